This is an optimization exercise on Yosys and OpenROAD, whose aim is small area and a short achievable clock period, not a production implementation.
RTL that was checked went through simulation tests only; none was proved equivalent to the original.
Runs are listed by start time; runs that overlapped did not see each other's results, and the first one shown may already differ from the original design.
Some runs may be left out. An edit can pass the tests and still lose a function that they never use.
Function not checked in run 1: the RTL went through the layout flow alone.

--- flow/design.v ---
module mux # (parameter WIDTH = 32)
(input [WIDTH-1:0] d0, d1,
input s,
output [WIDTH-1:0] OUT);
assign OUT = s ? d1 : d0;
endmodule
module Adder #(parameter ADDER_WIDTH = 32)
(
input  [ADDER_WIDTH - 1 : 0] IN_1 , IN_2 ,
output [ADDER_WIDTH - 1 : 0] OUT  
);
assign OUT = IN_1 + IN_2 ;
endmodule
module Shifter
(
input   [31 : 0]  in ,
output  [31 : 0]  shifted_in
);
assign shifted_in = in << 2 ;
endmodule
module Sign_Extend #(parameter DATA_IN = 16 , DATA_OUT = 32 )
(
 input   [DATA_IN  - 1 : 0]  IN ,
 output  [DATA_OUT - 1 : 0]  OUT 
);
assign OUT = { {DATA_IN{IN[DATA_IN-1]} } , IN } ;  
endmodule
module PC #(parameter PC_WIDTH = 32)
(
input                          CLK ,RST,
input      [PC_WIDTH - 1 : 0]   PC_reg ,
output reg [PC_WIDTH - 1 : 0]   PC 
);
always @( posedge CLK or negedge RST )
begin
if (!RST)
  PC <= 32'b0 ;
else 
  PC <= PC_reg ;
end
endmodule
module Register_File #(parameter RegAdd_WIDTH = 5 , RegFile_WIDTH = 32 , RegFile_DEPTH = 32)
(
 input                                  CLK ,RST ,
 input                                  WE3 ,
 input      [RegAdd_WIDTH - 1 : 0]      A1 , A2 , A3 ,
 input      [RegFile_WIDTH - 1 : 0]     WD3 ,
 output reg [RegFile_WIDTH - 1 : 0]     RD1 ,RD2
);
reg [RegFile_WIDTH - 1 : 0] RegFile [RegFile_DEPTH - 1 : 0] ;
integer I ;
always @(posedge CLK or negedge RST)
begin
if(!RST)   
    begin
      for (I = 0 ; I < RegFile_DEPTH ; I = I +1)
        begin
          RegFile[I] <= {RegFile_WIDTH{1'b0}}; 
        end
     end
else if (WE3) 
   RegFile[A3] <= WD3 ;
end 
always @*
begin
   RD1 = RegFile[A1] ;
   RD2 = RegFile[A2] ;
end
endmodule
module ALU #(parameter ALUResult_WIDTH = 32 ,
                       ALUIN_WIDTH   = 32 ,
					             ALUControl_WIDTH = 3  
	        )
(
input          [ALUIN_WIDTH - 1 : 0]         SrcA , SrcB , 
input          [ALUControl_WIDTH - 1 : 0]    ALUControl ,
output reg     [ALUResult_WIDTH - 1 : 0]     ALUResult ,
output reg                                   Zero_flag 
) ;
always @*
begin
 ALUResult = 32'b0 ;
 case (ALUControl)
 3'b000 : ALUResult = SrcA & SrcB ;
 3'b001 : ALUResult = SrcA | SrcB ;
 3'b010 : ALUResult = SrcA + SrcB ;
 3'b100 : ALUResult = SrcA - SrcB ;
 3'b101 : ALUResult = SrcA * SrcB ;
 3'b110 : begin 
           if(SrcA < SrcB)
             ALUResult = 32'b1 ; 
		   else
		     ALUResult = 32'b0 ; 
		  end
default : ALUResult = 32'b0 ;
 endcase
end
always @* begin
 Zero_flag = (ALUResult == 32'b0);
end 
endmodule
module Data_Path 
   #(parameter MIPS_SIZE = 32 , 
			   ALUControl_WIDTH = 3 ,
			   RegAdd_WIDTH = 5  
    )
(
 input                                 CLK , RST ,
 input   [MIPS_SIZE - 1 : 0 ]          ReadData ,
 output  [MIPS_SIZE - 1 : 0 ]          WriteData ,
 output  [MIPS_SIZE - 1 : 0]           PC ,
 input   [MIPS_SIZE - 1 : 0]           instr ,
 output  [MIPS_SIZE - 1 : 0]           ALUResult ,
 output                                Zero_flag ,
 input                                 MemtoReg ,
 input                                 PCSrc ,
 input   [ALUControl_WIDTH - 1 : 0]    ALUControl ,
 input                                 ALUSrc ,
 input                                 RegDst ,
 input                                 RegWrite  ,
 input                                 Jump
);
wire  [RegAdd_WIDTH - 1 : 0]   A3_mux ;
wire  [MIPS_SIZE - 1 : 0]      WD3_Result ;
wire  [MIPS_SIZE - 1 : 0]      RD1_SrcA ;
wire  [MIPS_SIZE - 1 : 0]      SrcB_mux ;
wire  [MIPS_SIZE - 1 : 0]      Signlmm ; 
wire  [MIPS_SIZE - 1 : 0]      Signlmm_Shift ; 
wire  [MIPS_SIZE - 1 : 0]      PCPlus4 ;
wire  [MIPS_SIZE - 1 : 0]      PCBranch ;
wire  [MIPS_SIZE - 1 : 0]      Branch_mux ;
wire  [MIPS_SIZE - 1 : 0]      Shift_mux ;
wire  [MIPS_SIZE - 1 : 0]      PC_mux ;
Register_File RegFile (
.CLK(CLK) ,
.RST(RST) ,
.A1(instr[25:21]) ,
.A2(instr[20:16]) ,
.A3(A3_mux) ,
.WE3(RegWrite) ,
.WD3(WD3_Result) ,
.RD1(RD1_SrcA) ,
.RD2(WriteData)
);
mux #(.WIDTH(5)) MUX_A3 (
.d0(instr[20:16]) ,
.d1(instr[15:11]) ,
.s(RegDst) ,
.OUT(A3_mux)
);
mux  MUX_Result (
.d0(ALUResult) ,
.d1(ReadData) ,
.s(MemtoReg) ,
.OUT(WD3_Result)
);
Sign_Extend Sign_Extend (
.IN(instr[15:0]) ,
.OUT(Signlmm) 
);
mux  MUX_SrcB (
.d0(WriteData) ,
.d1(Signlmm) ,
.s(ALUSrc) ,
.OUT(SrcB_mux)
);
ALU ALU1 (
.SrcA(RD1_SrcA) ,
.SrcB(SrcB_mux) ,
.ALUControl(ALUControl) ,
.ALUResult(ALUResult) ,
.Zero_flag(Zero_flag)
);
Shifter SLT_Signlmm (
.in(Signlmm) ,
.shifted_in(Signlmm_Shift)
);
Shifter SLT_PCJump (
.in({6'd0 ,instr[25:0] }) ,
.shifted_in(Shift_mux)
);
Adder Adder_PCBranch(
.IN_1(Signlmm_Shift) ,
.IN_2(PCPlus4) ,
.OUT(PCBranch)
);
Adder Adder_PCPlus4(
.IN_1(PC) ,
.IN_2(32'd4) ,
.OUT(PCPlus4)
);
mux MUX_Branch (
.d0(PCPlus4) ,
.d1(PCBranch) ,
.s(PCSrc) ,
.OUT(Branch_mux)
);
mux MUX_PCJump (
.d0(Branch_mux) ,
.d1({PCPlus4[31:28],Shift_mux[27:0]}) ,
.s(Jump) ,
.OUT(PC_mux)
);
PC PC1 (
.CLK(CLK) ,
.RST(RST) ,
.PC_reg(PC_mux) ,
.PC(PC)
);
endmodule
module MainDecoder 
						(
						input[5:0] OpCode,
						output reg [1:0] ALUOp,
						output reg Jump,
						output reg MemWrite,RegWrite,MemtoReg,RegDest,ALUSrc,Branch
						);
						always @(*)
						begin
						    Jump     = 1'b0 ;
                ALUOp    = 2'b00 ;
                MemWrite = 1'b0 ;
                RegWrite = 1'b0 ;
                RegDest   = 1'b0 ;
                ALUSrc   = 1'b0 ;
                MemtoReg = 1'b0 ;
                Branch   = 1'b0 ;
							case(OpCode)
								6'b100011:                     
								begin
									RegWrite = 1'b1;
									ALUSrc = 1'b1;
									MemtoReg = 1'b1;
								end
								6'b10_1011:                    
								begin
									MemWrite = 1'b1;
									ALUSrc = 1'b1;
									MemtoReg = 1'b1;
								end
								 6'b00_0000 : begin    
                    ALUOp    = 2'b10 ;
                    RegWrite = 1'b1 ;
                     RegDest   = 1'b1 ;
                end
								6'b00_1000:                  
								begin									
								  RegWrite = 1'b1;
									ALUSrc = 1'b1;
								end
								6'b00_0100:                     
								begin
									ALUOp = 2'b01;
									Branch = 1'b1;
								end
								6'b00_0010:                      
								begin
									Jump = 1'b1;
								end
								default:
								begin
									Jump = 1'b0;
									ALUOp = 2'b00;
									MemWrite = 1'b0;
									RegWrite = 1'b0;
									RegDest = 1'b0;
									ALUSrc = 1'b0;
									MemtoReg = 1'b0;
									Branch = 1'b0; 
								end
							endcase
						end
endmodule 
module ALUDecoder
					  (
					  input[1:0] ALUOp,
					  input [5:0] Funct,
					  output reg [2:0] ALUControl
					  );
					  always @(*)
					  begin
						case(ALUOp)
						2'b00: ALUControl = 3'b010;
						2'b01:ALUControl = 3'b100;
						2'b10: 
						begin
							case(Funct)
								6'b100000: ALUControl = 3'b010;    
								6'b100010: ALUControl = 3'b100;    
								6'b101010: ALUControl = 3'b110;    
								6'b011100: ALUControl = 3'b101;    
								default: ALUControl = 3'b010;    
							endcase
						end
						default:ALUControl = 3'b010;
						endcase
					  end
endmodule 
module ControlUnit
						(
						input [5:0] OpCode,
						input [5:0] Funct,
						input zero,
						output Jump,
						output MemtoReg,MemWrite,ALUSrc,RegDest,RegWrite,PCSrc,
					   output [2:0] ALUControl
						);
						wire Branch;
						wire [1:0] ALUOp;
						MainDecoder maindec
						(
						.OpCode(OpCode),
						.Jump(Jump),
						.ALUOp(ALUOp),
						.MemtoReg(MemtoReg),
						.MemWrite(MemWrite),
						.Branch(Branch),
						.ALUSrc(ALUSrc),
						.RegDest(RegDest),
						.RegWrite(RegWrite)
						);
						ALUDecoder aludec
						(
						.ALUOp(ALUOp),
					   .Funct(Funct),
					   .ALUControl(ALUControl)
						);
						and (PCSrc,zero,Branch);
endmodule 
module MIPS
#( parameter    MIPS_SIZE = 32 ,
			    ALUControl_WIDTH = 3
)
(
input  wire                           CLK ,
input  wire                           RST ,
output wire [MIPS_SIZE - 1 : 0]       imem_addr ,
input  wire [MIPS_SIZE - 1 : 0]       imem_rdata ,
output wire [MIPS_SIZE - 1 : 0]       dmem_addr ,
output wire [MIPS_SIZE - 1 : 0]       dmem_wdata ,
output wire                           dmem_we ,
input  wire [MIPS_SIZE - 1 : 0]       dmem_rdata
);
 wire                                 Zero_flag ;
 wire                                 MemtoReg ;
 wire                                 PCSrc ;
 wire   [ALUControl_WIDTH - 1 : 0]    ALUControl ;
 wire                                 ALUSrc ;
 wire                                 RegDst ;
 wire                                 RegWrite  ;
 wire                                 Jump ;
 wire                                 MemWrite ;
 wire   [MIPS_SIZE - 1 : 0 ]          ReadData ;
 wire   [MIPS_SIZE - 1 : 0 ]          WriteData ;
 wire   [MIPS_SIZE - 1 : 0]           PC ;
 wire   [MIPS_SIZE - 1 : 0]           instr ;
 wire   [MIPS_SIZE - 1 : 0]           ALUOut ;
Data_Path DP (
.CLK(CLK) ,
.RST(RST) ,
.ReadData(ReadData) ,
.WriteData(WriteData) ,
.PC(PC) ,
.instr(instr) ,
.ALUResult(ALUOut) ,
.Zero_flag(Zero_flag) ,
.MemtoReg(MemtoReg) ,
.PCSrc(PCSrc) ,
.ALUControl(ALUControl) ,
.ALUSrc(ALUSrc) ,
.RegDst(RegDst) ,
.RegWrite(RegWrite) ,
.Jump(Jump)
);
ControlUnit CU (
.OpCode(instr[31:26]) ,
.Funct(instr[5:0]) ,
.zero(Zero_flag) ,
.MemtoReg(MemtoReg) ,
.MemWrite(MemWrite) ,
.PCSrc(PCSrc) ,
.ALUControl(ALUControl) ,
.ALUSrc(ALUSrc) ,
.RegDest(RegDst) ,
.RegWrite(RegWrite)  ,
.Jump(Jump)
);
assign imem_addr  = PC ;
assign instr      = imem_rdata ;
assign dmem_addr  = ALUOut ;
assign dmem_wdata = WriteData ;
assign dmem_we    = MemWrite ;
assign ReadData   = dmem_rdata ;
endmodule
--- flow/run.sh ---
#!/bin/bash
# synth_recipe.tcl (not shown) runs the flow's synth.tcl, then flattens the netlist and writes it again
# the make line also repeats each setting of config.mk as NAME=value (left out here)
make -C /OpenROAD-flow-scripts/flow DESIGN_CONFIG=/design/flow/config.mk WORK_HOME=/design/flow/orfs CLKGATE_MAP_FILE= SYNTH_SCRIPT=/design/flow/synth_recipe.tcl finish
--- flow/config.mk ---
export PLATFORM = sky130hd
export DESIGN_NAME = MIPS
export DESIGN_NICKNAME = MIPS
export VERILOG_FILES = /design/flow/design.v
export SDC_FILE = /design/flow/constraint.sdc
export NUM_CORES = 4
export LEC_CHECK = 0
export CAP_MARGIN = 20
export CORE_MARGIN = 2
export CORE_UTILIZATION = 30
export SETUP_SLACK_MARGIN = 0.5
export SLEW_MARGIN = 20
--- flow/constraint.sdc ---
create_clock -name core_clock -period 18.5 [get_ports {CLK}]
set_input_delay 3.7000 -clock core_clock [delete_from_list [all_inputs] [get_ports {CLK}]]
set_output_delay 3.7000 -clock core_clock [all_outputs]
set_load 0.01 [all_outputs]
==> flow_results.xml, run 1 <==
<?xml version="1.0" encoding="UTF-8"?>
<metrics>
  <group name="place">
    <metric name="place_congestion" unit="">1.07</metric>
    <metric name="placement.io_buffers" unit="">160</metric>
    <metric name="hpwlAfterDp" unit="um">303000</metric>
  </group>
  <group name="detailed_routing">
    <metric name="drt.antenna.violating_nets" unit="">0</metric>
    <metric name="drt_first_iter_violations" unit="">12603</metric>
    <metric name="drt-pass1-iter-count" unit="">14</metric>
    <metric name="route.detailed.vias_per_inst" unit="">6.17</metric>
    <metric name="postRouteWirelength" unit="um">434000</metric>
    <metric name="drc" unit="">0</metric>
    <metric name="wl_per_cell" unit="um">34.3</metric>
    <metric name="routed-via-count" unit="">78086</metric>
  </group>
  <group name="synthesis">
    <metric name="post_synth_inst_count" unit="">8925</metric>
    <metric name="synth_top_cells_by_count" unit="">nand2_1 (1475), dfrtp_1 (1054), o21ai_0 (1041), inv_1 (638), nor2_1 (555)</metric>
    <metric name="synth.cell_area" unit="sq um">75400</metric>
    <metric name="post_synth_num_cell_types" unit="">103</metric>
    <metric name="dominantRegCellSynth" unit="">dfrtp_1</metric>
    <metric name="synth_area_leaders" unit="">dfrtp_1 (35%), fa_1 (11%), nand2_1 (7.3%)</metric>
    <metric name="synth.top_cell.area_share" unit="%">35.0</metric>
    <metric name="ys_async_sr_fraction" unit="%">100</metric>
    <metric name="syn-mean-instance-area" unit="sq um">8.44</metric>
    <metric name="synth_enable_flop_cells" unit="">0</metric>
    <metric name="sequential_to_total_area_share_from_yosys_stat" unit="%">35.0</metric>
    <metric name="biggest_area_consumer_among_synthesized_cells" unit="">dfrtp_1</metric>
    <metric name="synth.ff_latch_count" unit="">1054</metric>
    <metric name="synth.most_common_cell" unit="">nand2_1</metric>
    <metric name="synth-warning-count" unit="">6</metric>
  </group>
  <group name="floorplanning">
    <metric name="total_core_area" unit="sq um">250000</metric>
    <metric name="ioPinCount" unit="">163</metric>
    <metric name="rows" unit="">184</metric>
    <metric name="die_area" unit="sq um">255000</metric>
    <metric name="die_y" unit="um">505</metric>
    <metric name="fp.dieW" unit="um">505</metric>
    <metric name="initial_utilization" unit="%">30.1</metric>
  </group>
  <group name="global_route">
    <metric name="grt_start_max_net_pins" unit="">176</metric>
    <metric name="first_pass_grt_wire_length" unit="um">599000</metric>
    <metric name="grt_pass1_vias" unit="">74553</metric>
    <metric name="globalRouteOverflowTotal" unit="">0</metric>
    <metric name="all_layer_gr_usage" unit="%">33.0</metric>
    <metric name="antenna_found_initial" unit="">39</metric>
  </group>
  <group name="worst_setup_path">
    <metric name="crit-reg2reg-capture" unit="">DP.PC1.PC[19]$_DFF_PN0_</metric>
    <metric name="cp-startpoint" unit="">imem_rdata[17]</metric>
    <metric name="path_delay_family" unit="">adder cells</metric>
    <metric name="crit_arrival" unit="ns">14.10</metric>
    <metric name="stage_delay_of_the_slowest_cell_on_the_critical_path" unit="ns">0.62</metric>
    <metric name="path_class" unit="">in2out</metric>
    <metric name="startpoint_type" unit="">input pin</metric>
    <metric name="worstSetupEndpoint" unit="">dmem_addr[31]</metric>
    <metric name="worstSetupPathDepth" unit="">36</metric>
    <metric name="worstPathBufferInverterCount" unit="">11</metric>
    <metric name="reg2reg_setup_slack" unit="ns">6.73</metric>
    <metric name="critPathMaxFanout" unit="">31</metric>
    <metric name="worstReg2RegStart" unit="">DP.RegFile.RegFile[18][11]$_DFFE_PN0P_</metric>
    <metric name="worstPathRequired" unit="ns">14.80</metric>
    <metric name="cp_common_cell" unit="">fa_1</metric>
    <metric name="worstRegToRegCells" unit="">41</metric>
    <metric name="cp-end-kind" unit="">primary output</metric>
    <metric name="crit_path_top_delay_cell" unit="">buf_4</metric>
  </group>
  <group name="status">
    <metric name="status" unit="">finished clean</metric>
  </group>
  <group name="timing">
    <metric name="tightest_slew" unit="ns">1.26</metric>
    <metric name="final_max_slew_viol_count" unit="">0</metric>
    <metric name="finalWorstPathRequiredPeriod" unit="ns">17.80</metric>
    <metric name="count_of_endpoints_failing_hold_in_the_final_timing_report" unit="">0</metric>
    <metric name="maxSlewHeadroom" unit="%">16.0</metric>
    <metric name="fmax" unit="GHz">0.0562</metric>
    <metric name="rsz0062_at_grt" unit="">no</metric>
    <metric name="finalSetupViolations" unit="">0</metric>
    <metric name="finalClockSkew" unit="ns">0.0960</metric>
    <metric name="final.period_utilization" unit="%">96.2</metric>
  </group>
  <group name="clocking">
    <metric name="cts_hold_repair.buffers" unit="">0</metric>
    <metric name="clk_pin_slew" unit="ns">0.06</metric>
    <metric name="tritoncts" unit="">built</metric>
    <metric name="cts_max_path_buffers" unit="">3</metric>
    <metric name="tritoncts.num_buffers" unit="">118</metric>
    <metric name="cts.root.buffer_cell" unit="">clkbuf_16</metric>
    <metric name="worst_skew_pair.late_latency" unit="ns">0.84</metric>
    <metric name="h-tree-depth" unit="">3</metric>
    <metric name="cts.sinks" unit="">1054</metric>
  </group>
  <group name="finish">
    <metric name="finish.utilization" unit="%">35.7</metric>
    <metric name="max_reg_flops" unit="">1024</metric>
    <metric name="areaGrowthSynthToFinish" unit="%">18.7</metric>
    <metric name="layout-drive-gt1-share" unit="%">13.2</metric>
    <metric name="nets" unit="">9918</metric>
  </group>
  <group name="min_path">
    <metric name="type_of_the_worst_min_delay_path" unit="">reg2reg</metric>
  </group>
  <group name="flow_run">
    <metric name="maxCapViolations" unit="">0</metric>
  </group>
</metrics>
routing by layer:
layer / track usage, % / share of wire [%]
met3: 12.5 / 14
met4: 22.1 / 8.4
met5: 0.0938 / 0.091
met1: 42.3 / 38
met2: 45.7 / 40
logic make-up (layout without fill, tap and decap cells):
logic type,after synthesis,after routing,share of synthesized area [%]
buf+inv,1368,1728,7.37
mux,144,144,2.05
xor+xnor,140,140,1.76
compound gates,2220,2220,18.5
other cells,1,23,0.00498
simple gates,3336,3336,20.2
flops,1054,1054,35.0
fa+ha+maj,662,662,15.1
per-stage QoR:
step                      setup WS [ns]  hold WS (ns)  cells  setup TNS (ns)  instance area [sq um]
final                             0.704         0.503  12655               0                  89500
after global routing              0.440         0.529  12641               0                  89400
after CTS                         0.575         0.504  12611               0                  88700
after detailed placement          0.126         0.490  12385               0                  84500
after global placement          -0.0187         0.466  12384         -0.0187                  84400
after floorplan                    2.01         0.450   8926               0                  75400
cells in the final DEF, fill, tap and decap left out, drive strengths merged, types with 212 or more instances in the layout:
master	n
nand3	536
buf	703
ha	251
a21oi	213
nor2	560
nand2	1475
dfrtp	1054
inv	637
a22oi	493
fa	411
and3	212
o21ai	1057
how the worst min path moves through the flow:
stage	start	end	slack, ns	depth (start not counted)
2_1_floorplan	DP.RegFile.RegFile[4][19]$_DFFE_PN0P_	DP.RegFile.RegFile[4][19]$_DFFE_PN0P_	0.45	2
3_3_place_gp	DP.RegFile.RegFile[4][19]$_DFFE_PN0P_	DP.RegFile.RegFile[4][19]$_DFFE_PN0P_	0.47	2
3_5_place_dp	DP.RegFile.RegFile[3][12]$_DFFE_PN0P_	DP.RegFile.RegFile[3][12]$_DFFE_PN0P_	0.49	2
4_1_cts	DP.RegFile.RegFile[3][12]$_DFFE_PN0P_	DP.RegFile.RegFile[3][12]$_DFFE_PN0P_	0.50	2
5_1_grt	DP.RegFile.RegFile[4][19]$_DFFE_PN0P_	DP.RegFile.RegFile[4][19]$_DFFE_PN0P_	0.53	2
6_report	DP.RegFile.RegFile[0][19]$_DFFE_PN0P_	DP.RegFile.RegFile[0][19]$_DFFE_PN0P_	0.50	2
repair_timing:
action	4_1_cts	5_1_grt
pin swaps	2	5
resized for setup	29	99
setup endpoints to repair	2	8
setup buffers	10	20
gates cloned	0	1
worst register-to-register path, delay by kind of cell, from the launching register on:
family,cells,cell delay [ns]
buffers and inverters,12,1.99
muxes,2,0.62
AOI/OAI and AO/OA,7,1.97
adders and majority gates,9,3.60
and+or+nand+nor,10,2.73
xor gates and xnor gates,1,0.15
DFF,1,0.51
layout make-up:
cell class,count,area [sq um]
diodes,21,52.6
flip-flops and latches,1054,26400
clock buffers,166,3380
multi-input cells,6504,44700
fillers,25823,161000
well taps,3348,4190
repair buffers,857,7640
clock inverters,50,646
inverters,655,2500
Power of run 1 is not shown: the default activity estimate is doubtful for this run.
--- run 2: outline of the changes from run 1 ---
flow/design.v: 394 -> 2159 lines; modules unchanged: 0
  Register_File: edited, 28 -> 41 lines
  RegWord: new, 10 lines
  HoldBit: new, 3 lines
  RdBit: new, 10 lines
  AOI3: new, 3 lines
  ALU: edited, 32 -> 13 lines
  MulTree: new, 1991 lines, shown in part
  MulResolve: new, 3 lines
  PPBit: new, 1 line
  FA: new, 1 line
  HA: new, 1 line
  MIPS: edited, 65 -> 82 lines
  removed: mux, Adder, Shifter, Sign_Extend, PC, Data_Path, MainDecoder, ALUDecoder, ControlUnit
==> module Register_File as of run 2 <==
module Register_File
(
 input         CLK, RST,
 input         WE3,
 input  [4:0]  A1, A2, A3,
 input  [31:0] WD3,
 input         pv,
 input  [4:0]  pd,
 input  [31:0] Pval,
 output [31:0] RD1, RD2
);
reg  [31:0] valid;
wire [31:0] sel1 = 32'b1 << A1;
wire [31:0] sel2 = 32'b1 << A2;
wire [31:0] selw = 32'b1 << A3;
wire [31:0] selp = pv ? (32'b1 << pd) : 32'b0;
wire [31:0] en   = valid & ~selp;
wire [32:0] s1   = {pv & (A1 == pd), sel1 & en};
wire [32:0] s2   = {pv & (A2 == pd), sel2 & en};
wire [31:0] nwe  = ~(selw & {32{WE3}});
wire [31:0] nwd  = ~WD3;
wire [1023:0] q;
genvar i, j;
generate
  for (i = 0; i < 32; i = i + 1) begin : r
    RegWord w (.CLK(CLK), .nwe(nwe[i]), .nwd(nwd), .q(q[i*32 +: 32]));
    always @(posedge CLK or negedge RST)
      if (!RST)       valid[i] <= 1'b0;
      else if (~nwe[i]) valid[i] <= 1'b1;
  end
  for (j = 0; j < 32; j = j + 1) begin : b
    wire [32:0] d;
    for (i = 0; i < 32; i = i + 1) begin : c
      assign d[i] = q[i*32 + j];
    end
    assign d[32] = Pval[j];
    RdBit r1 (.d(d), .s(s1), .y(RD1[j]));
    RdBit r2 (.d(d), .s(s2), .y(RD2[j]));
  end
endgenerate
endmodule
==> module RegWord as of run 2 <==
module RegWord (input CLK, input nwe, input [31:0] nwd, output reg [31:0] q);
wire [31:0] d;
genvar j;
generate
  for (j = 0; j < 32; j = j + 1) begin : b
    HoldBit h (.nwe(nwe), .nwd(nwd[j]), .q(q[j]), .d(d[j]));
  end
endgenerate
always @(posedge CLK) q <= d;
endmodule
==> module HoldBit as of run 2 <==
module HoldBit (input nwe, input nwd, input q, output d);
assign d = ~((nwd | nwe) & ~(q & nwe));
endmodule
==> module RdBit as of run 2 <==
module RdBit (input [32:0] d, input [32:0] s, output y);
wire [10:0] g;
genvar k;
generate
  for (k = 0; k < 11; k = k + 1) begin : a
    AOI3 u (.d(d[3*k +: 3]), .s(s[3*k +: 3]), .y(g[k]));
  end
endgenerate
assign y = ~&g;
endmodule
==> module AOI3 as of run 2 <==
module AOI3 (input [2:0] d, input [2:0] s, output y);
assign y = ~((d[0] & s[0]) | (d[1] & s[1]) | (d[2] & s[2]));
endmodule
==> module ALU as of run 2 <==
module ALU
(
 input  [31:0] A, B, M,
 input         sub,
 output [31:0] sum,
 output        ltu,
 output [63:0] rows
);
wire cout;
assign {cout, sum} = {1'b0, A} + {1'b0, B ^ {32{sub}}} + {32'b0, sub};
assign ltu = ~cout;
MulTree mul (.a(A), .b(M), .rows(rows));
endmodule
==> module MulTree as of run 2, first 56 of 1991 lines <==
module MulTree (input [31:0] a, b, output [63:0] rows);
wire [31:0] an = ~a;
wire [31:0] bn = ~b;
wire pp0_0;
PPBit upp0_0 (.an(an[0]), .bn(bn[0]), .y(pp0_0));
wire pp0_1;
PPBit upp0_1 (.an(an[1]), .bn(bn[0]), .y(pp0_1));
wire pp0_2;
PPBit upp0_2 (.an(an[2]), .bn(bn[0]), .y(pp0_2));
wire pp0_3;
PPBit upp0_3 (.an(an[3]), .bn(bn[0]), .y(pp0_3));
wire pp0_4;
PPBit upp0_4 (.an(an[4]), .bn(bn[0]), .y(pp0_4));
wire pp0_5;
PPBit upp0_5 (.an(an[5]), .bn(bn[0]), .y(pp0_5));
wire pp0_6;
PPBit upp0_6 (.an(an[6]), .bn(bn[0]), .y(pp0_6));
wire pp0_7;
PPBit upp0_7 (.an(an[7]), .bn(bn[0]), .y(pp0_7));
wire pp0_8;
PPBit upp0_8 (.an(an[8]), .bn(bn[0]), .y(pp0_8));
wire pp0_9;
PPBit upp0_9 (.an(an[9]), .bn(bn[0]), .y(pp0_9));
wire pp0_10;
PPBit upp0_10 (.an(an[10]), .bn(bn[0]), .y(pp0_10));
wire pp0_11;
PPBit upp0_11 (.an(an[11]), .bn(bn[0]), .y(pp0_11));
wire pp0_12;
PPBit upp0_12 (.an(an[12]), .bn(bn[0]), .y(pp0_12));
wire pp0_13;
PPBit upp0_13 (.an(an[13]), .bn(bn[0]), .y(pp0_13));
wire pp0_14;
PPBit upp0_14 (.an(an[14]), .bn(bn[0]), .y(pp0_14));
wire pp0_15;
PPBit upp0_15 (.an(an[15]), .bn(bn[0]), .y(pp0_15));
wire pp0_16;
PPBit upp0_16 (.an(an[16]), .bn(bn[0]), .y(pp0_16));
wire pp0_17;
PPBit upp0_17 (.an(an[17]), .bn(bn[0]), .y(pp0_17));
wire pp0_18;
PPBit upp0_18 (.an(an[18]), .bn(bn[0]), .y(pp0_18));
wire pp0_19;
PPBit upp0_19 (.an(an[19]), .bn(bn[0]), .y(pp0_19));
wire pp0_20;
PPBit upp0_20 (.an(an[20]), .bn(bn[0]), .y(pp0_20));
wire pp0_21;
PPBit upp0_21 (.an(an[21]), .bn(bn[0]), .y(pp0_21));
wire pp0_22;
PPBit upp0_22 (.an(an[22]), .bn(bn[0]), .y(pp0_22));
wire pp0_23;
PPBit upp0_23 (.an(an[23]), .bn(bn[0]), .y(pp0_23));
wire pp0_24;
PPBit upp0_24 (.an(an[24]), .bn(bn[0]), .y(pp0_24));
wire pp0_25;
PPBit upp0_25 (.an(an[25]), .bn(bn[0]), .y(pp0_25));
wire pp0_26;
==> module MulResolve as of run 2 <==
module MulResolve (input [63:0] rows, output [31:0] p);
assign p = rows[31:0] + rows[63:32];
endmodule
==> module PPBit as of run 2 <==
module PPBit (input an, bn, output y); assign y = ~(an | bn); endmodule
==> module FA as of run 2 <==
module FA (input a, b, c, output s, co); assign s = a ^ b ^ c; assign co = (a & b) | (a & c) | (b & c); endmodule
==> module HA as of run 2 <==
module HA (input a, b, output s, co); assign s = a ^ b; assign co = a & b; endmodule
==> module MIPS as of run 2 <==
module MIPS
(
input  wire        CLK ,
input  wire        RST ,
output wire [31:0] imem_addr ,
input  wire [31:0] imem_rdata ,
output wire [31:0] dmem_addr ,
output wire [31:0] dmem_wdata ,
output wire        dmem_we ,
input  wire [31:0] dmem_rdata
);
wire [5:0]  op    = imem_rdata[31:26];
wire [4:0]  rs    = imem_rdata[25:21];
wire [4:0]  rt    = imem_rdata[20:16];
wire [4:0]  rd    = imem_rdata[15:11];
wire [5:0]  funct = imem_rdata[5:0];
wire [15:0] imm16 = imem_rdata[15:0];
wire [31:0] imm   = {{16{imm16[15]}}, imm16};
wire isR    = (op == 6'b000000);
wire isLW   = (op == 6'b100011);
wire isSW   = (op == 6'b101011);
wire isADDI = (op == 6'b001000);
wire isBEQ  = (op == 6'b000100);
wire isJ    = (op == 6'b000010);
wire fSub   = (funct == 6'b100010);
wire fSlt   = (funct == 6'b101010);
wire fMul   = (funct == 6'b011100);
wire        useImm = isLW | isSW | isADDI;
wire        sub    = isR & (fSub | fSlt);
wire        isMul  = isR & fMul;
wire        selSlt = isR & fSlt;
reg  [63:0] P;
reg  [4:0]  pd;
reg         pv;
wire [31:0] Pval;
MulResolve mres (.rows(P), .p(Pval));
wire        normWE = (isR & ~fMul) | isLW | isADDI;
wire [4:0]  normWA = isR ? rd : rt;
wire        regWE  = isMul ? pv : normWE;
wire [4:0]  wAddr  = isMul ? pd : normWA;
wire [31:0] RD1, RD2;
wire [31:0] WD;
Register_File RF (
  .CLK(CLK), .RST(RST), .WE3(regWE),
  .A1(rs), .A2(rt), .A3(wAddr), .WD3(WD),
  .pv(pv), .pd(pd), .Pval(Pval),
  .RD1(RD1), .RD2(RD2)
);
wire [31:0] sum;
wire        ltu;
wire [63:0] rows;
ALU ALU1 (
  .A(RD1), .B(useImm ? imm : RD2), .M(RD2), .sub(sub),
  .sum(sum), .ltu(ltu), .rows(rows)
);
assign WD = isMul  ? Pval :
            isLW   ? dmem_rdata :
            selSlt ? {31'b0, ltu} :
                     sum;
always @(posedge CLK)
  if (isMul) begin
    P  <= rows;
    pd <= rd;
  end
always @(posedge CLK or negedge RST)
  if (!RST)                          pv <= 1'b0;
  else if (isMul)                    pv <= 1'b1;
  else if (normWE && normWA == pd)   pv <= 1'b0;
wire        eq   = (RD1 == RD2);
reg  [29:0] pc;
wire [29:0] pc4  = pc + 30'd1;
wire [29:0] pcbr = pc4 + {{14{imm16[15]}}, imm16};
wire [29:0] pcj  = {pc4[29:26], imem_rdata[25:0]};
wire [29:0] npc  = isJ ? pcj : ((isBEQ & eq) ? pcbr : pc4);
always @(posedge CLK or negedge RST)
  if (!RST) pc <= 30'b0;
  else      pc <= npc;
assign imem_addr  = {pc, 2'b00};
assign dmem_addr  = sum;
assign dmem_wdata = RD2;
assign dmem_we    = isSW;
endmodule
--- a/flow/config.mk
+++ b/flow/config.mk
@@ -7,6 +7,8 @@
 export LEC_CHECK = 0
 export CAP_MARGIN = 20
 export CORE_MARGIN = 2
-export CORE_UTILIZATION = 30
-export SETUP_SLACK_MARGIN = 0.5
+export CORE_UTILIZATION = 35
+export SETUP_SLACK_MARGIN = 5
 export SLEW_MARGIN = 20
+export SYNTH_HIERARCHICAL = 1
+export SYNTH_MINIMUM_KEEP_SIZE = 0
==> run 2 against run 1 <==
Effect of this change: cell count decreased by 24%; synthesized cell count down 23%; critical path depth fell by 18; routed wire length down 32%; register-to-register slack better by 2.5 ns; largest cell class unchanged; hold slack lost 0.042 ns; maximum frequency rose by 33%; core utilization increased by 5.1 points; critical endpoint is now dmem_addr[25]; first-iteration DRC count fell by 9.5%; non-clock buffer count down 512; critical path type unchanged; highest routed layer unchanged.
==> flow_results.xml, run 2 <==
<?xml version="1.0" encoding="UTF-8"?>
<metrics>
  <group name="clocking">
    <metric name="cts_max_path_buffers" unit="">3</metric>
    <metric name="worst_skew_pair.late_latency" unit="ns">0.80</metric>
    <metric name="h-tree-depth" unit="">4</metric>
    <metric name="clk_pin_slew" unit="ns">0.06</metric>
    <metric name="tritoncts" unit="">built</metric>
    <metric name="cts_hold_repair.buffers" unit="">0</metric>
    <metric name="tritoncts.num_buffers" unit="">131</metric>
    <metric name="cts.root.buffer_cell" unit="">clkbuf_16</metric>
    <metric name="cts.sinks" unit="">1156</metric>
  </group>
  <group name="detailed_routing">
    <metric name="met2WireLength" unit="um">121000</metric>
    <metric name="postRouteWirelength" unit="um">295000</metric>
    <metric name="drt.antenna.violating_nets" unit="">0</metric>
    <metric name="drc" unit="">0</metric>
    <metric name="routedLengthMet1" unit="um">112000</metric>
    <metric name="routed-via-count" unit="">62158</metric>
    <metric name="route.detailed.vias_per_inst" unit="">6.43</metric>
    <metric name="top_layer" unit="">met5</metric>
    <metric name="wl_per_cell" unit="um">30.5</metric>
    <metric name="met3RoutedLength" unit="um">37000</metric>
    <metric name="drt_first_iter_violations" unit="">11409</metric>
    <metric name="drt-pass1-iter-count" unit="">14</metric>
  </group>
  <group name="worst_setup_path">
    <metric name="worstPathRequired" unit="ns">14.80</metric>
    <metric name="reg2reg_setup_slack" unit="ns">9.19</metric>
    <metric name="crit-reg2reg-capture" unit="">P[31]$_DFFE_PP_</metric>
    <metric name="cp-end-kind" unit="">primary output</metric>
    <metric name="crit_arrival" unit="ns">9.63</metric>
    <metric name="path_class" unit="">in2out</metric>
    <metric name="startpoint_type" unit="">input pin</metric>
    <metric name="worstRegToRegCells" unit="">21</metric>
    <metric name="worstReg2RegStart" unit="">P[4]$_DFFE_PP_</metric>
    <metric name="cp-startpoint" unit="">imem_rdata[18]</metric>
    <metric name="worstSetupEndpoint" unit="">dmem_addr[25]</metric>
    <metric name="critPathMaxFanout" unit="">32</metric>
  </group>
  <group name="synthesis">
    <metric name="synthXorXnorAreaFrac" unit="%">2.51</metric>
    <metric name="synth.top_cell.area_share" unit="%">32.2</metric>
    <metric name="yosys.area_share.adder" unit="%">16.3</metric>
    <metric name="ys_async_sr_fraction" unit="%">5.45</metric>
    <metric name="synth.ff_latch_count" unit="">1156</metric>
    <metric name="sequential_to_total_area_share_from_yosys_stat" unit="%">37.9</metric>
    <metric name="biggest_area_consumer_among_synthesized_cells" unit="">dfxtp_1</metric>
    <metric name="synth.cell_area" unit="sq um">63800</metric>
    <metric name="post_synth_num_cell_types" unit="">103</metric>
    <metric name="synth_top_family_by_area" unit="">compound AO/OA/AOI/OAI gates</metric>
    <metric name="synth_area_leaders" unit="">dfxtp_1 (32%), fa_1 (14%), a222oi_1 (11%)</metric>
    <metric name="synth-warning-count" unit="">9</metric>
    <metric name="synth_enable_flop_cells" unit="">69</metric>
    <metric name="syn-mean-instance-area" unit="sq um">9.29</metric>
    <metric name="synth_top_cells_by_count" unit="">nand2_1 (1214), o21ai_1 (1028), dfxtp_1 (1024), a222oi_1 (705), nor2_1 (655)</metric>
    <metric name="post_synth_inst_count" unit="">6866</metric>
    <metric name="dominantRegCellSynth" unit="">dfxtp_1</metric>
    <metric name="post_synthesis_share_of_cell_area_spent_on_and_or_nand_and_nor_gates" unit="%">17.2</metric>
    <metric name="synth.mux.area_fraction" unit="%">0.538</metric>
    <metric name="synth-compound-area-share" unit="%">23.5</metric>
    <metric name="synth.most_common_cell" unit="">nand2_1</metric>
  </group>
  <group name="finish">
    <metric name="multi_input_comb_area" unit="sq um">39000</metric>
    <metric name="layout.cells.non_filler" unit="">9669</metric>
    <metric name="nets" unit="">7831</metric>
    <metric name="ff_latch_area" unit="sq um">24100</metric>
    <metric name="layout-drive-gt1-share" unit="%">8.14</metric>
    <metric name="finish.utilization" unit="%">40.8</metric>
    <metric name="top_regs" unit="">RF.r.w.q (1024), P (64), RF.valid (32)</metric>
    <metric name="final_common_cell" unit="">nand2_1</metric>
    <metric name="final.fill_count" unit="">17705</metric>
    <metric name="largest_register_by_flop_count" unit="">RF.r.w.q</metric>
    <metric name="max_reg_flops" unit="">1024</metric>
    <metric name="areaGrowthSynthToFinish" unit="%">15.9</metric>
    <metric name="mostFrequentLayoutCells" unit="">nand2_1 (1189), o21ai_1 (1033), dfxtp_1 (1024)</metric>
  </group>
  <group name="timing">
    <metric name="maxSlewHeadroom" unit="%">13.0</metric>
    <metric name="finalHoldWorstSlack" unit="ns">0.461</metric>
    <metric name="fmax" unit="GHz">0.0750</metric>
    <metric name="rsz0062_at_grt" unit="">no</metric>
    <metric name="finalSetupViolations" unit="">0</metric>
    <metric name="count_of_endpoints_failing_hold_in_the_final_timing_report" unit="">0</metric>
    <metric name="final.period_utilization" unit="%">72.1</metric>
    <metric name="setup_total_negative_slack" unit="ns">0</metric>
    <metric name="final_max_slew_viol_count" unit="">0</metric>
    <metric name="finalWorstPathRequiredPeriod" unit="ns">13.33</metric>
    <metric name="tightest_slew" unit="ns">1.30</metric>
    <metric name="finalClockSkew" unit="ns">0.0495</metric>
  </group>
  <group name="floorplanning">
    <metric name="total_core_area" unit="sq um">181000</metric>
    <metric name="initial_utilization" unit="%">35.2</metric>
    <metric name="ioPinCount" unit="">163</metric>
    <metric name="die_area" unit="sq um">186000</metric>
    <metric name="fp.dieW" unit="um">431</metric>
    <metric name="rows" unit="">156</metric>
    <metric name="die_y" unit="um">431</metric>
  </group>
  <group name="global_route">
    <metric name="antenna_found_initial" unit="">35</metric>
    <metric name="globalRouteOverflowTotal" unit="">0</metric>
    <metric name="grt_pass1_vias" unit="">59678</metric>
    <metric name="grt_start_max_net_pins" unit="">66</metric>
    <metric name="all_layer_gr_usage" unit="%">31.0</metric>
    <metric name="first_pass_grt_wire_length" unit="um">421000</metric>
  </group>
  <group name="min_path">
    <metric name="type_of_the_worst_min_delay_path" unit="">reg2reg</metric>
  </group>
  <group name="place">
    <metric name="place_congestion" unit="">1.01</metric>
    <metric name="placedCellCount" unit="">9425</metric>
    <metric name="hpwlAfterDp" unit="um">192000</metric>
    <metric name="placement.io_buffers" unit="">160</metric>
  </group>
  <group name="flow_run">
    <metric name="maxCapViolations" unit="">0</metric>
  </group>
  <group name="status">
    <metric name="status" unit="">finished clean</metric>
  </group>
</metrics>
run 2: changes by cell type in the layout (fill, tap and decap cells not counted), moves of 195 or more:
cell,previous run,this run
a222oi_1,17,705
a22oi_1,491,2
and3_1,210,15
buf_4,624,183
dfrtp_1,1054,63
dfxtp_1,0,1024
inv_1,629,109
nand2_1,1445,1189
nand3_1,527,132
o21ai_0,1035,74
o21ai_1,14,1033
run 2: cells by family (layout without fill, tap and decap cells):
group           Yosys count  after routing
compound gates         2147           2147
flops                  1156           1156
xor+xnor                183            183
fa+ha+maj               568            568
other cells               2             13
buf+inv                 269            691
simple gates           2509           2509
mux                      32             32
run 2: critical path: stages:
cell	delay, ns
clkbuf_2	0.26
nor2_1	0.08
nand2_1	0.27
nor3_2	0.10
buf_4	0.32
a222oi_1	0.42
nand4_1	0.41
or3_1	0.62
mux2_2	0.32
xor2_1	0.38
ha_1	0.38
a211oi_1	0.28
nor2_1	0.09
a211o_1	0.31
a21o_1	0.23
or2_4	0.28
a311oi_2	0.50
clkdlybuf4s50_1	0.64
run 2: modules after synthesis (local to each module, per instance):
module / cell area (sq um) / flip-flops and latches
HoldBit: 8.76 / 0
RdBit: 23.8 / 0
ALU: 2350 / 0
MulResolve: 1720 / 0
PPBit: 3.75 / 0
FA: 20.0 / 0
HA: 12.5 / 0
MulTree: 733 / 0
AOI3: 10.0 / 0
Register_File: 2410 / 32
RegWord: 641 / 32
MIPS: 7460 / 100
run 2: repair_timing:
item | in CTS | in global routing
resized for setup | 22 | 25
endpoints found under the setup margin | 22 | 18
pin swaps | 6 | 8
gates cloned | 0 | 0
buffers inserted | 3 | 5
run 2: layer usage:
metal / GRT usage [%] / up-vias
met3: 9.16 / 1046
met5: 0.598 / -
met1: 39.3 / 29913
li1: - / 26955
met4: 21.4 / 26
met2: 45.1 / 4218
run 2: worst min path at each step:
stage                     cells after the start                        to  slack (ns)                startpoint
after floorplan                               1  RF.valid[10]$_DFFE_PN0P_        0.43  RF.valid[10]$_DFFE_PN0P_
after global placement                        1  RF.valid[26]$_DFFE_PN0P_        0.44  RF.valid[26]$_DFFE_PN0P_
after detailed placement                      1  RF.valid[26]$_DFFE_PN0P_        0.45  RF.valid[26]$_DFFE_PN0P_
after CTS                                     1  RF.valid[30]$_DFFE_PN0P_        0.46  RF.valid[30]$_DFFE_PN0P_
after global routing                          2  RF.r[16].w.q[26]$_DFF_P_        0.48  RF.r[16].w.q[26]$_DFF_P_
final                                         1  RF.valid[30]$_DFFE_PN0P_        0.46  RF.valid[30]$_DFFE_PN0P_
run 2: final cells by class:
class	instances	area share [%]
diodes	10	0.0339
clock buffers	179	5.18
clock inverters	46	0.701
inverters	121	0.616
multi-input cells	5442	52.7
flip-flops and latches	1156	32.7
well taps	2370	4.01
repair buffers	345	4.05
run 2: metrics by stage:
stage	worst slack (ns)	instance area (sq um)
global placement	4.07	69300
detailed placement	4.06	69300
floorplan	5.93	63800
finish	5.17	73900
global route	5.06	73900
CTS	5.04	73800
Power of run 2 is not shown: the default activity estimate is doubtful for this run.
==> inputs of run 3 (changes only) <==
==> flow/flow/run.sh (new file) <==
#!/bin/bash
# The standard layout (standard.sh), with two changes to how it is made:
# the port buffers are buf_2 cells, which timing repair may then resize,
# instead of the default delay buffers; and timing repair aims for 7 ns of
# setup slack instead of the usual margin. The constraints are the standard flow's.
set -euo pipefail
export BUFFER_PORTS_ARGS="-buffer_cell sky130_fd_sc_hd__buf_2"
export SETUP_SLACK_MARGIN=7
bash standard.sh > standard.log 2>&1
==> flow/standard.sh (new file) <==
#!/bin/bash
# synth_recipe.tcl (not shown) runs the flow's synth.tcl, then flattens the netlist and writes it again
# the make line also repeats each setting of config.mk as NAME=value (left out here)
make -C /OpenROAD-flow-scripts/flow DESIGN_CONFIG=/design/flow/config.mk WORK_HOME=/design/flow/orfs CLKGATE_MAP_FILE= SYNTH_SCRIPT=/design/flow/synth_recipe.tcl "${@:-finish}"
--- a/flow/config.mk
+++ b/flow/config.mk
@@ -8,7 +8,6 @@
 export CAP_MARGIN = 20
 export CORE_MARGIN = 2
 export CORE_UTILIZATION = 35
-export SETUP_SLACK_MARGIN = 5
 export SLEW_MARGIN = 20
 export SYNTH_HIERARCHICAL = 1
 export SYNTH_MINIMUM_KEEP_SIZE = 0
removed: flow/run.sh
==> run 3 against run 2 <==
Effect of this change: final area increased by 4.5%; critical path type unchanged; cell count increased by 1.6%; still clean on timing, DRC and antenna; synthesized cell count unchanged; routed wire length increased by 5.4%; critical endpoint is now dmem_addr[31]; highest routed layer unchanged; first-iteration DRC count increased by 8.3%.
==> flow_results.xml, run 3 <==
<?xml version="1.0" encoding="UTF-8"?>
<metrics>
  <group name="status">
    <metric name="status" unit="">finished clean</metric>
  </group>
  <group name="place">
    <metric name="place_congestion" unit="">1.03</metric>
    <metric name="placement.io_buffers" unit="">160</metric>
    <metric name="hpwlAfterDp" unit="um">200000</metric>
  </group>
  <group name="synthesis">
    <metric name="synth.ff_latch_count" unit="">1156</metric>
    <metric name="synth-warning-count" unit="">9</metric>
    <metric name="synth.cell_area" unit="sq um">63800</metric>
    <metric name="synth_top_cells_by_count" unit="">nand2_1 (1214), o21ai_1 (1028), dfxtp_1 (1024), a222oi_1 (705), nor2_1 (655)</metric>
    <metric name="biggest_area_consumer_among_synthesized_cells" unit="">dfxtp_1</metric>
    <metric name="sequential_to_total_area_share_from_yosys_stat" unit="%">37.9</metric>
    <metric name="post_synth_num_cell_types" unit="">103</metric>
    <metric name="synth.top_cell.area_share" unit="%">32.2</metric>
    <metric name="synth_enable_flop_cells" unit="">69</metric>
    <metric name="synth_area_leaders" unit="">dfxtp_1 (32%), fa_1 (14%), a222oi_1 (11%)</metric>
    <metric name="synth.most_common_cell" unit="">nand2_1</metric>
    <metric name="syn-mean-instance-area" unit="sq um">9.29</metric>
    <metric name="dominantRegCellSynth" unit="">dfxtp_1</metric>
    <metric name="post_synth_inst_count" unit="">6866</metric>
    <metric name="ys_async_sr_fraction" unit="%">5.45</metric>
  </group>
  <group name="global_route">
    <metric name="first_pass_grt_wire_length" unit="um">430000</metric>
    <metric name="all_layer_gr_usage" unit="%">31.9</metric>
    <metric name="grt_pass1_vias" unit="">59846</metric>
    <metric name="globalRouteOverflowTotal" unit="">0</metric>
    <metric name="grt_start_max_net_pins" unit="">66</metric>
    <metric name="antenna_found_initial" unit="">21</metric>
  </group>
  <group name="floorplanning">
    <metric name="rows" unit="">156</metric>
    <metric name="fp.dieW" unit="um">431</metric>
    <metric name="die_area" unit="sq um">186000</metric>
    <metric name="ioPinCount" unit="">163</metric>
    <metric name="total_core_area" unit="sq um">181000</metric>
    <metric name="die_y" unit="um">431</metric>
    <metric name="initial_utilization" unit="%">35.2</metric>
  </group>
  <group name="timing">
    <metric name="finalWorstPathRequiredPeriod" unit="ns">12.30</metric>
    <metric name="rsz0062_at_grt" unit="">yes</metric>
    <metric name="setup_total_negative_slack" unit="ns">0</metric>
    <metric name="finalSetupViolations" unit="">0</metric>
    <metric name="count_of_endpoints_failing_hold_in_the_final_timing_report" unit="">0</metric>
    <metric name="finalClockSkew" unit="ns">0.0424</metric>
    <metric name="tightest_slew" unit="ns">1.22</metric>
    <metric name="fmax" unit="GHz">0.0813</metric>
    <metric name="maxSlewHeadroom" unit="%">18.1</metric>
    <metric name="final_max_slew_viol_count" unit="">0</metric>
    <metric name="final.period_utilization" unit="%">66.5</metric>
  </group>
  <group name="finish">
    <metric name="multi_input_comb_area" unit="sq um">40700</metric>
    <metric name="mostFrequentLayoutCells" unit="">nand2_1 (1176), o21ai_1 (1033), dfxtp_1 (1024)</metric>
    <metric name="max_reg_flops" unit="">1024</metric>
    <metric name="areaGrowthSynthToFinish" unit="%">21.1</metric>
    <metric name="top_regs" unit="">RF.r.w.q (1024), P (64), RF.valid (32)</metric>
    <metric name="largest_register_by_flop_count" unit="">RF.r.w.q</metric>
    <metric name="ff_latch_area" unit="sq um">24100</metric>
    <metric name="nets" unit="">7970</metric>
    <metric name="layout-drive-gt1-share" unit="%">14.7</metric>
    <metric name="final_common_cell" unit="">nand2_1</metric>
    <metric name="final.fill_count" unit="">17552</metric>
  </group>
  <group name="worst_setup_path">
    <metric name="worstPathRequired" unit="ns">14.80</metric>
    <metric name="startpoint_type" unit="">input pin</metric>
    <metric name="critPathMaxFanout" unit="">32</metric>
    <metric name="cp-end-kind" unit="">primary output</metric>
    <metric name="path_class" unit="">in2out</metric>
    <metric name="crit_arrival" unit="ns">8.60</metric>
  </group>
  <group name="clocking">
    <metric name="cts.sinks" unit="">1156</metric>
    <metric name="clk_pin_slew" unit="ns">0.06</metric>
    <metric name="worst_skew_pair.late_latency" unit="ns">0.82</metric>
    <metric name="cts_max_path_buffers" unit="">3</metric>
    <metric name="tritoncts" unit="">built</metric>
    <metric name="tritoncts.num_buffers" unit="">132</metric>
    <metric name="h-tree-depth" unit="">4</metric>
    <metric name="cts.root.buffer_cell" unit="">clkbuf_16</metric>
  </group>
  <group name="detailed_routing">
    <metric name="drt-pass1-iter-count" unit="">13</metric>
    <metric name="drt_first_iter_violations" unit="">12352</metric>
    <metric name="routed-via-count" unit="">63890</metric>
    <metric name="drc" unit="">0</metric>
    <metric name="drt.antenna.violating_nets" unit="">0</metric>
    <metric name="wl_per_cell" unit="um">31.6</metric>
    <metric name="route.detailed.vias_per_inst" unit="">6.50</metric>
    <metric name="postRouteWirelength" unit="um">311000</metric>
  </group>
  <group name="min_path">
    <metric name="type_of_the_worst_min_delay_path" unit="">reg2reg</metric>
  </group>
  <group name="flow_run">
    <metric name="maxCapViolations" unit="">0</metric>
  </group>
</metrics>
-- run 3: cell count changes in the layout (fill, tap and decap cells not counted), moves of 35 or more --
cell             delta
or3_1              -49
buf_4              +63
nor3_4             +55
clkdlybuf4s50_1   -149
buf_2             +138
or3_4              +49
nor3_2             -54
buf_6              +35
-- run 3: worst paths after layout --
check	slack, ns	startpoint	cells past startpoint	end
worst min-delay path	0.46	RF.r[19].w.q[27]$_DFF_P_	2	RF.r[19].w.q[27]$_DFF_P_
worst max-delay path	6.20	imem_rdata[20]	20	dmem_addr[31]
worst max register to register	9.11	P[0]$_DFFE_PP_	22	P[31]$_DFFE_PP_
worst min register to register	0.46	RF.r[19].w.q[27]$_DFF_P_	2	RF.r[19].w.q[27]$_DFF_P_
min in group asynchronous	3.11	RST	2	pc[0]$_DFF_PN0_
max in group asynchronous	14.74	RST	2	RF.valid[1]$_DFFE_PN0P_
-- run 3: cells by family after synthesis --
family,share of synthesized area [%]
compound gates,23.5
xor+xnor,2.51
fa+ha+maj,16.3
buf+inv,2.07
flops,37.9
mux,0.538
other cells,0.0118
simple gates,17.2
-- run 3: what timing repair did --
item | 4_1_cts | 5_1_grt
pin swaps | 121 | 105
buffers inserted | 85 | 54
gates cloned | 10 | 11
resized for setup | 283 | 154
hold buffers | 0 | 0
setup endpoints to repair | 31 | 27
-- run 3: routing by layer --
layer	track usage [%]	part of all wire, %	vias to the layer above	routed length, um
met1	39.8	37	30793	114000
li1	-	-	27261	-
met3	10.6	14	1182	42100
met4	22.0	8.2	22	25600
met5	0.0781	0.10	-	311
met2	46.3	41	4632	129000
-- run 3: stage by stage --
| step | instances | hold WS (ns) | setup slack, ns | instance area, sq um | utilization (%) |
|---|---|---|---|---|---|
| after floorplan | 6867 | 0.427 | 7.04 | 64300 | - |
| after global placement | 9410 | 0.443 | 5.30 | 68800 | 38.0 |
| after detailed placement | 9411 | 0.447 | 5.31 | 68800 | 38.0 |
| after CTS | 9747 | 0.463 | 6.45 | 75700 | 41.8 |
| after global routing | 9813 | 0.475 | 6.26 | 77200 | 42.7 |
| final | 9826 | 0.463 | 6.20 | 77200 | 42.7 |
-- run 3: final cells by class --
class | count | share of cell area, %
clock buffer | 188 | 4.94
sequential | 1156 | 31.3
clock inverter | 53 | 0.953
tap | 2370 | 3.84
antenna | 13 | 0.0421
multi-input combinational | 5442 | 52.8
timing repair buffer | 483 | 5.59
inverter | 121 | 0.590
-- run 3: Yosys stat by module (local to each module, per instance), a selection --
module / flip-flops and latches / cell area (sq um)
RegWord: 32 / 641
HoldBit: 0 / 8.76
MulResolve: 0 / 1720
MIPS: 100 / 7460
HA: 0 / 12.5
AOI3: 0 / 10.0
RdBit: 0 / 23.8
MulTree: 0 / 733
Register_File: 32 / 2410
ALU: 0 / 2350
-- run 3: worst max-delay path, stage by stage --
cell      delay (ns)
buf_12          0.11
or2_4           0.21
buf_4           0.15
nor3_4          0.05
buf_12          0.18
a222oi_1        0.45
nand4_1         0.75
or3_4           0.68
nand2_2         0.07
nand2_2         0.07
xor2_2          0.20
ha_4            0.33
and4_4          0.23
and4_4          0.24
or3b_4          0.41
a211oi_4        0.22
a211oi_2        0.07
xnor2_1         0.14
buf_4           0.16
buf_6           0.12
Power of run 3 is not shown: the default activity estimate is doubtful for this run.
==> inputs of run 4 (changes only) <==
--- a/flow/design.v
+++ b/flow/design.v
@@ -7,7 +7,7 @@
  input         pv,
  input  [4:0]  pd,
  input  [31:0] Pval,
- output [31:0] RD1, RD2
+ output [31:0] RD1n, RD2n
 );
 reg  [31:0] valid;
 wire [31:0] sel1 = 32'b1 << A1;
@@ -34,8 +34,8 @@
       assign d[i] = q[i*32 + j];
     end
     assign d[32] = Pval[j];
-    RdBit r1 (.d(d), .s(s1), .y(RD1[j]));
-    RdBit r2 (.d(d), .s(s2), .y(RD2[j]));
+    RdBit r1 (.d(d), .s(s1), .yn(RD1n[j]));
+    RdBit r2 (.d(d), .s(s2), .yn(RD2n[j]));
   end
 endgenerate
 endmodule
@@ -52,7 +52,7 @@
 module HoldBit (input nwe, input nwd, input q, output d);
 assign d = ~((nwd | nwe) & ~(q & nwe));
 endmodule
-module RdBit (input [32:0] d, input [32:0] s, output y);
+module RdBit (input [32:0] d, input [32:0] s, output yn);
 wire [10:0] g;
 genvar k;
 generate
@@ -60,27 +60,272 @@
     AOI3 u (.d(d[3*k +: 3]), .s(s[3*k +: 3]), .y(g[k]));
   end
 endgenerate
-assign y = ~&g;
+assign yn = &g;
 endmodule
 module AOI3 (input [2:0] d, input [2:0] s, output y);
 assign y = ~((d[0] & s[0]) | (d[1] & s[1]) | (d[2] & s[2]));
 endmodule
 module ALU
 (
- input  [31:0] A, B, M,
+ input  [31:0] An, Bx, Mn,
  input         sub,
  output [31:0] sum,
  output        ltu,
  output [63:0] rows
 );
 wire cout;
-assign {cout, sum} = {1'b0, A} + {1'b0, B ^ {32{sub}}} + {32'b0, sub};
+KSAdd32 add (.an(An), .b(Bx), .cin(sub), .s(sum), .cout(cout));
 assign ltu = ~cout;
-MulTree mul (.a(A), .b(M), .rows(rows));
+MulTree mul (.an(An), .bn(Mn), .rows(rows));
 endmodule
-module MulTree (input [31:0] a, b, output [63:0] rows);
-wire [31:0] an = ~a;
-wire [31:0] bn = ~b;
+module KSAdd32 (input [31:0] an, b, input cin, output [31:0] s, output cout);
+wire [31:0] p0, g0r, g0;
+genvar i;
+generate for (i = 0; i < 32; i = i + 1) begin : pg
+  XnorBit x (.an(an[i]), .b(b[i]), .y(p0[i]));
+  AndnBit n (.an(an[i]), .b(b[i]), .y(g0r[i]));
+end endgenerate
+GP0 c0 (.g(g0r[0]), .p(p0[0]), .c(cin), .y(g0[0]));
+assign g0[31:1] = g0r[31:1];
+wire g1_0 = ~g0[0];
+wire p1_0 = ~p0[0];
+wire g1_1, p1_1; BlackAOI c1_1 (.gh(g0[1]), .ph(p0[1]), .gl(g0[0]), .pl(p0[0]), .gn(g1_1), .pn(p1_1));
+wire g1_2, p1_2; BlackAOI c1_2 (.gh(g0[2]), .ph(p0[2]), .gl(g0[1]), .pl(p0[1]), .gn(g1_2), .pn(p1_2));
+wire g1_3, p1_3; BlackAOI c1_3 (.gh(g0[3]), .ph(p0[3]), .gl(g0[2]), .pl(p0[2]), .gn(g1_3), .pn(p1_3));
+wire g1_4, p1_4; BlackAOI c1_4 (.gh(g0[4]), .ph(p0[4]), .gl(g0[3]), .pl(p0[3]), .gn(g1_4), .pn(p1_4));
+wire g1_5, p1_5; BlackAOI c1_5 (.gh(g0[5]), .ph(p0[5]), .gl(g0[4]), .pl(p0[4]), .gn(g1_5), .pn(p1_5));
+wire g1_6, p1_6; BlackAOI c1_6 (.gh(g0[6]), .ph(p0[6]), .gl(g0[5]), .pl(p0[5]), .gn(g1_6), .pn(p1_6));
+wire g1_7, p1_7; BlackAOI c1_7 (.gh(g0[7]), .ph(p0[7]), .gl(g0[6]), .pl(p0[6]), .gn(g1_7), .pn(p1_7));
+wire g1_8, p1_8; BlackAOI c1_8 (.gh(g0[8]), .ph(p0[8]), .gl(g0[7]), .pl(p0[7]), .gn(g1_8), .pn(p1_8));
+wire g1_9, p1_9; BlackAOI c1_9 (.gh(g0[9]), .ph(p0[9]), .gl(g0[8]), .pl(p0[8]), .gn(g1_9), .pn(p1_9));
+wire g1_10, p1_10; BlackAOI c1_10 (.gh(g0[10]), .ph(p0[10]), .gl(g0[9]), .pl(p0[9]), .gn(g1_10), .pn(p1_10));
+wire g1_11, p1_11; BlackAOI c1_11 (.gh(g0[11]), .ph(p0[11]), .gl(g0[10]), .pl(p0[10]), .gn(g1_11), .pn(p1_11));
+wire g1_12, p1_12; BlackAOI c1_12 (.gh(g0[12]), .ph(p0[12]), .gl(g0[11]), .pl(p0[11]), .gn(g1_12), .pn(p1_12));
+wire g1_13, p1_13; BlackAOI c1_13 (.gh(g0[13]), .ph(p0[13]), .gl(g0[12]), .pl(p0[12]), .gn(g1_13), .pn(p1_13));
+wire g1_14, p1_14; BlackAOI c1_14 (.gh(g0[14]), .ph(p0[14]), .gl(g0[13]), .pl(p0[13]), .gn(g1_14), .pn(p1_14));
+wire g1_15, p1_15; BlackAOI c1_15 (.gh(g0[15]), .ph(p0[15]), .gl(g0[14]), .pl(p0[14]), .gn(g1_15), .pn(p1_15));
+wire g1_16, p1_16; BlackAOI c1_16 (.gh(g0[16]), .ph(p0[16]), .gl(g0[15]), .pl(p0[15]), .gn(g1_16), .pn(p1_16));
+wire g1_17, p1_17; BlackAOI c1_17 (.gh(g0[17]), .ph(p0[17]), .gl(g0[16]), .pl(p0[16]), .gn(g1_17), .pn(p1_17));
+wire g1_18, p1_18; BlackAOI c1_18 (.gh(g0[18]), .ph(p0[18]), .gl(g0[17]), .pl(p0[17]), .gn(g1_18), .pn(p1_18));
+wire g1_19, p1_19; BlackAOI c1_19 (.gh(g0[19]), .ph(p0[19]), .gl(g0[18]), .pl(p0[18]), .gn(g1_19), .pn(p1_19));
+wire g1_20, p1_20; BlackAOI c1_20 (.gh(g0[20]), .ph(p0[20]), .gl(g0[19]), .pl(p0[19]), .gn(g1_20), .pn(p1_20));
+wire g1_21, p1_21; BlackAOI c1_21 (.gh(g0[21]), .ph(p0[21]), .gl(g0[20]), .pl(p0[20]), .gn(g1_21), .pn(p1_21));
+wire g1_22, p1_22; BlackAOI c1_22 (.gh(g0[22]), .ph(p0[22]), .gl(g0[21]), .pl(p0[21]), .gn(g1_22), .pn(p1_22));
+wire g1_23, p1_23; BlackAOI c1_23 (.gh(g0[23]), .ph(p0[23]), .gl(g0[22]), .pl(p0[22]), .gn(g1_23), .pn(p1_23));
+wire g1_24, p1_24; BlackAOI c1_24 (.gh(g0[24]), .ph(p0[24]), .gl(g0[23]), .pl(p0[23]), .gn(g1_24), .pn(p1_24));
+wire g1_25, p1_25; BlackAOI c1_25 (.gh(g0[25]), .ph(p0[25]), .gl(g0[24]), .pl(p0[24]), .gn(g1_25), .pn(p1_25));
+wire g1_26, p1_26; BlackAOI c1_26 (.gh(g0[26]), .ph(p0[26]), .gl(g0[25]), .pl(p0[25]), .gn(g1_26), .pn(p1_26));
+wire g1_27, p1_27; BlackAOI c1_27 (.gh(g0[27]), .ph(p0[27]), .gl(g0[26]), .pl(p0[26]), .gn(g1_27), .pn(p1_27));
+wire g1_28, p1_28; BlackAOI c1_28 (.gh(g0[28]), .ph(p0[28]), .gl(g0[27]), .pl(p0[27]), .gn(g1_28), .pn(p1_28));
+wire g1_29, p1_29; BlackAOI c1_29 (.gh(g0[29]), .ph(p0[29]), .gl(g0[28]), .pl(p0[28]), .gn(g1_29), .pn(p1_29));
+wire g1_30, p1_30; BlackAOI c1_30 (.gh(g0[30]), .ph(p0[30]), .gl(g0[29]), .pl(p0[29]), .gn(g1_30), .pn(p1_30));
+wire g1_31, p1_31; BlackAOI c1_31 (.gh(g0[31]), .ph(p0[31]), .gl(g0[30]), .pl(p0[30]), .gn(g1_31), .pn(p1_31));
+wire g2_0 = ~g1_0;
+wire p2_0 = ~p1_0;
+wire g2_1 = ~g1_1;
+wire p2_1 = ~p1_1;
+wire g2_2, p2_2; BlackOAI c2_2 (.ghn(g1_2), .phn(p1_2), .gln(g1_0), .pln(p1_0), .g(g2_2), .p(p2_2));
+wire g2_3, p2_3; BlackOAI c2_3 (.ghn(g1_3), .phn(p1_3), .gln(g1_1), .pln(p1_1), .g(g2_3), .p(p2_3));
+wire g2_4, p2_4; BlackOAI c2_4 (.ghn(g1_4), .phn(p1_4), .gln(g1_2), .pln(p1_2), .g(g2_4), .p(p2_4));
+wire g2_5, p2_5; BlackOAI c2_5 (.ghn(g1_5), .phn(p1_5), .gln(g1_3), .pln(p1_3), .g(g2_5), .p(p2_5));
+wire g2_6, p2_6; BlackOAI c2_6 (.ghn(g1_6), .phn(p1_6), .gln(g1_4), .pln(p1_4), .g(g2_6), .p(p2_6));
+wire g2_7, p2_7; BlackOAI c2_7 (.ghn(g1_7), .phn(p1_7), .gln(g1_5), .pln(p1_5), .g(g2_7), .p(p2_7));
+wire g2_8, p2_8; BlackOAI c2_8 (.ghn(g1_8), .phn(p1_8), .gln(g1_6), .pln(p1_6), .g(g2_8), .p(p2_8));
+wire g2_9, p2_9; BlackOAI c2_9 (.ghn(g1_9), .phn(p1_9), .gln(g1_7), .pln(p1_7), .g(g2_9), .p(p2_9));
+wire g2_10, p2_10; BlackOAI c2_10 (.ghn(g1_10), .phn(p1_10), .gln(g1_8), .pln(p1_8), .g(g2_10), .p(p2_10));
+wire g2_11, p2_11; BlackOAI c2_11 (.ghn(g1_11), .phn(p1_11), .gln(g1_9), .pln(p1_9), .g(g2_11), .p(p2_11));
+wire g2_12, p2_12; BlackOAI c2_12 (.ghn(g1_12), .phn(p1_12), .gln(g1_10), .pln(p1_10), .g(g2_12), .p(p2_12));
+wire g2_13, p2_13; BlackOAI c2_13 (.ghn(g1_13), .phn(p1_13), .gln(g1_11), .pln(p1_11), .g(g2_13), .p(p2_13));
+wire g2_14, p2_14; BlackOAI c2_14 (.ghn(g1_14), .phn(p1_14), .gln(g1_12), .pln(p1_12), .g(g2_14), .p(p2_14));
+wire g2_15, p2_15; BlackOAI c2_15 (.ghn(g1_15), .phn(p1_15), .gln(g1_13), .pln(p1_13), .g(g2_15), .p(p2_15));
+wire g2_16, p2_16; BlackOAI c2_16 (.ghn(g1_16), .phn(p1_16), .gln(g1_14), .pln(p1_14), .g(g2_16), .p(p2_16));
+wire g2_17, p2_17; BlackOAI c2_17 (.ghn(g1_17), .phn(p1_17), .gln(g1_15), .pln(p1_15), .g(g2_17), .p(p2_17));
+wire g2_18, p2_18; BlackOAI c2_18 (.ghn(g1_18), .phn(p1_18), .gln(g1_16), .pln(p1_16), .g(g2_18), .p(p2_18));
+wire g2_19, p2_19; BlackOAI c2_19 (.ghn(g1_19), .phn(p1_19), .gln(g1_17), .pln(p1_17), .g(g2_19), .p(p2_19));
+wire g2_20, p2_20; BlackOAI c2_20 (.ghn(g1_20), .phn(p1_20), .gln(g1_18), .pln(p1_18), .g(g2_20), .p(p2_20));
+wire g2_21, p2_21; BlackOAI c2_21 (.ghn(g1_21), .phn(p1_21), .gln(g1_19), .pln(p1_19), .g(g2_21), .p(p2_21));
+wire g2_22, p2_22; BlackOAI c2_22 (.ghn(g1_22), .phn(p1_22), .gln(g1_20), .pln(p1_20), .g(g2_22), .p(p2_22));
+wire g2_23, p2_23; BlackOAI c2_23 (.ghn(g1_23), .phn(p1_23), .gln(g1_21), .pln(p1_21), .g(g2_23), .p(p2_23));
+wire g2_24, p2_24; BlackOAI c2_24 (.ghn(g1_24), .phn(p1_24), .gln(g1_22), .pln(p1_22), .g(g2_24), .p(p2_24));
+wire g2_25, p2_25; BlackOAI c2_25 (.ghn(g1_25), .phn(p1_25), .gln(g1_23), .pln(p1_23), .g(g2_25), .p(p2_25));
+wire g2_26, p2_26; BlackOAI c2_26 (.ghn(g1_26), .phn(p1_26), .gln(g1_24), .pln(p1_24), .g(g2_26), .p(p2_26));
+wire g2_27, p2_27; BlackOAI c2_27 (.ghn(g1_27), .phn(p1_27), .gln(g1_25), .pln(p1_25), .g(g2_27), .p(p2_27));
+wire g2_28, p2_28; BlackOAI c2_28 (.ghn(g1_28), .phn(p1_28), .gln(g1_26), .pln(p1_26), .g(g2_28), .p(p2_28));
+wire g2_29, p2_29; BlackOAI c2_29 (.ghn(g1_29), .phn(p1_29), .gln(g1_27), .pln(p1_27), .g(g2_29), .p(p2_29));
+wire g2_30, p2_30; BlackOAI c2_30 (.ghn(g1_30), .phn(p1_30), .gln(g1_28), .pln(p1_28), .g(g2_30), .p(p2_30));
+wire g2_31, p2_31; BlackOAI c2_31 (.ghn(g1_31), .phn(p1_31), .gln(g1_29), .pln(p1_29), .g(g2_31), .p(p2_31));
+wire g3_0 = ~g2_0;
+wire p3_0 = ~p2_0;
+wire g3_1 = ~g2_1;
+wire p3_1 = ~p2_1;
+wire g3_2 = ~g2_2;
+wire p3_2 = ~p2_2;
+wire g3_3 = ~g2_3;
+wire p3_3 = ~p2_3;
+wire g3_4, p3_4; BlackAOI c3_4 (.gh(g2_4), .ph(p2_4), .gl(g2_0), .pl(p2_0), .gn(g3_4), .pn(p3_4));
+wire g3_5, p3_5; BlackAOI c3_5 (.gh(g2_5), .ph(p2_5), .gl(g2_1), .pl(p2_1), .gn(g3_5), .pn(p3_5));
+wire g3_6, p3_6; BlackAOI c3_6 (.gh(g2_6), .ph(p2_6), .gl(g2_2), .pl(p2_2), .gn(g3_6), .pn(p3_6));
+wire g3_7, p3_7; BlackAOI c3_7 (.gh(g2_7), .ph(p2_7), .gl(g2_3), .pl(p2_3), .gn(g3_7), .pn(p3_7));
+wire g3_8, p3_8; BlackAOI c3_8 (.gh(g2_8), .ph(p2_8), .gl(g2_4), .pl(p2_4), .gn(g3_8), .pn(p3_8));
+wire g3_9, p3_9; BlackAOI c3_9 (.gh(g2_9), .ph(p2_9), .gl(g2_5), .pl(p2_5), .gn(g3_9), .pn(p3_9));
+wire g3_10, p3_10; BlackAOI c3_10 (.gh(g2_10), .ph(p2_10), .gl(g2_6), .pl(p2_6), .gn(g3_10), .pn(p3_10));
+wire g3_11, p3_11; BlackAOI c3_11 (.gh(g2_11), .ph(p2_11), .gl(g2_7), .pl(p2_7), .gn(g3_11), .pn(p3_11));
+wire g3_12, p3_12; BlackAOI c3_12 (.gh(g2_12), .ph(p2_12), .gl(g2_8), .pl(p2_8), .gn(g3_12), .pn(p3_12));
+wire g3_13, p3_13; BlackAOI c3_13 (.gh(g2_13), .ph(p2_13), .gl(g2_9), .pl(p2_9), .gn(g3_13), .pn(p3_13));
+wire g3_14, p3_14; BlackAOI c3_14 (.gh(g2_14), .ph(p2_14), .gl(g2_10), .pl(p2_10), .gn(g3_14), .pn(p3_14));
+wire g3_15, p3_15; BlackAOI c3_15 (.gh(g2_15), .ph(p2_15), .gl(g2_11), .pl(p2_11), .gn(g3_15), .pn(p3_15));
+wire g3_16, p3_16; BlackAOI c3_16 (.gh(g2_16), .ph(p2_16), .gl(g2_12), .pl(p2_12), .gn(g3_16), .pn(p3_16));
+wire g3_17, p3_17; BlackAOI c3_17 (.gh(g2_17), .ph(p2_17), .gl(g2_13), .pl(p2_13), .gn(g3_17), .pn(p3_17));
+wire g3_18, p3_18; BlackAOI c3_18 (.gh(g2_18), .ph(p2_18), .gl(g2_14), .pl(p2_14), .gn(g3_18), .pn(p3_18));
+wire g3_19, p3_19; BlackAOI c3_19 (.gh(g2_19), .ph(p2_19), .gl(g2_15), .pl(p2_15), .gn(g3_19), .pn(p3_19));
+wire g3_20, p3_20; BlackAOI c3_20 (.gh(g2_20), .ph(p2_20), .gl(g2_16), .pl(p2_16), .gn(g3_20), .pn(p3_20));
+wire g3_21, p3_21; BlackAOI c3_21 (.gh(g2_21), .ph(p2_21), .gl(g2_17), .pl(p2_17), .gn(g3_21), .pn(p3_21));
+wire g3_22, p3_22; BlackAOI c3_22 (.gh(g2_22), .ph(p2_22), .gl(g2_18), .pl(p2_18), .gn(g3_22), .pn(p3_22));
+wire g3_23, p3_23; BlackAOI c3_23 (.gh(g2_23), .ph(p2_23), .gl(g2_19), .pl(p2_19), .gn(g3_23), .pn(p3_23));
+wire g3_24, p3_24; BlackAOI c3_24 (.gh(g2_24), .ph(p2_24), .gl(g2_20), .pl(p2_20), .gn(g3_24), .pn(p3_24));
+wire g3_25, p3_25; BlackAOI c3_25 (.gh(g2_25), .ph(p2_25), .gl(g2_21), .pl(p2_21), .gn(g3_25), .pn(p3_25));
+wire g3_26, p3_26; BlackAOI c3_26 (.gh(g2_26), .ph(p2_26), .gl(g2_22), .pl(p2_22), .gn(g3_26), .pn(p3_26));
+wire g3_27, p3_27; BlackAOI c3_27 (.gh(g2_27), .ph(p2_27), .gl(g2_23), .pl(p2_23), .gn(g3_27), .pn(p3_27));
+wire g3_28, p3_28; BlackAOI c3_28 (.gh(g2_28), .ph(p2_28), .gl(g2_24), .pl(p2_24), .gn(g3_28), .pn(p3_28));
+wire g3_29, p3_29; BlackAOI c3_29 (.gh(g2_29), .ph(p2_29), .gl(g2_25), .pl(p2_25), .gn(g3_29), .pn(p3_29));
+wire g3_30, p3_30; BlackAOI c3_30 (.gh(g2_30), .ph(p2_30), .gl(g2_26), .pl(p2_26), .gn(g3_30), .pn(p3_30));
+wire g3_31, p3_31; BlackAOI c3_31 (.gh(g2_31), .ph(p2_31), .gl(g2_27), .pl(p2_27), .gn(g3_31), .pn(p3_31));
+wire g4_0 = ~g3_0;
+wire p4_0 = ~p3_0;
+wire g4_1 = ~g3_1;
+wire p4_1 = ~p3_1;
+wire g4_2 = ~g3_2;
+wire p4_2 = ~p3_2;
+wire g4_3 = ~g3_3;
+wire p4_3 = ~p3_3;
+wire g4_4 = ~g3_4;
+wire p4_4 = ~p3_4;
+wire g4_5 = ~g3_5;
+wire p4_5 = ~p3_5;
+wire g4_6 = ~g3_6;
+wire p4_6 = ~p3_6;
+wire g4_7 = ~g3_7;
+wire p4_7 = ~p3_7;
+wire g4_8, p4_8; BlackOAI c4_8 (.ghn(g3_8), .phn(p3_8), .gln(g3_0), .pln(p3_0), .g(g4_8), .p(p4_8));
+wire g4_9, p4_9; BlackOAI c4_9 (.ghn(g3_9), .phn(p3_9), .gln(g3_1), .pln(p3_1), .g(g4_9), .p(p4_9));
+wire g4_10, p4_10; BlackOAI c4_10 (.ghn(g3_10), .phn(p3_10), .gln(g3_2), .pln(p3_2), .g(g4_10), .p(p4_10));
+wire g4_11, p4_11; BlackOAI c4_11 (.ghn(g3_11), .phn(p3_11), .gln(g3_3), .pln(p3_3), .g(g4_11), .p(p4_11));
+wire g4_12, p4_12; BlackOAI c4_12 (.ghn(g3_12), .phn(p3_12), .gln(g3_4), .pln(p3_4), .g(g4_12), .p(p4_12));
+wire g4_13, p4_13; BlackOAI c4_13 (.ghn(g3_13), .phn(p3_13), .gln(g3_5), .pln(p3_5), .g(g4_13), .p(p4_13));
+wire g4_14, p4_14; BlackOAI c4_14 (.ghn(g3_14), .phn(p3_14), .gln(g3_6), .pln(p3_6), .g(g4_14), .p(p4_14));
+wire g4_15, p4_15; BlackOAI c4_15 (.ghn(g3_15), .phn(p3_15), .gln(g3_7), .pln(p3_7), .g(g4_15), .p(p4_15));
+wire g4_16, p4_16; BlackOAI c4_16 (.ghn(g3_16), .phn(p3_16), .gln(g3_8), .pln(p3_8), .g(g4_16), .p(p4_16));
+wire g4_17, p4_17; BlackOAI c4_17 (.ghn(g3_17), .phn(p3_17), .gln(g3_9), .pln(p3_9), .g(g4_17), .p(p4_17));
+wire g4_18, p4_18; BlackOAI c4_18 (.ghn(g3_18), .phn(p3_18), .gln(g3_10), .pln(p3_10), .g(g4_18), .p(p4_18));
+wire g4_19, p4_19; BlackOAI c4_19 (.ghn(g3_19), .phn(p3_19), .gln(g3_11), .pln(p3_11), .g(g4_19), .p(p4_19));
+wire g4_20, p4_20; BlackOAI c4_20 (.ghn(g3_20), .phn(p3_20), .gln(g3_12), .pln(p3_12), .g(g4_20), .p(p4_20));
+wire g4_21, p4_21; BlackOAI c4_21 (.ghn(g3_21), .phn(p3_21), .gln(g3_13), .pln(p3_13), .g(g4_21), .p(p4_21));
+wire g4_22, p4_22; BlackOAI c4_22 (.ghn(g3_22), .phn(p3_22), .gln(g3_14), .pln(p3_14), .g(g4_22), .p(p4_22));
+wire g4_23, p4_23; BlackOAI c4_23 (.ghn(g3_23), .phn(p3_23), .gln(g3_15), .pln(p3_15), .g(g4_23), .p(p4_23));
+wire g4_24, p4_24; BlackOAI c4_24 (.ghn(g3_24), .phn(p3_24), .gln(g3_16), .pln(p3_16), .g(g4_24), .p(p4_24));
+wire g4_25, p4_25; BlackOAI c4_25 (.ghn(g3_25), .phn(p3_25), .gln(g3_17), .pln(p3_17), .g(g4_25), .p(p4_25));
+wire g4_26, p4_26; BlackOAI c4_26 (.ghn(g3_26), .phn(p3_26), .gln(g3_18), .pln(p3_18), .g(g4_26), .p(p4_26));
+wire g4_27, p4_27; BlackOAI c4_27 (.ghn(g3_27), .phn(p3_27), .gln(g3_19), .pln(p3_19), .g(g4_27), .p(p4_27));
+wire g4_28, p4_28; BlackOAI c4_28 (.ghn(g3_28), .phn(p3_28), .gln(g3_20), .pln(p3_20), .g(g4_28), .p(p4_28));
+wire g4_29, p4_29; BlackOAI c4_29 (.ghn(g3_29), .phn(p3_29), .gln(g3_21), .pln(p3_21), .g(g4_29), .p(p4_29));
+wire g4_30, p4_30; BlackOAI c4_30 (.ghn(g3_30), .phn(p3_30), .gln(g3_22), .pln(p3_22), .g(g4_30), .p(p4_30));
+wire g4_31, p4_31; BlackOAI c4_31 (.ghn(g3_31), .phn(p3_31), .gln(g3_23), .pln(p3_23), .g(g4_31), .p(p4_31));
+wire g5_0 = ~g4_0;
+wire p5_0 = ~p4_0;
+wire g5_1 = ~g4_1;
+wire p5_1 = ~p4_1;
+wire g5_2 = ~g4_2;
+wire p5_2 = ~p4_2;
+wire g5_3 = ~g4_3;
+wire p5_3 = ~p4_3;
+wire g5_4 = ~g4_4;
+wire p5_4 = ~p4_4;
+wire g5_5 = ~g4_5;
+wire p5_5 = ~p4_5;
+wire g5_6 = ~g4_6;
+wire p5_6 = ~p4_6;
+wire g5_7 = ~g4_7;
+wire p5_7 = ~p4_7;
+wire g5_8 = ~g4_8;
+wire p5_8 = ~p4_8;
+wire g5_9 = ~g4_9;
+wire p5_9 = ~p4_9;
+wire g5_10 = ~g4_10;
+wire p5_10 = ~p4_10;
+wire g5_11 = ~g4_11;
+wire p5_11 = ~p4_11;
+wire g5_12 = ~g4_12;
+wire p5_12 = ~p4_12;
+wire g5_13 = ~g4_13;
+wire p5_13 = ~p4_13;
+wire g5_14 = ~g4_14;
+wire p5_14 = ~p4_14;
+wire g5_15 = ~g4_15;
+wire p5_15 = ~p4_15;
+wire g5_16, p5_16; BlackAOI c5_16 (.gh(g4_16), .ph(p4_16), .gl(g4_0), .pl(p4_0), .gn(g5_16), .pn(p5_16));
+wire g5_17, p5_17; BlackAOI c5_17 (.gh(g4_17), .ph(p4_17), .gl(g4_1), .pl(p4_1), .gn(g5_17), .pn(p5_17));
+wire g5_18, p5_18; BlackAOI c5_18 (.gh(g4_18), .ph(p4_18), .gl(g4_2), .pl(p4_2), .gn(g5_18), .pn(p5_18));
+wire g5_19, p5_19; BlackAOI c5_19 (.gh(g4_19), .ph(p4_19), .gl(g4_3), .pl(p4_3), .gn(g5_19), .pn(p5_19));
+wire g5_20, p5_20; BlackAOI c5_20 (.gh(g4_20), .ph(p4_20), .gl(g4_4), .pl(p4_4), .gn(g5_20), .pn(p5_20));
+wire g5_21, p5_21; BlackAOI c5_21 (.gh(g4_21), .ph(p4_21), .gl(g4_5), .pl(p4_5), .gn(g5_21), .pn(p5_21));
+wire g5_22, p5_22; BlackAOI c5_22 (.gh(g4_22), .ph(p4_22), .gl(g4_6), .pl(p4_6), .gn(g5_22), .pn(p5_22));
+wire g5_23, p5_23; BlackAOI c5_23 (.gh(g4_23), .ph(p4_23), .gl(g4_7), .pl(p4_7), .gn(g5_23), .pn(p5_23));
+wire g5_24, p5_24; BlackAOI c5_24 (.gh(g4_24), .ph(p4_24), .gl(g4_8), .pl(p4_8), .gn(g5_24), .pn(p5_24));
+wire g5_25, p5_25; BlackAOI c5_25 (.gh(g4_25), .ph(p4_25), .gl(g4_9), .pl(p4_9), .gn(g5_25), .pn(p5_25));
+wire g5_26, p5_26; BlackAOI c5_26 (.gh(g4_26), .ph(p4_26), .gl(g4_10), .pl(p4_10), .gn(g5_26), .pn(p5_26));
+wire g5_27, p5_27; BlackAOI c5_27 (.gh(g4_27), .ph(p4_27), .gl(g4_11), .pl(p4_11), .gn(g5_27), .pn(p5_27));
+wire g5_28, p5_28; BlackAOI c5_28 (.gh(g4_28), .ph(p4_28), .gl(g4_12), .pl(p4_12), .gn(g5_28), .pn(p5_28));
+wire g5_29, p5_29; BlackAOI c5_29 (.gh(g4_29), .ph(p4_29), .gl(g4_13), .pl(p4_13), .gn(g5_29), .pn(p5_29));
+wire g5_30, p5_30; BlackAOI c5_30 (.gh(g4_30), .ph(p4_30), .gl(g4_14), .pl(p4_14), .gn(g5_30), .pn(p5_30));
+wire g5_31, p5_31; BlackAOI c5_31 (.gh(g4_31), .ph(p4_31), .gl(g4_15), .pl(p4_15), .gn(g5_31), .pn(p5_31));
+assign s[0] = p0[0] ^ cin;
+assign s[1] = p0[1] ^ ~g5_0;
+assign s[2] = p0[2] ^ ~g5_1;
+assign s[3] = p0[3] ^ ~g5_2;
+assign s[4] = p0[4] ^ ~g5_3;
+assign s[5] = p0[5] ^ ~g5_4;
+assign s[6] = p0[6] ^ ~g5_5;
+assign s[7] = p0[7] ^ ~g5_6;
+assign s[8] = p0[8] ^ ~g5_7;
+assign s[9] = p0[9] ^ ~g5_8;
+assign s[10] = p0[10] ^ ~g5_9;
+assign s[11] = p0[11] ^ ~g5_10;
+assign s[12] = p0[12] ^ ~g5_11;
+assign s[13] = p0[13] ^ ~g5_12;
+assign s[14] = p0[14] ^ ~g5_13;
+assign s[15] = p0[15] ^ ~g5_14;
+assign s[16] = p0[16] ^ ~g5_15;
+assign s[17] = p0[17] ^ ~g5_16;
+assign s[18] = p0[18] ^ ~g5_17;
+assign s[19] = p0[19] ^ ~g5_18;
+assign s[20] = p0[20] ^ ~g5_19;
+assign s[21] = p0[21] ^ ~g5_20;
+assign s[22] = p0[22] ^ ~g5_21;
+assign s[23] = p0[23] ^ ~g5_22;
+assign s[24] = p0[24] ^ ~g5_23;
+assign s[25] = p0[25] ^ ~g5_24;
+assign s[26] = p0[26] ^ ~g5_25;
+assign s[27] = p0[27] ^ ~g5_26;
+assign s[28] = p0[28] ^ ~g5_27;
+assign s[29] = p0[29] ^ ~g5_28;
+assign s[30] = p0[30] ^ ~g5_29;
+assign s[31] = p0[31] ^ ~g5_30;
+assign cout = ~g5_31;
+endmodule
+module XnorBit (input an, b, output y); assign y = ~(an ^ b); endmodule
+module AndnBit (input an, b, output y); assign y = ~an & b; endmodule
+module GP0 (input g, p, c, output y);
+assign y = g | (p & c);
+endmodule
+module BlackAOI (input gh, ph, gl, pl, output gn, pn);
+assign gn = ~(gh | (ph & gl));
+assign pn = ~(ph & pl);
+endmodule
+module BlackOAI (input ghn, phn, gln, pln, output g, p);
+assign g = ~(ghn & (phn | gln));
+assign p = ~(phn | pln);
+endmodule
+module MulTree (input [31:0] an, bn, output [63:0] rows);
 wire pp0_0;
 PPBit upp0_0 (.an(an[0]), .bn(bn[0]), .y(pp0_0));
 wire pp0_1;
@@ -2072,6 +2317,7 @@
 module MulResolve (input [63:0] rows, output [31:0] p);
 assign p = rows[31:0] + rows[63:32];
 endmodule
+module BoothBit (input a, am, one, two, neg, output y); assign y = neg ^ ((a & one) | (am & two)); endmodule
 module PPBit (input an, bn, output y); assign y = ~(an | bn); endmodule
 module FA (input a, b, c, output s, co); assign s = a ^ b ^ c; assign co = (a & b) | (a & c) | (b & c); endmodule
 module HA (input a, b, output s, co); assign s = a ^ b; assign co = a & b; endmodule
@@ -2115,19 +2361,28 @@
 wire [4:0]  normWA = isR ? rd : rt;
 wire        regWE  = isMul ? pv : normWE;
 wire [4:0]  wAddr  = isMul ? pd : normWA;
-wire [31:0] RD1, RD2;
+wire [31:0] RD1n, RD2n;
 wire [31:0] WD;
 Register_File RF (
   .CLK(CLK), .RST(RST), .WE3(regWE),
   .A1(rs), .A2(rt), .A3(wAddr), .WD3(WD),
   .pv(pv), .pd(pd), .Pval(Pval),
-  .RD1(RD1), .RD2(RD2)
+  .RD1n(RD1n), .RD2n(RD2n)
 );
+wire [31:0] x0 = useImm ? imm : {32{sub}};
+wire [31:0] x1 = useImm ? imm : {32{~sub}};
+wire [31:0] Bx;
+genvar gi;
+generate
+  for (gi = 0; gi < 32; gi = gi + 1) begin : bs
+    BSel u (.rdn(RD2n[gi]), .x0(x0[gi]), .x1(x1[gi]), .y(Bx[gi]));
+  end
+endgenerate
 wire [31:0] sum;
 wire        ltu;
 wire [63:0] rows;
 ALU ALU1 (
-  .A(RD1), .B(useImm ? imm : RD2), .M(RD2), .sub(sub),
+  .An(RD1n), .Bx(Bx), .Mn(RD2n), .sub(sub),
   .sum(sum), .ltu(ltu), .rows(rows)
 );
 assign WD = isMul  ? Pval :
@@ -2143,7 +2398,7 @@
   if (!RST)                          pv <= 1'b0;
   else if (isMul)                    pv <= 1'b1;
   else if (normWE && normWA == pd)   pv <= 1'b0;
-wire        eq   = (RD1 == RD2);
+wire        eq   = (RD1n == RD2n);
 reg  [29:0] pc;
 wire [29:0] pc4  = pc + 30'd1;
 wire [29:0] pcbr = pc4 + {{14{imm16[15]}}, imm16};
@@ -2154,6 +2409,9 @@
   else      pc <= npc;
 assign imem_addr  = {pc, 2'b00};
 assign dmem_addr  = sum;
-assign dmem_wdata = RD2;
+assign dmem_wdata = ~RD2n;
 assign dmem_we    = isSW;
 endmodule
+module BSel (input rdn, x0, x1, output y);
+assign y = rdn ? x0 : x1;
+endmodule
==> flow/flow/run.sh (replaced) <==
#!/bin/bash
# The standard layout (standard.sh), with two changes to how it is made:
# the port buffers are buf_2 cells, which timing repair may then resize,
# instead of the default delay buffers; and timing repair aims for 7.5 ns of
# setup slack instead of the usual margin. The constraints are the standard flow's.
set -euo pipefail
export BUFFER_PORTS_ARGS="-buffer_cell sky130_fd_sc_hd__buf_2"
export SETUP_SLACK_MARGIN=7.5
bash standard.sh > standard.log 2>&1
==> run 4 against run 3 <==
Effect of this change: flip-flop and latch count is the same; count of clock-buffer cells in the layout is 20 lower; via count decreased by 1.4%; cell count is 0.50% higher; area after synthesis grew 0.48%; largest cell class unchanged.
==> flow_results.xml, run 4 <==
<?xml version="1.0" encoding="UTF-8"?>
<metrics>
  <group name="floorplanning">
    <metric name="die_area" unit="sq um">186000</metric>
    <metric name="total_core_area" unit="sq um">182000</metric>
    <metric name="initial_utilization" unit="%">35.1</metric>
    <metric name="fp.dieW" unit="um">432</metric>
    <metric name="ioPinCount" unit="">163</metric>
    <metric name="rows" unit="">157</metric>
    <metric name="die_y" unit="um">432</metric>
  </group>
  <group name="worst_setup_path">
    <metric name="cp-end-kind" unit="">primary output</metric>
    <metric name="startpoint_type" unit="">input pin</metric>
    <metric name="path_class" unit="">in2out</metric>
    <metric name="crit_arrival" unit="ns">7.94</metric>
    <metric name="critPathMaxFanout" unit="">5</metric>
    <metric name="cp_common_cell" unit="">buf_12</metric>
    <metric name="worstPathRequired" unit="ns">14.80</metric>
    <metric name="worstRegToRegCells" unit="">20</metric>
    <metric name="crit_path_top_delay_cell" unit="">nand4_1</metric>
    <metric name="worstReg2RegStart" unit="">pv$_DFFE_PN0P_</metric>
    <metric name="crit-reg2reg-capture" unit="">P[31]$_DFFE_PP_</metric>
    <metric name="crit_chain" unit="">buf_12 &gt; nand3b_1 &gt; buf_6 &gt; nor3_4 &gt; buf_12 &gt; buf_16 &gt; a222oi_1 &gt; nand4_1 &gt; nor3_4 &gt; buf_12 &gt; mux2_4 &gt; xnor2_4 &gt; buf_12 &gt; a21oi_4 &gt; o21ai_4 &gt; a21oi_4 &gt; o21ai_2 &gt; a21oi_2 &gt; xnor2_1 &gt; buf_2</metric>
    <metric name="reg2reg_setup_slack" unit="ns">9.54</metric>
    <metric name="stage_delay_of_the_slowest_cell_on_the_critical_path" unit="ns">0.79</metric>
  </group>
  <group name="global_route">
    <metric name="all_layer_gr_usage" unit="%">30.6</metric>
    <metric name="antenna_found_initial" unit="">9</metric>
    <metric name="globalRouteOverflowTotal" unit="">0</metric>
    <metric name="grt_pass1_vias" unit="">61219</metric>
    <metric name="first_pass_grt_wire_length" unit="um">421000</metric>
    <metric name="grt_start_max_net_pins" unit="">66</metric>
  </group>
  <group name="finish">
    <metric name="nets" unit="">7980</metric>
    <metric name="max_reg_flops" unit="">1024</metric>
    <metric name="areaGrowthSynthToFinish" unit="%">23.8</metric>
    <metric name="layout-drive-gt1-share" unit="%">18.0</metric>
    <metric name="final_cell_area" unit="sq um">79300</metric>
    <metric name="finish.utilization" unit="%">43.5</metric>
    <metric name="final.fill_count" unit="">17200</metric>
    <metric name="mostFrequentLayoutCells" unit="">nand2_1 (1137), o21ai_1 (1026), dfxtp_1 (1024)</metric>
    <metric name="final_common_cell" unit="">nand2_1</metric>
    <metric name="top_regs" unit="">RF.r.w.q (1024), P (64), RF.valid (32)</metric>
    <metric name="largest_register_by_flop_count" unit="">RF.r.w.q</metric>
  </group>
  <group name="status">
    <metric name="status" unit="">finished clean</metric>
  </group>
  <group name="flow_run">
    <metric name="maxCapViolations" unit="">0</metric>
  </group>
  <group name="timing">
    <metric name="tightest_slew" unit="ns">1.32</metric>
    <metric name="fmax" unit="GHz">0.0859</metric>
    <metric name="finalWorstPathRequiredPeriod" unit="ns">11.64</metric>
    <metric name="maxSlewHeadroom" unit="%">11.9</metric>
    <metric name="setup_total_negative_slack" unit="ns">0</metric>
    <metric name="finalSetupViolations" unit="">0</metric>
    <metric name="count_of_endpoints_failing_hold_in_the_final_timing_report" unit="">0</metric>
    <metric name="finalClockSkew" unit="ns">0.0537</metric>
    <metric name="final_max_slew_viol_count" unit="">0</metric>
    <metric name="final.period_utilization" unit="%">62.9</metric>
    <metric name="rsz0062_at_grt" unit="">yes</metric>
  </group>
  <group name="clocking">
    <metric name="cts_max_path_buffers" unit="">3</metric>
    <metric name="tritoncts" unit="">built</metric>
    <metric name="worst_skew_pair.late_latency" unit="ns">0.79</metric>
    <metric name="clk_pin_slew" unit="ns">0.06</metric>
    <metric name="cts.sinks" unit="">1156</metric>
    <metric name="tritoncts.num_buffers" unit="">120</metric>
    <metric name="cts.root.buffer_cell" unit="">clkbuf_16</metric>
    <metric name="h-tree-depth" unit="">3</metric>
    <metric name="cts_hold_repair.buffers" unit="">0</metric>
  </group>
  <group name="detailed_routing">
    <metric name="drc" unit="">0</metric>
    <metric name="routed-via-count" unit="">63026</metric>
    <metric name="wl_per_cell" unit="um">30.1</metric>
    <metric name="postRouteWirelength" unit="um">297000</metric>
    <metric name="drt.antenna.violating_nets" unit="">0</metric>
    <metric name="drt_first_iter_violations" unit="">11608</metric>
    <metric name="route.detailed.vias_per_inst" unit="">6.38</metric>
    <metric name="drt-pass1-iter-count" unit="">13</metric>
  </group>
  <group name="min_path">
    <metric name="worstHoldEndpoint" unit="">RF.r[1].w.q[25]$_DFF_P_</metric>
    <metric name="type_of_the_worst_min_delay_path" unit="">reg2reg</metric>
    <metric name="hold_path_startpoint" unit="">RF.r[1].w.q[25]$_DFF_P_</metric>
    <metric name="worstHoldPathCells" unit="">2</metric>
  </group>
  <group name="synthesis">
    <metric name="post_synth_inst_count" unit="">6808</metric>
    <metric name="synth-warning-count" unit="">9</metric>
    <metric name="synth.cell_area" unit="sq um">64100</metric>
    <metric name="syn-mean-instance-area" unit="sq um">9.41</metric>
  </group>
  <group name="place">
    <metric name="placement.io_buffers" unit="">160</metric>
    <metric name="hpwlAfterDp" unit="um">180000</metric>
    <metric name="dpl_cell_area" unit="sq um">69900</metric>
    <metric name="place_congestion" unit="">0.943</metric>
  </group>
</metrics>
## run 4: repair_timing
item,CTS,global route
hold endpoints to repair,0,0
setup endpoints to repair,45,29
buffers inserted,146,54
pin swaps,192,75
gates resized for setup,391,84
cloned,19,8
## run 4: layout make-up
class	instances	area [sq um]	area share (%)
clock inverters	61	898	1.13
flip-flops and latches	1156	24100	30.4
inverters	91	349	0.440
clock buffers	168	3510	4.42
repair buffers	580	5790	7.30
multi-input cells	5431	41600	52.5
well taps	2385	2980	3.76
diodes	3	7.51	0.00947
## run 4: metrics by stage
stage / setup slack (ns) / std cells / hold WS [ns]
floorplan: 7.45 / 6809 / 0.427
global placement: 5.54 / 9416 / 0.445
detailed placement: 5.56 / 9416 / 0.449
CTS: 7.29 / 9810 / 0.463
global route: 6.86 / 9874 / 0.477
finish: 6.86 / 9875 / 0.463
## run 4: metal layers
metal	GRT usage, %	up-vias	wire, um
li1	-	27163	-
met4	21.7	8	24200
met3	9.55	989	41400
met5	0.807	-	258
met2	44.4	4570	124000
met1	38.5	30296	108000
## run 4: worst max-delay path: cells and delay by family
family          cells  cell delay, ns
buf+inv             7            1.00
xor+xnor            2            0.32
mux                 1            0.33
compound gates      6            1.09
simple gates        4            1.46
## run 4: how the worst max path moves through the flow
| stage | end | cells after the start | startpoint | slack (ns) |
|---|---|---|---|---|
| after CTS | dmem_addr[30] | 19 | imem_rdata[18] | 7.29 |
| after floorplan | dmem_addr[24] | 15 | imem_rdata[17] | 7.45 |
| after detailed placement | dmem_addr[25] | 16 | imem_rdata[20] | 5.56 |
| final | dmem_addr[30] | 20 | imem_rdata[17] | 6.86 |
| after global placement | dmem_addr[25] | 16 | imem_rdata[20] | 5.54 |
| after global routing | dmem_addr[28] | 20 | imem_rdata[17] | 6.86 |
Power of run 4 is not shown: the default activity estimate is doubtful for this run.
==> inputs of run 5 (changes only) <==
==> flow/flow/run.sh (replaced) <==
#!/bin/bash
# The standard layout (standard.sh), with two changes to how it is made:
# the port buffers are buf_2 cells, which timing repair may then resize,
# instead of the default delay buffers; and timing repair aims for 7 ns of
# setup slack instead of the usual margin. The constraints are the standard flow's.
set -euo pipefail
export BUFFER_PORTS_ARGS="-buffer_cell sky130_fd_sc_hd__buf_2"
export SETUP_SLACK_MARGIN=7
bash standard.sh > standard.log 2>&1
==> run 5 against run 4 <==
Effect of this change: first-iteration DRC count is 4.0% higher; critical path depth is 4 lower; area after synthesis stayed put; flip-flop and latch count stayed put; maximum frequency is 0.80% higher; cell count is 0.90% lower; register-to-register slack worse by 0.13 ns.
==> flow_results.xml, run 5 <==
<?xml version="1.0" encoding="UTF-8"?>
<metrics>
  <group name="detailed_routing">
    <metric name="route.detailed.vias_per_inst" unit="">6.37</metric>
    <metric name="drc" unit="">0</metric>
    <metric name="wl_per_cell" unit="um">29.6</metric>
    <metric name="drt_first_iter_violations" unit="">12071</metric>
    <metric name="drt.antenna.violating_nets" unit="">0</metric>
    <metric name="postRouteWirelength" unit="um">290000</metric>
    <metric name="drt-pass1-iter-count" unit="">17</metric>
    <metric name="routed-via-count" unit="">62336</metric>
  </group>
  <group name="synthesis">
    <metric name="synth-warning-count" unit="">9</metric>
    <metric name="post_synth_inst_count" unit="">6808</metric>
    <metric name="syn-mean-instance-area" unit="sq um">9.41</metric>
    <metric name="synth.cell_area" unit="sq um">64100</metric>
  </group>
  <group name="finish">
    <metric name="mostFrequentLayoutCells" unit="">nand2_1 (1158), o21ai_1 (1026), dfxtp_1 (1024)</metric>
    <metric name="max_reg_flops" unit="">1024</metric>
    <metric name="nets" unit="">7893</metric>
    <metric name="final.fill_count" unit="">17562</metric>
    <metric name="final_cell_area" unit="sq um">77000</metric>
    <metric name="top_regs" unit="">RF.r.w.q (1024), P (64), RF.valid (32)</metric>
    <metric name="largest_register_by_flop_count" unit="">RF.r.w.q</metric>
    <metric name="ff_latch_area" unit="sq um">24100</metric>
    <metric name="layout.cells.non_filler" unit="">9786</metric>
    <metric name="multi_input_comb_area" unit="sq um">41000</metric>
    <metric name="final_common_cell" unit="">nand2_1</metric>
    <metric name="finish.utilization" unit="%">42.2</metric>
    <metric name="layout-drive-gt1-share" unit="%">16.2</metric>
    <metric name="areaGrowthSynthToFinish" unit="%">20.1</metric>
  </group>
  <group name="timing">
    <metric name="finalSetupViolations" unit="">0</metric>
    <metric name="final.period_utilization" unit="%">62.4</metric>
    <metric name="finalClockSkew" unit="ns">0.0474</metric>
    <metric name="setup_total_negative_slack" unit="ns">0</metric>
    <metric name="finalWorstPathRequiredPeriod" unit="ns">11.55</metric>
    <metric name="fmax" unit="GHz">0.0866</metric>
    <metric name="count_of_endpoints_failing_hold_in_the_final_timing_report" unit="">0</metric>
    <metric name="rsz0062_at_grt" unit="">yes</metric>
    <metric name="maxSlewHeadroom" unit="%">17.2</metric>
    <metric name="final_max_slew_viol_count" unit="">0</metric>
    <metric name="tightest_slew" unit="ns">1.24</metric>
  </group>
  <group name="worst_setup_path">
    <metric name="path_class" unit="">in2out</metric>
    <metric name="crit-reg2reg-capture" unit="">P[31]$_DFFE_PP_</metric>
    <metric name="reg2reg_setup_slack" unit="ns">9.41</metric>
    <metric name="cp-end-kind" unit="">primary output</metric>
    <metric name="worstPathRequired" unit="ns">14.80</metric>
    <metric name="crit_arrival" unit="ns">7.85</metric>
    <metric name="worstRegToRegCells" unit="">19</metric>
    <metric name="critPathMaxFanout" unit="">32</metric>
    <metric name="worstReg2RegStart" unit="">pd[0]$_DFFE_PP_</metric>
    <metric name="startpoint_type" unit="">input pin</metric>
  </group>
  <group name="status">
    <metric name="status" unit="">finished clean</metric>
  </group>
  <group name="floorplanning">
    <metric name="total_core_area" unit="sq um">182000</metric>
    <metric name="initial_utilization" unit="%">35.1</metric>
    <metric name="die_area" unit="sq um">186000</metric>
    <metric name="rows" unit="">157</metric>
    <metric name="ioPinCount" unit="">163</metric>
    <metric name="die_y" unit="um">432</metric>
    <metric name="fp.dieW" unit="um">432</metric>
  </group>
  <group name="clocking">
    <metric name="clk_pin_slew" unit="ns">0.06</metric>
    <metric name="h-tree-depth" unit="">3</metric>
    <metric name="tritoncts.num_buffers" unit="">118</metric>
    <metric name="tritoncts" unit="">built</metric>
    <metric name="cts_hold_repair.buffers" unit="">0</metric>
    <metric name="cts.sinks" unit="">1156</metric>
    <metric name="cts.root.buffer_cell" unit="">clkbuf_16</metric>
    <metric name="worst_skew_pair.late_latency" unit="ns">0.81</metric>
    <metric name="cts_max_path_buffers" unit="">3</metric>
  </group>
  <group name="min_path">
    <metric name="type_of_the_worst_min_delay_path" unit="">reg2reg</metric>
    <metric name="hold_path_startpoint" unit="">RF.r[10].w.q[22]$_DFF_P_</metric>
    <metric name="worstHoldEndpoint" unit="">RF.r[10].w.q[22]$_DFF_P_</metric>
    <metric name="worstHoldPathCells" unit="">2</metric>
  </group>
  <group name="place">
    <metric name="dpl_cell_area" unit="sq um">69700</metric>
    <metric name="placement.io_buffers" unit="">160</metric>
    <metric name="place_congestion" unit="">0.972</metric>
    <metric name="placedCellCount" unit="">9421</metric>
    <metric name="hpwlAfterDp" unit="um">180000</metric>
  </group>
  <group name="global_route">
    <metric name="globalRouteOverflowTotal" unit="">0</metric>
    <metric name="grt_pass1_vias" unit="">60298</metric>
    <metric name="first_pass_grt_wire_length" unit="um">413000</metric>
    <metric name="antenna_found_initial" unit="">10</metric>
    <metric name="all_layer_gr_usage" unit="%">30.0</metric>
    <metric name="grt_start_max_net_pins" unit="">66</metric>
  </group>
  <group name="flow_run">
    <metric name="maxCapViolations" unit="">0</metric>
  </group>
</metrics>
[run 5: worst max path at each step]
stage                         from             to  slack, ns  depth (start not counted)
CTS                 imem_rdata[18]  dmem_addr[31]       7.00                         17
floorplan           imem_rdata[24]  dmem_addr[30]       7.02                         15
global route        imem_rdata[19]  dmem_addr[30]       6.97                         19
finish              imem_rdata[21]  dmem_addr[25]       6.95                         16
global placement    imem_rdata[20]  dmem_addr[21]       5.61                         17
detailed placement  imem_rdata[20]  dmem_addr[25]       5.71                         17
[run 5: area by class of cell]
class / count / area share, %
antenna: 7 / 0.0228
tap: 2385 / 3.88
multi-input combinational: 5430 / 53.3
sequential: 1156 / 31.4
timing repair buffer: 496 / 5.66
inverter: 91 / 0.454
clock buffer: 155 / 4.29
clock inverter: 66 / 1.01
[run 5: metal layers]
metal	track usage (%)	share of wire, %	vias to the layer above
li1	-	-	26991
met1	37.3	37	29868
met2	43.6	42	4465
met3	9.50	13	1004
met4	21.8	8.3	8
met5	0.130	0.071	-
[run 5: through the flow]
| stage | hold WS, ns | setup slack [ns] |
|---|---|---|
| final | 0.464 | 6.95 |
| after global routing | 0.478 | 6.97 |
| after CTS | 0.463 | 7.00 |
| after detailed placement | 0.446 | 5.71 |
| after global placement | 0.443 | 5.61 |
| after floorplan | 0.427 | 7.02 |
[run 5: timing repair]
action | in CTS | in global routing
buffers inserted | 59 | 62
gates cloned | 6 | 8
endpoints found under the setup margin | 31 | 23
pin swaps | 76 | 108
resized for setup | 210 | 124
[run 5: critical path, cell delays in order]
cell and delay [ns]:
buf_4 0.31, nand2b_2 0.34, nor3_4 0.06, buf_4 0.32, a222oi_1 0.48, nand4_1 0.45
nor3_2 0.36, buf_4 0.35, xnor2_4 0.19, nand2_2 0.15, nor2_2 0.23, nand2_1 0.13
nor2_1 0.16, a21oi_2 0.10, xnor2_2 0.22, buf_2 0.18
Power of run 5 is not shown: the default activity estimate is doubtful for this run.

afterwards: timing with drivers on the ports:
In the flow no input, the clock included, has a driving cell. The finished layouts below were timed again as built, in two steps.
Step 1 sets driving cells, clkbuf_16 on the clock port and buf_2 on the other inputs (assumed; they add their load-dependent delay and slew).
Step 2, shift: input delay + t, output delay - t, t = (earliest + latest rising clock arrival at the registers) / 2. This alone moves slack from input paths to output paths.
a / b / c = ideal / step 1 / step 2; a / b = the first two.
run	t (ns)	setup WS [ns]	latest minus earliest clock arrival (ns)
run 1	0.891	0.704 / 0.472 / 0.472	0.096 / 0.096
run 2	0.855	5.166 / 5.140 / 5.140	0.050 / 0.049
run 3	0.887	6.200 / 6.089 / 6.089	0.043 / 0.043
run 4	0.843	6.856 / 6.618 / 6.618	0.054 / 0.053
run 5	0.877	6.949 / 6.876 / 6.876	0.048 / 0.048
After both steps setup and hold are still met in every run listed. The setup slack of run 4, which loses most, moves by -0.238 ns with the drivers and by -0.238 ns with both steps.
